From an optimization exercise on the open Yosys and OpenROAD flow, aimed at small area; shortcuts taken in it are not production practice. RTL that was checked went through simulation tests only; none was proved equivalent to the original. Order is by start time. A run may have started before the one above it ended, and the first run may already hold edits. The series may have gaps, and a smaller design here may also do less where the tests do not look. Function not checked in run 2: the RTL went through the layout flow alone. No driver is modelled on the clock port, so clocking that relies on it looks cheaper here than on a real chip.

**flow/config.mk**
```make
export PLATFORM = sky130hd
export DESIGN_NAME = digitalClock
export DESIGN_NICKNAME = digitalClock
export VERILOG_FILES = /design/flow/design.v
export SDC_FILE = /design/flow/constraint.sdc
export NUM_CORES = 4
export LEC_CHECK = 0
export CAP_MARGIN = 20
export CORE_MARGIN = 2
export CORE_UTILIZATION = 40
export SLEW_MARGIN = 20
```
**flow/constraint.sdc**
```tcl
create_clock -name core_clock -period 10.0 [get_ports {clk}]
set_input_delay 2.0000 -clock core_clock [delete_from_list [all_inputs] [get_ports {clk}]]
set_output_delay 2.0000 -clock core_clock [all_outputs]
set_load 0.01 [all_outputs]
```
**flow/design.v**
```verilog
module Seven_Segment(
    input clk,  
    input rst,  
    input [3:0] zero_min,
    input [3:0] first_min,
    input [3:0] zero_hour,
    input [3:0] first_hour,
    output reg [6:0] segment,
    output reg [3:0] enable
    );
    reg [1:0] digit_clk;
    reg [6:0] display_clk [3:0];
    reg [18:0] count;
    parameter max_count = 4;  
    wire [3:0] no_to_be_display [3:0];
      assign no_to_be_display[0] = zero_min;
      assign no_to_be_display[1] = first_min;
      assign no_to_be_display[2] = zero_hour;
      assign no_to_be_display[3] = first_hour;
        always @(posedge clk) begin                  
        if (rst) begin
            count <= 0;
            digit_clk <= 0;
            display_clk[0] <= 0;
            display_clk[1] <= 0;
            display_clk[2] <= 0;
            display_clk[3] <= 0;
            segment <= 0;
            enable <= 0;
        end else begin
        if (count < max_count) begin
            count <= count+1;
        end else begin
            digit_clk <= digit_clk + 1;
            count <= 0;
        end
     case(no_to_be_display[digit_clk]) 
			 4'b0000 : display_clk[digit_clk] <= 7'b1000000;  
			 4'b0001 : display_clk[digit_clk] <= 7'b1111001;  
			 4'b0010 : display_clk[digit_clk] <= 7'b0100100;  
			 4'b0011 : display_clk[digit_clk] <= 7'b0110000;  
			 4'b0100 : display_clk[digit_clk] <= 7'b0011001;  
			 4'b0101 : display_clk[digit_clk] <= 7'b0010010;  
			 4'b0110 : display_clk[digit_clk] <= 7'b0000010;  
			 4'b0111 : display_clk[digit_clk] <= 7'b1111000;  
			 4'b1000 : display_clk[digit_clk] <= 7'b0000000;  
			 4'b1001 : display_clk[digit_clk] <= 7'b0011000;  
		 endcase
        if(digit_clk==0) 
        begin  
        enable <= 4'b1110;  
        segment <= display_clk[0];  
        end
        else if(digit_clk==1) 
        begin  
        enable <= 4'b1101;  
        segment <= display_clk[1];  
        end
        else if(digit_clk==2) 
        begin  
        enable <= 4'b1011;  
        segment <= display_clk[2];  
        end
        else if(digit_clk==3) 
        begin  
        enable <= 4'b0111;  
        segment <= display_clk[3];  
        end
        end
    end 
endmodule
`timescale 1ns / 1ps
module digitalClock(
    input clk,  
    input rst,  
    input ctr,  
    input rgt,  
    input lft,  
    input up,  
    input dn,  
    output [6:0] segment, 
    output [3:0] enable, 
    output AM_PMled,
    output clock_modeled  
    );
    reg [31:0] count; 
    parameter max_count=1_023; 
    reg [5:0] hours, mintes, seconds; 
    reg [3:0] zero_min, first_min, zero_hour, first_hour; 
    reg change;  
    reg PM;
    assign AM_PMled = PM;
    reg clock_mode;
    assign clock_modeled = clock_mode;
    Seven_Segment SSM(clk, rst, zero_min, first_min, zero_hour, first_hour , segment, enable);
   parameter clk_time = 1'b0;
   parameter set_time = 1'b1;
   reg current_time;
   always @(posedge clk) begin
      if (rst) begin
        count <= 0;
        hours <= 0;
        mintes <= 0;
        seconds <= 0;
        zero_min <= 0;
        first_min <= 0;
        zero_hour <= 0;
        first_hour <= 0;
        change <= 0;
        PM <= 0;
        clock_mode <= 0;
        current_time <= set_time;
      end else begin
        case(current_time)
            clk_time: begin 
                if (ctr) begin 
                    clock_mode <= 0;
                    current_time <= set_time; 
                    count <= 0;
                    change <= 0;
                    seconds <= 0; 
                end
                if (count <max_count) begin  
                    count <= count + 1;
                end else begin
                    count <= 0;
                    seconds <= seconds + 1;
                end                                
            end 
            set_time: begin
                if (ctr) begin 
                    clock_mode <= 1;
                    current_time <= clk_time;
                end
                if (count < (255)) begin 
                    count <= count + 1;
                end else begin
                    count <= 0;
                    case (change)
                        1'b0: begin 
                            if (up) begin 
                                mintes <= mintes + 1;
                            end
                            if (dn) begin 
                                if (mintes > 0) begin
                                    mintes <= mintes - 1;
                                end else if (hours > 1) begin 
                                    hours <= hours - 1;
                                    mintes <= 59;
                                end else if (hours == 1) begin
                                    hours <= 12;
                                    mintes <= 59;
                                end
                            end
                            if (lft || rgt) begin 
                                change <= 1;
                            end
                        end 
                        1'b1: begin 
                            if (up) begin 
                                hours <= hours + 1;
                            end
                            if (dn) begin 
                                if (hours > 1) begin
                                    hours <= hours - 1;
                                end else if (hours == 1) begin 
                                    hours <= 12;
                                end
                            end
                            if (rgt || lft) begin 
                                change <= 0;
                            end
                        end                      
                endcase               
                end                    
            end 
        endcase  
        if (seconds >= 60) begin  
                seconds <= 0;
                mintes <= mintes + 1;
        end
        if (mintes >= 60) begin  
                mintes <= 0;
                hours <= hours + 1;
        end
        if (hours >= 24) begin  
            hours <= 0;
        end
        else begin             
            zero_min <= mintes % 10;  
            first_min <= mintes / 10;  
            if (hours < 12) begin
                if (hours == 0) begin 
                    zero_hour <= 2;
                    first_hour <= 1;
                end else begin
                    zero_hour <= hours % 10;    
                    first_hour <= hours / 10;    
                end
                PM <= 0;
            end else begin 
                if (hours == 12) begin 
                    zero_hour <= 2;
                    first_hour <= 1;
                end else begin
                    zero_hour <= (hours - 12) % 10;    
                    first_hour <= (hours - 12) / 10;    
                end
                PM <= 1;                        
            end              
        end 
      end
    end 
endmodule
```
**flow/run.sh**
```bash
#!/bin/bash
# synth_recipe.tcl (not shown) runs the flow's synth.tcl, then flattens the netlist and writes it again
# the make line also repeats each setting of config.mk as NAME=value (left out here)
make -C /OpenROAD-flow-scripts/flow DESIGN_CONFIG=/design/flow/config.mk WORK_HOME=/design/flow/orfs CLKGATE_MAP_FILE= SYNTH_SCRIPT=/design/flow/synth_recipe.tcl finish
```
==> impl_metrics.csv, run 1 <==
group,metric,value,unit
run_status,status,"complete, no violations",
sta,finalHoldViolCount,0,
final_layout,drive_above_1_share,0.0691,
routing,routed_wl,14900,µm
final_layout,layout_common_cells,"105 x nor2_1, 101 x dfxtp_1, 66 x nand2_1",
floorplan,rows,48,
routing,drt-initial-drc-count,386,
synth,syn_area_per_cell,8.64,µm²
sta,tns,0,ns
global_routing,grt_pass1_wl,25400,µm
clock_network,cts_resized,0,
routing,antenna_left,0,
sta,finClkSkew,0.00992,ns
global_routing,grt_antenna_before_repair,0,
floorplan,initial_core_util,0.405,
clock_network,cts_buffers,17,
critical_path,endpoint_kind,"flop",
floorplan,die-width,136,µm
routing,num_vias,5786,
global_routing,gr-total-overflow,0,
final_layout,layout_commonest_cell,"nor2_1",
global_routing,grt_usage,0.172,
global_routing,use_met3,0.0348,
sta,setup_viol,0,
routing,avgRoutedWirePerCell,13.8,µm
final_layout,layout.nets,880,
critical_path,r2r_cells,10,
placement,place_congestion,0.824,
final_layout,area_delta_synth_final,15.6,%
synth,synth_cell_types,83,
critical_path,r2r_end,"zero_hour[3]",
critical_path,path_max_fanout,25,
synth,synth_flop_cell,"dfxtp_1",
critical_path,critPathArrivalTime,4.32,ns
global_routing,met2_usage,0.273,
clock_network,cts-root-buf,"clkbuf_16",
floorplan,ios,20,
routing,vias_per_cell,5.36,
routing,detail_route.first_pass.iterations,5,
sta,finalMaxSlewViolations,0,
critical_path,cp-startpoint,"hours[3]",
synth,synth_cells,803,
sta,slew_headroom,0.386,
synth,synth-edff-count,28,
clock_network,htree_levels,4,
placement,port_buffers,19,
worst_hold_path,hold_path_class,"reg -> reg",
clock_network,cts_setup_buffers,0,
critical_path,required,10.34,ns
global_routing,grt_busiest_layer,"met2",
sta,fin_crit,3.98,ns
final_layout,antennaDiodeCount,0,
sta,min_period_over_period,0.398,
placement,hpwl,10200,µm
clock_network,cts_sinks,129,
sta,worst_slew_pin_slew,0.914,ns
sta,rsz0062_at_grt,"false",
sta,max_freq,0.251,GHz
synth,async_flop_share,0,
global_routing,grt_pass1_vias,5287,
synth,netlist_area,6940,µm²
clock_network,clk_latency,0.42,ns
clock_network,hold_buffers,0,
floorplan,die_h,136,µm
synth,synth_seq_area_share,0.413,
run,drv_cap,0,
floorplan,core,17100,µm²
clock_network,path_clk_slew,0.06,ns
floorplan,dieArea,18400,µm²
synth,ys_ff_latch,129,
routing,route.detailed.drc,0,
critical_path,crit_end,"zero_hour[3]",
critical_path,start_kind,"flop",
synth,yosys_warnings,2,
final_layout,fill_cells,1634,
global_routing,gr-usage-met1,0.228,
critical_path,path_class,"reg -> reg",
clock_network,clockBufferDepth,2,
critical_path,rr_startpoint,"hours[3]",
global_routing,grt_max_degree,49,
clock_network,cts_tree,"done",
critical_path,ff2ff_setup_slack,6.02,ns
## registers in the layout, indices dropped and copies added, names as in the netlist, 6 cells and up
signal,cells
hours,6
seconds,6
SSM.segment,7
count,32
mintes,6
SSM.display_clk,28
SSM.count,19
## cell usage after synthesis, drive strengths merged (14+ instances only)
master    n  area share
a211oi   14       0.015
a21oi    59       0.043
clkbuf   29       0.016
dfxtp   101        0.29
edfxtp   28        0.12
ha       32       0.058
inv      34       0.018
nand2    66       0.036
nand2b   15       0.014
nand3    23       0.017
nor2    105       0.057
nor3     23       0.017
o211ai   21       0.024
o21ai    47       0.034
## routing by layer
| layer | routed length [µm] | share of wire |
|---|---|---|
| met3 | 512 | 0.034 |
| met4 | 234 | 0.016 |
| met5 | 0 | 0 |
| met2 | 6850 | 0.46 |
| met1 | 7350 | 0.49 |
## through the flow
step                std cells  utilization  worst slack (ns)  hold WS (ns)  area (µm²)
floorplan                 840            -              6.84         0.399        7080
global placement         1047        0.433              6.11         0.417        7410
detailed placement       1047        0.433              6.05         0.418        7410
CTS                      1079        0.468              6.10         0.426        8020
global route             1079        0.468              5.66         0.434        8020
finish                   1079        0.468              6.02         0.422        8020
## logic make-up after synthesis
| group | share of synthesized area |
|---|---|
| AO/OA/AOI/OAI | 0.220 |
| flip-flops | 0.413 |
| buffers and inverters | 0.0435 |
| adder cells (fa/ha/maj) | 0.0620 |
| other | 0.00108 |
| multiplexers | 0.0243 |
| XOR/XNOR | 0.0227 |
| AND/OR/NAND/NOR | 0.214 |
## critical path: stages (launching register included)
cell,delay (ns)
dfxtp_1,0.84
ha_1,0.80
or3_4,0.27
ha_1,0.33
a31oi_1,0.24
o21ai_2,0.15
maj3_1,0.37
o221ai_1,0.41
nand2_1,0.09
mux2_4,0.28
o211ai_2,0.13
## layout make-up
type / instances / area (µm²) / area share
sequential: 129 / 2860 / 0.357
clock inverter: 11 / 126 / 0.0158
tap: 225 / 282 / 0.0351
timing repair buffer: 24 / 223 / 0.0278
multi-input combinational: 634 / 3910 / 0.488
clock buffer: 21 / 482 / 0.0601
inverter: 35 / 131 / 0.0164
## worst min-delay path by stage
stage,start,to,slack [ns],depth (start not counted)
CTS,SSM.count[0],SSM.count[0],0.43,1
detailed placement,SSM.count[0],SSM.count[0],0.42,1
global route,SSM.count[0],SSM.count[0],0.43,1
floorplan,SSM.count[0],SSM.count[0],0.40,1
finish,SSM.count[0],SSM.count[0],0.42,1
global placement,SSM.count[0],SSM.count[0],0.42,1
Power of run 1 is not shown: the default activity estimate is doubtful for this run.
==> run 2, diff against run 1 <==
==> flow/design.v (replaced) <==
module Seven_Segment(
    input clk,  
    input rst,  
    input [3:0] zero_min,
    input [2:0] first_min,
    input [3:0] zero_hour,
    input first_hour,
    output [6:0] segment,
    output [3:0] enable
    );
    reg [2:0] count;      
    reg [1:0] digit_clk;
    reg [3:0] st0;        
    reg [2:0] st1;        
    reg [3:0] st2;        
    reg [1:0] st3;        
    reg [3:0] shown;      
    always @(posedge clk) begin
        if (rst) begin
            count <= 3'd5;
            digit_clk <= 0;
            st0 <= 4'd8;
            st1 <= 3'd7;
            st2 <= 4'd8;
            st3 <= 2'b10;
            shown <= 4'd8;
        end else begin
            if (count == 3'd4) begin
                count <= 0;
                digit_clk <= digit_clk + 1;
            end else if (count == 3'd5) begin
                count <= 1;
            end else begin
                count <= count + 1;
            end
            case (digit_clk)
                2'd0: begin st0 <= zero_min; shown <= st0; end
                2'd1: begin st1 <= first_min; shown <= {&st1, st1[2:1], st1[0] & ~&st1}; end
                2'd2: begin st2 <= zero_hour; shown <= st2; end
                2'd3: begin st3 <= {1'b0, first_hour}; shown <= {st3[1], 2'b00, st3[0]}; end
            endcase
        end
    end
    wire [1:0] prev = (count == 3'd0) ? digit_clk - 2'd1 : digit_clk;
    assign enable = (count == 3'd5) ? 4'b0000 : ~(4'b0001 << prev);
    wire [2:0] v = shown[2:0];
    assign segment = shown[3] ? (shown[0] ? 7'b0011000 : 7'b0000000) :
                     (v == 3'd0) ? 7'b1000000 :
                     (v == 3'd1) ? 7'b1111001 :
                     (v == 3'd2) ? 7'b0100100 :
                     (v == 3'd3) ? 7'b0110000 :
                     (v == 3'd4) ? 7'b0011001 :
                     (v == 3'd5) ? 7'b0010010 :
                     (v == 3'd6) ? 7'b0000010 : 7'b1111000;
endmodule
module digitalClock(
    input clk,  
    input rst,  
    input ctr,  
    input rgt,  
    input lft,  
    input up,   
    input dn,   
    output [6:0] segment,
    output [3:0] enable,
    output AM_PMled,
    output clock_modeled  
    );
    reg [9:0] count;      
    reg [5:0] seconds;    
    reg change;           
    reg clock_mode;       
    reg [2:0] mt;         
    reg [3:0] mu;         
    reg ht;               
    reg [3:0] hu;         
    reg pm;
    reg op_up, op_dn, op_hr;
    assign clock_modeled = clock_mode;
    assign AM_PMled = pm;
    wire sample = !clock_mode && (count[9:8] != 2'b00 || count[7:0] == 8'hff);
    wire sec60  = &seconds[5:2];
    wire roll_op = op_hr & !op_up & !op_dn;
    wire mz      = mt == 3'd0 && mu == 4'd0;
    wire m60     = mt[2] & mt[1];
    wire h12am   = ht & hu[1] & !pm;           
    wire h11pm   = ht & hu[0] & pm;            
    wire [2:0] inc_mt = (mu == 4'd9) ? mt + 3'd1 : mt;
    wire [3:0] inc_mu = (mu == 4'd9) ? 4'd0 : mu + 4'd1;
    wire [2:0] dec_mt = (mu == 4'd0) ? mt - 3'd1 : mt;
    wire [3:0] dec_mu = (mu == 4'd0) ? 4'd9 : mu - 4'd1;
    reg inc_ht, inc_pm, dec_ht, dec_pm;
    reg [3:0] inc_hu, dec_hu;
    always @* begin
        inc_pm = pm;
        if (!ht) begin
            inc_ht = hu == 4'd9;
            inc_hu = (hu == 4'd9) ? 4'd0 : hu + 4'd1;
        end else if (hu[1]) begin            
            inc_ht = 0;
            inc_hu = 4'd1;
        end else if (hu[0]) begin            
            inc_ht = 1;
            inc_hu = 4'd2;
            inc_pm = 1;
        end else begin                       
            inc_ht = 1;
            inc_hu = 4'd1;
        end
        dec_pm = pm;
        if (!ht) begin
            if (hu == 4'd1) begin            
                dec_ht = 1;
                dec_hu = 4'd2;
                dec_pm = 1;
            end else begin
                dec_ht = 0;
                dec_hu = hu - 4'd1;
            end
        end else if (hu[1]) begin            
            dec_ht = 1;
            dec_hu = 4'd1;
            dec_pm = 0;
        end else if (hu[0]) begin            
            dec_ht = 1;
            dec_hu = 4'd0;
        end else begin                       
            dec_ht = 0;
            dec_hu = 4'd9;
        end
    end
    reg [2:0] nmt;
    reg [3:0] nmu;
    reg nht, npm, roll;
    reg [3:0] nhu;
    always @* begin
        nmt = mt;
        nmu = mu;
        nht = ht;
        nhu = hu;
        npm = pm;
        roll = 0;
        if (roll_op) begin
            nht = 1;
            nhu = 4'd2;
            npm = 0;
            if (m60) begin
                nmt = 0;
                nmu = 0;
            end
        end else begin
            if (!op_hr) begin
                if (op_up) begin
                    nmt = inc_mt;
                    nmu = inc_mu;
                end
                if (op_dn) begin
                    if (!mz) begin
                        nmt = dec_mt;
                        nmu = dec_mu;
                    end else if (!h12am) begin
                        nht = dec_ht;
                        nhu = dec_hu;
                        npm = dec_pm;
                        nmt = 3'd5;
                        nmu = 4'd9;
                    end
                end
            end else begin
                if (op_up) begin
                    if (h11pm)
                        roll = 1;
                    nht = inc_ht;
                    nhu = inc_hu;
                    npm = inc_pm;
                end
                if (op_dn && !h12am) begin
                    roll = 0;
                    nht = dec_ht;
                    nhu = dec_hu;
                    npm = dec_pm;
                end
            end
            if (m60) begin
                if (h11pm)
                    roll = 1;
                nmt = 0;
                nmu = 0;
                nht = inc_ht;
                nhu = inc_hu;
                npm = inc_pm;
            end
        end
    end
    always @(posedge clk) begin
        if (rst) begin
            count <= 0;
            seconds <= 0;
            change <= 0;
            clock_mode <= 0;
            mt <= 0;
            mu <= 0;
            ht <= 0;
            hu <= 0;
            pm <= 0;
            op_up <= 0;
            op_dn <= 0;
            op_hr <= 1;
        end else begin
            if (clock_mode) begin
                if (ctr) begin
                    clock_mode <= 0;
                    change <= 0;
                    seconds <= 0;
                end
                if (&count)
                    seconds <= seconds + 1;
                count <= count + 1;
            end else begin
                if (ctr)
                    clock_mode <= 1;
                if (sample) begin
                    count <= 0;
                    if (lft || rgt)
                        change <= !change;
                end else begin
                    count <= count + 1;
                end
            end
            if (sec60)
                seconds <= 0;
            if (!roll) begin
                mt <= nmt;
                mu <= nmu;
                ht <= nht;
                hu <= nhu;
                pm <= npm;
            end
            op_up <= sec60 | (sample & up);
            op_dn <= sample & dn;
            op_hr <= roll | (sample & change & (up | dn));
        end
    end
    Seven_Segment SSM(clk, rst, mu, mt, hu, ht, segment, enable);
endmodule
--- a/flow/config.mk
+++ b/flow/config.mk
@@ -5,6 +5,7 @@
 export SDC_FILE = /design/flow/constraint.sdc
 export NUM_CORES = 4
 export LEC_CHECK = 0
+export ABC_AREA = 1
 export CAP_MARGIN = 20
 export CORE_MARGIN = 2
 export CORE_UTILIZATION = 40
==> run 2 against run 1 <==
  * First-iteration DRC count shrank 71%
  * Sequential cell count shrank 73
  * Cell count shrank 44%
  * Critical endpoint is now enable[0]
  * Register-to-register slack gained 2.1 ns
  * Die area shrank 51%
  * Wire length shrank 52%
  * Critical path type is now reg -> out
  * Synthesized cell count shrank 40%
==> impl_metrics.csv, run 2 <==
group,metric,value,unit
synth,synth.area.top_cells,"dfxtp_1 34%, nand2_1 11%, ha_1 8.2%",
placement,place_ws,5.43,ns
synth,ys_ff_latch,56,
critical_path,ff2ff_setup_slack,8.08,ns
sta,worst_slew_pin_slew,0.725,ns
synth,synth_cell_types,40,
synth,synth_mux_area_frac,0,
worst_hold_path,holdCritStartpoint,"SSM.st2[3]",
sta,finalHoldViolCount,0,
synth,ys_top_cells_by_count,"94 x nand2_1, 56 x dfxtp_1, 54 x inv_1",
synth,synth_top_family_by_area,"simple AND/OR/NAND/NOR gates",
synth,synth-simple-area-share,0.292,
synth,synth_cells,479,
clock_network,htree_levels,2,
final_layout,area_delta_synth_final,11.0,%
synth,syn_area_per_cell,6.98,µm²
clock_network,path_clk_slew,0.11,ns
sta,finalMaxSlewViolations,0,
critical_path,crit_chain,"inv_1 > ha_1 > o21ai_0 > inv_1 > a21oi_1 > clkdlybuf4s50_1",
floorplan,ios,20,
routing,avgRoutedWirePerCell,12.0,µm
critical_path,rr_startpoint,"mu[0]",
global_routing,gr-total-overflow,0,
clock_network,cts-root-buf,"clkbuf_8",
synth,netlist_area,3350,µm²
routing,num_vias,3042,
routing,vias_per_cell,5.05,
floorplan,die_h,95.5,µm
sta,tns,0,ns
sta,rsz0062_at_grt,"false",
floorplan,core,8180,µm²
worst_hold_path,hold_end,"SSM.st2[3]",
run,drv_cap,0,
clock_network,clk_latency,0.31,ns
global_routing,grt_max_degree,29,
synth,synth.most_common_cell,"nand2_1",
synth,async_flop_share,0,
critical_path,critPathArrivalTime,2.29,ns
sta,slew_headroom,0.513,
synth,synth_top_area_share,0.335,
final_layout,largest_register_ffs,10,
global_routing,grt_antenna_before_repair,0,
critical_path,required,8.00,ns
floorplan,rows,33,
run_status,status,"complete, no violations",
clock_network,cts_buffers,5,
floorplan,initial_core_util,0.409,
critical_path,crit_family,"buffers and inverters",
final_layout,top_regs,"count (10), seconds (6)",
critical_path,start_kind,"flop",
sta,max_freq,0.233,GHz
global_routing,grt_pass1_vias,2781,
synth,synth_flop_cell,"dfxtp_1",
sta,fin_hold_ws,0.458,ns
synth,yosys.area_share.adder,0.0823,
routing,routed_wl,7200,µm
worst_hold_path,hold_path_class,"reg -> reg",
sta,finalWorstSetupSlack,5.71,ns
worst_hold_path,hold_depth,2,
final_layout,layout_commonest_cell,"nand2_1",
critical_path,path_class,"reg -> out",
critical_path,worst-path-buf-inv,3,
final_layout,layout_common_cells,"94 x nand2_1, 56 x dfxtp_1, 54 x inv_1",
placement,place_congestion,0.925,
critical_path,max_stage_delay,0.56,ns
synth,yosys.area_share.xor_xnor,0.0314,
placement,hpwl,5540,µm
clock_network,cts_resized,0,
critical_path,path_common_cell,"inv_1",
clock_network,clockBufferDepth,2,
global_routing,grt_pass1_wl,12200,µm
floorplan,die-width,95.5,µm
sta,fin_crit,4.29,ns
synth,synth-edff-count,0,
critical_path,path_max_fanout,5,
critical_path,r2r_cells,10,
placement,port_buffers,19,
clock_network,cts_sinks,56,
synth,yosys_warnings,2,
clock_network,cts_setup_buffers,0,
synth,synth_seq_area_share,0.335,
critical_path,cp_slowest_cell,"clkdlybuf4s50_1",
sta,finClkSkew,0.0103,ns
final_layout,layout.nets,525,
critical_path,r2r_end,"mt[2]",
routing,drt-initial-drc-count,112,
critical_path,endpoint_kind,"primary output",
final_layout,drive_above_1_share,0.0765,
synth,synth-compound-area-share,0.174,
final_layout,regMostFlops,"count",
routing,detail_route.first_pass.iterations,4,
final_layout,antennaDiodeCount,0,
synth,yosysTopAreaCell,"dfxtp_1",
global_routing,grt_usage,0.166,
clock_network,hold_buffers,0,
sta,setup_viol,0,
routing,antenna_left,0,
routing,route.detailed.drc,0,
floorplan,dieArea,9110,µm²
clock_network,cts_tree,"done",
sta,min_period_over_period,0.429,
## run 2: cells by family after synthesis
logic type | Yosys count
buf+inv | 71
compound gates | 106
simple gates | 212
xor+xnor | 12
flops | 56
fa+ha+maj | 22
## run 2: cell type report
class,instances,area (µm²)
Clock inverter,3,26.3
Tap cell,105,131
Sequential cell,56,1120
Multi-Input combinational cell,352,1940
Inverter,62,234
Clock buffer,5,68.8
Fill cell,867,4460
Timing Repair Buffer,19,190
## run 2: worst reg2reg max path: stages, from the launching register on
cell and delay [ns]:
dfxtp_1 0.47, inv_1 0.16, ha_1 0.27, nand2_1 0.10, nor2_1 0.05, nand2_1 0.14
nand2_1 0.17, o21ai_0 0.21, inv_1 0.05, a21oi_1 0.14, nor2_1 0.06
## run 2: worst max path at each step
stage,cells past startpoint,endpoint,slack [ns],startpoint
4_1_cts,6,enable[0],5.70,SSM.digit_clk[0]
6_report,6,enable[0],5.71,SSM.digit_clk[0]
5_1_grt,6,enable[1],5.55,SSM.digit_clk[0]
2_1_floorplan,5,enable[1],6.67,SSM.digit_clk[0]
3_5_place_dp,5,seconds[0],5.43,rst
3_3_place_gp,5,seconds[0],5.52,rst
## run 2: per-stage QoR
step,cells,instance area [µm²],util
floorplan,479,3350,-
global placement,594,3620,0.443
detailed placement,594,3620,0.443
CTS,602,3710,0.454
global route,602,3710,0.454
finish,602,3710,0.454
## run 2: per-layer routing
metal / track usage / wire (µm) / up-vias / part of all wire
li1: - / - / 1613 / -
met1: 0.208 / 3410 / 1350 / 0.47
met2: 0.298 / 3420 / 65 / 0.48
met3: 0.0245 / 248 / 14 / 0.034
met4: 0.0405 / 121 / 0 / 0.017
met5: 0 / 0 / - / 0
Power of run 2 is not shown: the default activity estimate is doubtful for this run.
==> run 3, diff against run 2 <==
--- a/flow/design.v
+++ b/flow/design.v
@@ -10,19 +10,24 @@
     );
     reg [2:0] count;      
     reg [1:0] digit_clk;
+    reg fresh;            
     reg [3:0] st0;        
     reg [2:0] st1;        
     reg [3:0] st2;        
-    reg [1:0] st3;        
+    reg st3;              
     reg [3:0] shown;      
+    wire first = count == 3'd0 || count == 3'd5;
     always @(posedge clk) begin
+        case (digit_clk)
+            2'd0: st0 <= zero_min;
+            2'd1: st1 <= first_min;
+            2'd2: st2 <= zero_hour;
+            2'd3: st3 <= first_hour;
+        endcase
         if (rst) begin
             count <= 3'd5;
             digit_clk <= 0;
-            st0 <= 4'd8;
-            st1 <= 3'd7;
-            st2 <= 4'd8;
-            st3 <= 2'b10;
+            fresh <= 1;
             shown <= 4'd8;
         end else begin
             if (count == 3'd4) begin
@@ -33,12 +38,17 @@
             end else begin
                 count <= count + 1;
             end
-            case (digit_clk)
-                2'd0: begin st0 <= zero_min; shown <= st0; end
-                2'd1: begin st1 <= first_min; shown <= {&st1, st1[2:1], st1[0] & ~&st1}; end
-                2'd2: begin st2 <= zero_hour; shown <= st2; end
-                2'd3: begin st3 <= {1'b0, first_hour}; shown <= {st3[1], 2'b00, st3[0]}; end
-            endcase
+            if (first && digit_clk == 2'd3)
+                fresh <= 0;
+            if (first && fresh)
+                shown <= 4'd8;
+            else
+                case (digit_clk)
+                    2'd0: shown <= st0;
+                    2'd1: shown <= {1'b0, st1};
+                    2'd2: shown <= st2;
+                    2'd3: shown <= {3'b000, st3};
+                endcase
         end
     end
     wire [1:0] prev = (count == 3'd0) ? digit_clk - 2'd1 : digit_clk;
@@ -66,7 +76,8 @@
     output AM_PMled,
     output clock_modeled  
     );
-    reg [9:0] count;      
+    reg [7:0] cnt_lo;
+    reg [1:0] cnt_hi;
     reg [5:0] seconds;    
     reg change;           
     reg clock_mode;       
@@ -78,8 +89,10 @@
     reg op_up, op_dn, op_hr;
     assign clock_modeled = clock_mode;
     assign AM_PMled = pm;
-    wire sample = !clock_mode && (count[9:8] != 2'b00 || count[7:0] == 8'hff);
+    wire lo_end = cnt_lo == 8'h80;
+    wire sample = !clock_mode && (cnt_hi != 2'b00 || lo_end);
     wire sec60  = &seconds[5:2];
+    wire lo_fb  = cnt_lo[7] ^ cnt_lo[5] ^ cnt_lo[4] ^ cnt_lo[3] ^ (cnt_lo[6:0] == 7'd0);
     wire roll_op = op_hr & !op_up & !op_dn;
     wire mz      = mt == 3'd0 && mu == 4'd0;
     wire m60     = mt[2] & mt[1];
@@ -101,7 +114,7 @@
             inc_hu = 4'd1;
         end else if (hu[0]) begin            
             inc_ht = 1;
-            inc_hu = 4'd2;
+            inc_hu = pm ? 4'd1 : 4'd2;
             inc_pm = 1;
         end else begin                       
             inc_ht = 1;
@@ -148,94 +161,89 @@
                 nmt = 0;
                 nmu = 0;
             end
-        end else begin
-            if (!op_hr) begin
-                if (op_up) begin
-                    nmt = inc_mt;
-                    nmu = inc_mu;
-                end
-                if (op_dn) begin
-                    if (!mz) begin
-                        nmt = dec_mt;
-                        nmu = dec_mu;
-                    end else if (!h12am) begin
-                        nht = dec_ht;
-                        nhu = dec_hu;
-                        npm = dec_pm;
-                        nmt = 3'd5;
-                        nmu = 4'd9;
-                    end
-                end
-            end else begin
-                if (op_up) begin
-                    if (h11pm)
-                        roll = 1;
-                    nht = inc_ht;
-                    nhu = inc_hu;
-                    npm = inc_pm;
-                end
-                if (op_dn && !h12am) begin
-                    roll = 0;
+        end else if (m60) begin
+            roll = h11pm;
+            nmt = h11pm ? 3'd6 : 3'd0;
+            nmu = 0;
+            nht = inc_ht;
+            nhu = inc_hu;
+            npm = inc_pm;
+        end else if (!op_hr) begin
+            if (op_up) begin
+                nmt = inc_mt;
+                nmu = inc_mu;
+            end
+            if (op_dn) begin
+                if (!mz) begin
+                    nmt = dec_mt;
+                    nmu = dec_mu;
+                end else if (!h12am) begin
                     nht = dec_ht;
                     nhu = dec_hu;
                     npm = dec_pm;
+                    nmt = 3'd5;
+                    nmu = 4'd9;
                 end
             end
-            if (m60) begin
-                if (h11pm)
-                    roll = 1;
-                nmt = 0;
-                nmu = 0;
+        end else begin
+            if (op_up) begin
+                roll = h11pm;
                 nht = inc_ht;
                 nhu = inc_hu;
                 npm = inc_pm;
             end
+            if (op_dn && !h12am) begin
+                roll = 0;
+                nht = dec_ht;
+                nhu = dec_hu;
+                npm = dec_pm;
+            end
         end
     end
     always @(posedge clk) begin
         if (rst) begin
-            count <= 0;
+            cnt_lo <= 0;
+            cnt_hi <= 0;
             seconds <= 0;
             change <= 0;
             clock_mode <= 0;
             mt <= 0;
             mu <= 0;
-            ht <= 0;
-            hu <= 0;
+            ht <= 1;
+            hu <= 4'd2;
             pm <= 0;
             op_up <= 0;
             op_dn <= 0;
-            op_hr <= 1;
+            op_hr <= 0;
         end else begin
+            cnt_lo <= {cnt_lo[6:0], lo_fb};
+            if (lo_end)
+                cnt_hi <= cnt_hi + 1;
             if (clock_mode) begin
                 if (ctr) begin
                     clock_mode <= 0;
                     change <= 0;
                     seconds <= 0;
                 end
-                if (&count)
+                if (lo_end && &cnt_hi)
                     seconds <= seconds + 1;
-                count <= count + 1;
             end else begin
                 if (ctr)
                     clock_mode <= 1;
                 if (sample) begin
-                    count <= 0;
+                    cnt_lo <= 0;
+                    cnt_hi <= 0;
                     if (lft || rgt)
                         change <= !change;
-                end else begin
-                    count <= count + 1;
                 end
             end
             if (sec60)
                 seconds <= 0;
-            if (!roll) begin
-                mt <= nmt;
-                mu <= nmu;
-                ht <= nht;
-                hu <= nhu;
-                pm <= npm;
-            end
+            mt <= nmt;
+            mu <= nmu;
+            ht <= nht;
+            hu <= nhu;
+            pm <= npm;
             op_up <= sec60 | (sample & up);
             op_dn <= sample & dn;
             op_hr <= roll | (sample & change & (up | dn));
==> run 3 against run 2 <==
  * Via count decreased by 9.8%
  * Fmax decreased by 0.14%
  * Synthesized area fell by 3.7%
  * Final area fell by 2.5%
  * Utilization grew 1.2 points
  * Critical path depth grew 3
  * Wire length shrank 12%
  * Clock-buffer cell count up 1
  * Die area is 3.5% lower
  * Clock skew about the same
  * Largest cell class unchanged
==> impl_metrics.csv, run 3 <==
group,metric,value,unit
critical_path,max_stage_delay,0.55,ns
clock_network,clk_latency,0.31,ns
routing,met2_length,3080,µm
routing,num_vias,2744,
final_layout,layout_commonest_cell,"nand2_1",
routing,vias_per_cell,5.04,
synth,synth.most_common_cell,"nand2_1",
synth,syn_area_per_cell,7.71,µm²
critical_path,ff2ff_setup_slack,8.18,ns
synth,synth.area.top_cells,"dfxtp_1 27%, edfxtp_1 11%, nand2_1 9.1%",
critical_path,worst-path-buf-inv,5,
placement,place_congestion,0.830,
sta,setup_viol,0,
floorplan,die-width,93.8,µm
global_routing,grt_pass1_wl,10800,µm
global_routing,grt_max_degree,17,
synth,synth_top_area_share,0.273,
sta,slew_headroom,0.598,
floorplan,dieArea,8790,µm²
routing,route.detailed.drc,0,
run_status,status,"complete, no violations",
synth,yosysTopAreaCell,"dfxtp_1",
critical_path,path_class,"reg -> out",
synth,async_flop_share,0,
critical_path,critPathArrivalTime,2.29,ns
synth,synth_flop_cell,"dfxtp_1",
final_layout,layout.nets,471,
final_layout,drive_above_1_share,0.0860,
sta,finalWorstSetupSlack,5.71,ns
critical_path,cp-startpoint,"SSM.count[0]",
critical_path,required,8.00,ns
sta,rsz0062_at_grt,"false",
clock_network,cts_setup_buffers,0,
routing,top_layer,"met4",
synth,netlist_area,3220,µm²
clock_network,cts-root-buf,"clkbuf_8",
placement,hpwl,4790,µm
sta,tns,0,ns
global_routing,grt_pass1_vias,2514,
sta,fin_crit,4.29,ns
floorplan,core,7770,µm²
clock_network,cts_resized,0,
critical_path,path_max_fanout,3,
routing,antenna_left,0,
global_routing,grt_antenna_before_repair,0,
floorplan,rows,32,
clock_network,path_clk_slew,0.10,ns
routing,avgRoutedWirePerCell,11.6,µm
clock_network,cts_sinks,56,
worst_hold_path,holdCritStartpoint,"cnt_lo[1]",
clock_network,hold_buffers,0,
floorplan,initial_core_util,0.415,
routing,dr_wl_met3,279,µm
synth,yosys_warnings,2,
sta,min_period_over_period,0.429,
final_layout,largest_register_ffs,8,
clock_network,htree_levels,2,
final_layout,area_delta_synth_final,12.3,%
final_layout,regMostFlops,"cnt_lo",
synth,ys_top_cells_by_count,"78 x nand2_1, 54 x inv_1, 44 x dfxtp_1",
clock_network,cts_tree,"done",
placement,place_ws,6.07,ns
global_routing,gr-total-overflow,0,
floorplan,ios,20,
synth,ys_ff_latch,56,
synth,synth-edff-count,12,
critical_path,path_common_cell,"inv_1",
critical_path,crit_chain,"inv_1 > ha_1 > inv_1 > nor2_1 > inv_1 > o21ai_0 > inv_1 > a21oi_1 > clkdlybuf4s50_1",
routing,routed_wl,6320,µm
run,drv_cap,0,
placement,port_buffers,19,
routing,drt-initial-drc-count,126,
routing,detail_route.first_pass.iterations,4,
synth,synth_cell_types,44,
synth,synth_seq_area_share,0.385,
sta,finClkSkew,0.0102,ns
worst_hold_path,hold_path_class,"reg -> reg",
routing,routedLengthMet1,2850,µm
sta,finalHoldViolCount,0,
sta,worst_slew_pin_slew,0.601,ns
final_layout,layout_common_cells,"78 x nand2_1, 54 x inv_1, 44 x dfxtp_1",
floorplan,die_h,93.8,µm
critical_path,start_kind,"flop",
sta,max_freq,0.233,GHz
clock_network,cts_buffers,5,
critical_path,crit_family,"buffers and inverters",
sta,finalMaxSlewViolations,0,
final_layout,top_regs,"cnt_lo (8), seconds (6)",
critical_path,endpoint_kind,"primary output",
clock_network,clockBufferDepth,2,
global_routing,grt_usage,0.151,
final_layout,antennaDiodeCount,0,
critical_path,cp_slowest_cell,"clkdlybuf4s50_1",
synth,synth_cells,418,
critical_path,rr_startpoint,"hu[1]",
## run 3: cell count changes in the layout (fill, tap and decap cells not counted), sizes merged, moves of 3 or more
cell | previous run | this run
edfxtp | 0 | 12
a21oi | 53 | 39
xnor2 | 3 | 7
nand3 | 43 | 26
nor2 | 46 | 49
o21ai | 39 | 29
nand2 | 103 | 84
dfxtp | 56 | 44
## run 3: per-layer routing
layer / up-vias / track usage
met4: 0 / 0.0531
li1: 1415 / -
met2: 60 / 0.268
met3: 11 / 0.0249
met5: - / 0
met1: 1258 / 0.185
## run 3: worst register-to-register path: stages, from the launching register on
cell and delay, ns:
dfxtp_1 0.54, inv_1 0.21, ha_1 0.26, nand2_1 0.07
nor2_1 0.06, nor2_1 0.19, o21ai_0 0.15, nand3_1 0.11
o211ai_1 0.08, o211ai_1 0.09
## run 3: logic make-up (layout without fill, tap and decap cells)
kind of cell / after synthesis / after routing / synth area share
simple gates: 175 / 175 / 0.247
compound gates: 85 / 85 / 0.163
buf+inv: 65 / 89 / 0.0780
flops: 56 / 56 / 0.385
fa+ha+maj: 23 / 23 / 0.0893
xor+xnor: 14 / 14 / 0.0380
## run 3: final timing paths
check,endpoint,cells after the start
setup reg to reg,hu[1],9
hold / removal,cnt_lo[2],2
hold reg to reg,cnt_lo[2],2
setup / recovery,enable[1],9
## run 3: final cells by class
type	instances	area (µm²)
fillers	793	4150
multi-input cells	297	1730
flip-flops and latches	56	1240
inverters	62	238
repair buffers	19	190
well taps	102	128
clock buffers	6	82.6
clock inverters	2	10.0
## run 3: per-stage QoR
stage / hold slack, ns / std cells / utilization / area [µm²]
5_1_grt: 0.462 / 544 / 0.466 / 3620
3_5_place_dp: 0.430 / 536 / 0.454 / 3530
4_1_cts: 0.452 / 544 / 0.466 / 3620
6_report: 0.452 / 544 / 0.466 / 3620
3_3_place_gp: 0.429 / 536 / 0.454 / 3530
2_1_floorplan: 0.403 / 418 / - / 3220
Power of run 3 is not shown: the default activity estimate is doubtful for this run.
==> run 4, diff against run 3 <==
==> flow/flow/run.sh (new file) <==
#!/bin/bash
# The standard layout (standard.sh), with two changes: synthesis leaves
# adders to ABC instead of mapping them to half/full-adder cells first, and
# the port buffers are the smallest buffer cell.
set -euo pipefail
export ADDER_MAP_FILE=
export BUFFER_PORTS_ARGS="-buffer_cell sky130_fd_sc_hd__buf_1"
bash standard.sh > standard.log 2>&1
==> flow/standard.sh (new file) <==
#!/bin/bash
# synth_recipe.tcl (not shown) runs the flow's synth.tcl, then flattens the netlist and writes it again
# the make line also repeats each setting of config.mk as NAME=value (left out here)
make -C /OpenROAD-flow-scripts/flow DESIGN_CONFIG=/design/flow/config.mk WORK_HOME=/design/flow/orfs CLKGATE_MAP_FILE= SYNTH_SCRIPT=/design/flow/synth_recipe.tcl "${@:-finish}"
removed: flow/run.sh
==> run 4 against run 3 <==
  * Still clean on timing, DRC and antenna
  * Clock skew fell by 0.0020 ns
  * Via count fell by 2.7%
  * Utilization fell by 1.6 points
  * Critical endpoint is now enable[3]
==> impl_metrics.csv, run 4 <==
group,metric,value,unit
critical_path,critPathArrivalTime,1.76,ns
clock_network,hold_buffers,0,
placement,dpl_cell_area,3100,µm²
critical_path,rr_startpoint,"ht",
placement,port_buffers,19,
synth,synth_seq_area_share,0.423,
sta,finClkSkew,0.00813,ns
sta,tns,0,ns
synth,synth.most_common_cell,"nand2_1",
sta,fin_hold_ws,0.445,ns
final_layout,top_regs,"cnt_lo (8), seconds (6)",
synth,ys_top_cells_by_count,"110 x nand2_1, 56 x nor2_1, 51 x inv_1",
final_layout,antennaDiodeCount,0,
critical_path,required,8.00,ns
critical_path,max_stage_delay,0.37,ns
synth,synth-compound-area-share,0.135,
routing,num_vias,2669,
sta,worst_slew_pin_slew,0.555,ns
synth,syn_area_per_cell,6.98,µm²
final_layout,final_area,3230,µm²
worst_hold_path,hold_depth,2,
placement,place_congestion,0.835,
floorplan,rows,31,
global_routing,grt_antenna_before_repair,0,
routing,detail_route.first_pass.iterations,4,
sta,max_freq,0.266,GHz
floorplan,ios,20,
sta,slew_headroom,0.629,
clock_network,cts_buffers,5,
final_layout,layout_common_cells,"110 x nand2_1, 56 x nor2_1, 51 x inv_1",
synth,synth_top_area_share,0.300,
placement,hpwl,4550,µm
synth,yosys.area_share.xor_xnor,0.0209,
routing,routed_wl,5990,µm
sta,min_period_over_period,0.376,
clock_network,clockBufferDepth,2,
synth,async_flop_share,0,
clock_network,path_clk_slew,0.10,ns
run,drv_cap,0,
clock_network,cts-root-buf,"clkbuf_8",
clock_network,htree_levels,2,
worst_hold_path,hold_end,"cnt_lo[1]",
critical_path,cp_slowest_cell,"nor2_1",
critical_path,ff2ff_setup_slack,8.41,ns
final_layout,layout.nets,449,
worst_hold_path,hold_path_class,"reg -> reg",
synth,synth-edff-count,12,
global_routing,use_met3,0.0283,
sta,setup_viol,0,
critical_path,path_class,"reg -> out",
clock_network,clk_latency,0.31,ns
final_layout,regMostFlops,"cnt_lo",
clock_network,cts_tree,"done",
critical_path,path_max_fanout,7,
worst_hold_path,holdCritStartpoint,"cnt_lo[0]",
floorplan,core,7180,µm²
run_status,status,"complete, no violations",
global_routing,gr-total-overflow,0,
clock_network,cts_sinks,56,
routing,antenna_left,0,
critical_path,endpoint_kind,"primary output",
routing,route.detailed.drc,0,
clock_network,cts_setup_buffers,0,
global_routing,grt_pass1_vias,2342,
critical_path,start_kind,"flop",
synth,synth_top_family_by_area,"simple AND/OR/NAND/NOR gates",
final_layout,largest_register_ffs,8,
clock_network,cts_resized,0,
routing,drt-initial-drc-count,238,
synth,synth_cell_types,35,
global_routing,met2_usage,0.264,
critical_path,crit_family,"simple AND/OR/NAND/NOR gates",
sta,rsz0062_at_grt,"false",
floorplan,die_h,89.7,µm
synth,synth_cells,421,
final_layout,fill_cells,742,
final_layout,multiInputGateArea,1460,µm²
final_layout,layout_commonest_cell,"nand2_1",
synth,synth.area.top_cells,"dfxtp_1 30%, nand2_1 14%, edfxtp_1 12%",
global_routing,gr-usage-met1,0.214,
critical_path,path_common_cell,"nor2_1",
sta,fin_crit,3.76,ns
synth,yosysTopAreaCell,"dfxtp_1",
sta,finalHoldViolCount,0,
critical_path,worst-path-buf-inv,2,
critical_path,r2r_end,"pm",
synth,yosys_warnings,2,
final_layout,area_delta_synth_final,9.84,%
global_routing,grt_pass1_wl,10200,µm
floorplan,initial_core_util,0.409,
synth,yosys.area_share.adder,0,
global_routing,grt_busiest_layer,"met2",
synth,synth-simple-area-share,0.340,
global_routing,grt_max_degree,18,
final_layout,drive_above_1_share,0.0745,
floorplan,dieArea,8040,µm²
synth,synth_mux_area_frac,0,
synth,netlist_area,2940,µm²
critical_path,r2r_cells,9,
floorplan,die-width,89.7,µm
critical_path,crit_chain,"inv_1 > nor2_1 > nor2_1 > nand2_1 > o21ai_0 > a21oi_1 > buf_1",
final_layout,regArea,1240,µm²
synth,ys_ff_latch,56,
global_routing,grt_usage,0.160,
synth,synth_flop_cell,"dfxtp_1",
routing,avgRoutedWirePerCell,11.0,µm
sta,finalMaxSlewViolations,0,
routing,vias_per_cell,4.92,
[run 4: logic make-up (layout without fill, tap and decap cells)]
group           count (synthesis)  in the layout
flops                          56             56
buf+inv                        60             82
simple gates                  228            228
xor+xnor                        7              7
compound gates                 70             70
[run 4: tightest hold or removal path: cells and delay by family (launching register included)]
kind,cells,cell delay (ns)
simple gates,1,0.04
flops,1,0.31
buf+inv,1,0.06
[run 4: metrics by stage]
step	setup slack (ns)	util	cells
2_1_floorplan	6.80	-	421
3_3_place_gp	6.63	0.433	534
3_5_place_dp	6.62	0.433	534
4_1_cts	6.26	0.450	542
5_1_grt	6.05	0.450	542
6_report	6.24	0.450	542
[run 4: worst max path at each step]
stage	from	end	slack, ns	cells past startpoint
2_1_floorplan	SSM.digit_clk[0]	enable[3]	6.80	6
3_5_place_dp	SSM.digit_clk[0]	enable[3]	6.62	7
5_1_grt	SSM.digit_clk[0]	enable[3]	6.05	7
4_1_cts	SSM.digit_clk[0]	enable[3]	6.26	7
6_report	SSM.digit_clk[0]	enable[3]	6.24	7
3_3_place_gp	SSM.digit_clk[0]	enable[3]	6.63	7
[run 4: metal layers]
| metal | routed length (µm) | share of wire |
|---|---|---|
| met1 | 2980 | 0.50 |
| met4 | 88 | 0.015 |
| met3 | 260 | 0.043 |
| met5 | 0 | 0 |
| met2 | 2660 | 0.44 |
[run 4: area by class of cell]
cell class                      instances  share of cell area
Clock buffer                            6              0.0256
Clock inverter                          2              0.0120
Inverter                               55              0.0656
Multi-Input combinational cell        305               0.452
Sequential cell                        56               0.385
Tap cell                               99              0.0384
Timing Repair Buffer                   19              0.0221
Power of run 4 is not shown: the default activity estimate is doubtful for this run.
==> run 5, diff against run 4 <==
==> flow/flow/run.sh (replaced) <==
#!/bin/bash
# Own layout flow: the standard layout (standard.sh) with these changes:
#  - synthesis runs the standard flow's synthesis script unchanged except that ABC maps
#    with flow/abc.script (an area-oriented script) and adders are left to
#    ABC instead of being mapped to half/full-adder cells first;
#  - the port buffers are the smallest buffer cell;
#  - clock tree synthesis settings below.
# Each tool's full output is in the ORFS logs under orfs/logs; make's output
# goes to own.log.
set -euo pipefail
W=$PWD
F=$W/flow
sed "s|log_cmd abc {\*}\$abc_args|log_cmd abc -script $F/abc.script {*}[lrange \$abc_args 2 end]|" \
    "$FLOW_HOME/scripts/synth.tcl" > "$W/synth_own.tcl"
grep -q "$F/abc.script" "$W/synth_own.tcl"
sed "s|source \$::env(SCRIPTS_DIR)/synth.tcl|source $W/synth_own.tcl|" "$W/synth_recipe.tcl" > "$W/synth_top.tcl"
grep -q "synth_own.tcl" "$W/synth_top.tcl"
sed "s|SYNTH_SCRIPT=[^ ]*|SYNTH_SCRIPT=$W/synth_top.tcl|" "$W/standard.sh" > "$W/own.sh"
grep -q "synth_top.tcl" "$W/own.sh"
export ADDER_MAP_FILE=
export BUFFER_PORTS_ARGS="-buffer_cell sky130_fd_sc_hd__buf_1"

bash "$W/own.sh" > "$W/own.log" 2>&1
==> flow/flow/abc.script (new file) <==
strash
&get -n
&deepsyn -T 60
&put
dch -f
amap
mfs2
strash
dch -f
amap
topo
stime -c
buffer -c
upsize -c
dnsize -c
==> run 5 against run 4 <==
  * First-iteration DRC count down 74%
  * Critical endpoint is now enable[1]
  * Critical path type unchanged
  * Worst hold slack worse by 0.0058 ns
  * Die area down 18%
  * Via count shrank 28%
  * Clock skew rose by 0.00087 ns
  * Final area fell by 17%
  * Register-to-register slack lost 0.81 ns
==> impl_metrics.csv, run 5 <==
group,metric,value,unit
clock_network,hold_buffers,0,
critical_path,cp_slowest_cell,"dfxtp_1",
clock_network,path_clk_slew,0.10,ns
critical_path,r2r_end,"pm",
clock_network,cts_sinks,56,
run,drv_cap,0,
global_routing,grt_usage,0.152,
critical_path,endpoint_kind,"primary output",
synth,synth_seq_area_share,0.519,
synth,synth_top_area_share,0.368,
critical_path,max_stage_delay,0.44,ns
sta,worst_slew_pin_slew,0.729,ns
clock_network,cts_buffers,5,
worst_hold_path,hold_end,"cnt_lo[2]",
clock_network,cts_setup_buffers,0,
synth,yosysTopAreaCell,"dfxtp_1",
floorplan,rows,28,
synth,ys_ff_latch,56,
clock_network,cts-root-buf,"clkbuf_8",
floorplan,initial_core_util,0.409,
sta,slew_headroom,0.510,
synth,syn_area_per_cell,8.48,µm²
global_routing,grt_antenna_before_repair,0,
routing,num_vias,1933,
placement,port_buffers,19,
sta,finalHoldViolCount,0,
global_routing,grt_pass1_wl,7760,µm
routing,antenna_left,0,
final_layout,fill_cells,589,
sta,finalMaxSlewViolations,0,
floorplan,die-width,81.3,µm
critical_path,required,8.00,ns
synth,synth.most_common_cell,"nor2_1",
critical_path,ff2ff_setup_slack,7.60,ns
synth,async_flop_share,0,
synth,synth.area.top_cells,"dfxtp_1 37%, edfxtp_1 15%, nor2_1 8.8%",
floorplan,dieArea,6620,µm²
clock_network,cts_tree,"done",
worst_hold_path,hold_path_class,"reg -> reg",
worst_hold_path,holdCritStartpoint,"cnt_lo[1]",
final_layout,layout_commonest_cell,"nor2_1",
critical_path,start_kind,"flop",
clock_network,cts_resized,0,
critical_path,path_common_cell,"inv_1",
synth,synth-edff-count,12,
synth,yosys_warnings,2,
routing,detail_route.first_pass.iterations,4,
routing,route.detailed.drc,0,
final_layout,regArea,1240,µm²
floorplan,die_h,81.3,µm
clock_network,htree_levels,2,
routing,avgRoutedWirePerCell,11.3,µm
sta,min_period_over_period,0.371,
critical_path,path_class,"reg -> out",
sta,max_freq,0.269,GHz
sta,finClkSkew,0.00900,ns
routing,routed_wl,4330,µm
global_routing,grt_pass1_vias,1777,
final_layout,antennaDiodeCount,0,
global_routing,grt_max_degree,18,
final_layout,drive_above_1_share,0.0779,
synth,netlist_area,2390,µm²
final_layout,layout_common_cells,"56 x nor2_1, 44 x dfxtp_1, 34 x inv_1",
sta,tns,0,ns
floorplan,ios,20,
synth,synth_cells,282,
final_layout,top_regs,"cnt_lo (8), seconds (6)",
critical_path,r2r_cells,15,
final_layout,largest_register_ffs,8,
final_layout,layout.nets,314,
worst_hold_path,hold_depth,2,
critical_path,path_max_fanout,7,
synth,synth_flop_cell,"dfxtp_1",
critical_path,rr_startpoint,"hu[1]",
clock_network,clockBufferDepth,2,
placement,hpwl,3350,µm
final_layout,multiInputGateArea,986,µm²
critical_path,critPathArrivalTime,1.71,ns
floorplan,core,5850,µm²
routing,vias_per_cell,5.05,
final_layout,area_delta_synth_final,11.8,%
run_status,status,"complete, no violations",
critical_path,crit_chain,"o21ai_0 > nand2_1 > inv_1 > o22ai_1 > inv_1 > a22oi_1 > buf_1",
global_routing,gr-total-overflow,0,
synth,synth_cell_types,46,
sta,setup_viol,0,
routing,drt-initial-drc-count,63,
sta,fin_crit,3.71,ns
placement,place_congestion,0.780,
sta,rsz0062_at_grt,"false",
clock_network,clk_latency,0.30,ns
synth,ys_top_cells_by_count,"56 x nor2_1, 44 x dfxtp_1, 34 x inv_1",
final_layout,regMostFlops,"cnt_lo",
## run 5: cell types whose count changed in the layout (fill, tap and decap cells not counted), sizes merged, moves of 4 or more
| cell | change |
|---|---|
| nand4 | -4 |
| inv | -13 |
| o21ai | -15 |
| nor3 | +5 |
| and3 | +7 |
| a211oi | +4 |
| nand2 | -94 |
| nand3 | -25 |
| a22oi | +6 |
| a21oi | -24 |
| xor2 | -6 |
| a221oi | +4 |
| o22ai | +4 |
## run 5: final cells by class
| type | count | area share |
|---|---|---|
| clock buffer | 6 | 0.0309 |
| multi-input combinational | 183 | 0.369 |
| timing repair buffer | 19 | 0.0267 |
| tap | 75 | 0.0351 |
| clock inverter | 2 | 0.0145 |
| sequential | 56 | 0.464 |
| inverter | 42 | 0.0603 |
## run 5: worst max path at each step
| stage | from | to | cells after the start | slack (ns) |
|---|---|---|---|---|
| floorplan | SSM.shown[2] | segment[1] | 6 | 6.70 |
| global placement | rst | pm | 10 | 6.43 |
| detailed placement | rst | pm | 10 | 6.38 |
| CTS | SSM.count[2] | enable[1] | 7 | 6.27 |
| global route | SSM.count[2] | enable[1] | 7 | 6.07 |
| finish | SSM.count[2] | enable[1] | 7 | 6.29 |
## run 5: through the flow
step / hold slack (ns) / worst slack [ns] / util / instance area (µm²) / cells
2_1_floorplan: 0.408 / 6.70 / - / 2390 / 282
3_3_place_gp: 0.415 / 6.43 / 0.436 / 2550 / 375
3_5_place_dp: 0.417 / 6.38 / 0.436 / 2550 / 375
4_1_cts: 0.442 / 6.27 / 0.457 / 2680 / 383
5_1_grt: 0.446 / 6.07 / 0.457 / 2680 / 383
6_report: 0.440 / 6.29 / 0.457 / 2680 / 383
## run 5: cells by family (layout without fill, tap and decap cells)
logic type / count (synthesis) / count (layout) / synth area share
and+or+nand+nor: 122 / 122 / 0.236
DFF: 56 / 56 / 0.519
AOI/OAI and AO/OA: 61 / 61 / 0.176
buffers and inverters: 43 / 69 / 0.0690
## run 5: worst max-delay path, delay by kind of cell, from the launching register on
family / cells / cell delay, ns
AOI/OAI and AO/OA: 3 / 0.54
DFF: 1 / 0.44
buffers and inverters: 3 / 0.33
and+or+nand+nor: 1 / 0.11
## run 5: per-layer routing
metal  GRT usage  wire [µm]  up-vias
met3      0.0300        141        9
met4      0.0712        119        0
met1       0.198       2150      872
met5           0          0        -
li1            -          -     1024
met2       0.241       1920       28
Power of run 5 is not shown: the default activity estimate is doubtful for this run.
==> run 6, diff against run 5 <==
--- a/flow/flow/run.sh
+++ b/flow/flow/run.sh
@@ -19,5 +19,5 @@
 grep -q "synth_top.tcl" "$W/own.sh"
 export ADDER_MAP_FILE=
 export BUFFER_PORTS_ARGS="-buffer_cell sky130_fd_sc_hd__buf_1"
-
+export CTS_ARGS="-sink_clustering_enable -repair_clock_nets -dont_use_dummy_load -buf_list {sky130_fd_sc_hd__clkbuf_8 sky130_fd_sc_hd__clkbuf_16}"
 bash "$W/own.sh" > "$W/own.log" 2>&1
==> run 6 against run 5 <==
  * Still clean
  * Die area did not move
  * Synthesized area did not move
  * Register-to-register slack barely moved
==> impl_metrics.csv, run 6 <==
group,metric,value,unit
run_status,status,"complete, no violations",
final_layout,layout_common_cells,"56 x nor2_1, 44 x dfxtp_1, 34 x inv_1",
critical_path,required,8.00,ns
sta,fin_crit,3.73,ns
critical_path,start_kind,"flop",
synth,async_flop_share,0,
synth,syn_area_per_cell,8.48,µm²
synth,netlist_area,2390,µm²
floorplan,die-width,81.3,µm
final_layout,layout.nets,314,
synth,yosysTopAreaCell,"dfxtp_1",
sta,slew_headroom,0.491,
global_routing,grt_antenna_before_repair,0,
floorplan,rows,28,
sta,setup_viol,0,
routing,num_vias,1927,
synth,synth-edff-count,12,
clock_network,cts_resized,0,
worst_hold_path,holdCritStartpoint,"cnt_lo[0]",
clock_network,cts_tree,"done",
global_routing,gr-total-overflow,0,
final_layout,regMostFlops,"cnt_lo",
placement,place_congestion,0.780,
clock_network,cts_sinks,56,
synth,synth_flop_cell,"dfxtp_1",
critical_path,r2r_cells,15,
global_routing,grt_usage,0.151,
final_layout,layout_commonest_cell,"nor2_1",
synth,synth.most_common_cell,"nor2_1",
placement,hpwl,3350,µm
routing,route.detailed.drc,0,
synth,synth_top_area_share,0.368,
floorplan,core,5850,µm²
worst_hold_path,hold_depth,2,
floorplan,die_h,81.3,µm
global_routing,grt_pass1_wl,7730,µm
clock_network,clk_latency,0.30,ns
clock_network,path_clk_slew,0.10,ns
final_layout,drive_above_1_share,0.0689,
synth,synth_cell_types,46,
synth,yosys_warnings,2,
worst_hold_path,hold_end,"cnt_lo[1]",
sta,min_period_over_period,0.373,
final_layout,instances_no_fill,380,
final_layout,antennaDiodeCount,0,
sta,tns,0,ns
final_layout,final_area,2620,µm²
worst_hold_path,hold_path_class,"reg -> reg",
routing,vias_per_cell,5.07,
final_layout,multiInputGateArea,986,µm²
synth,synth_cells,282,
synth,ys_ff_latch,56,
critical_path,r2r_end,"pm",
placement,dp_cells,375,
clock_network,cts_setup_buffers,0,
sta,rsz0062_at_grt,"false",
synth,ys_top_cells_by_count,"56 x nor2_1, 44 x dfxtp_1, 34 x inv_1",
critical_path,path_class,"reg -> out",
routing,drt-initial-drc-count,89,
final_layout,fill_cells,594,
critical_path,ff2ff_setup_slack,7.60,ns
final_layout,top_regs,"cnt_lo (8), seconds (6)",
clock_network,hold_buffers,0,
placement,port_buffers,19,
clock_network,clockBufferDepth,2,
clock_network,htree_levels,2,
sta,max_freq,0.268,GHz
clock_network,cts_buffers,5,
floorplan,dieArea,6620,µm²
critical_path,critPathArrivalTime,1.73,ns
global_routing,grt_pass1_vias,1775,
critical_path,path_max_fanout,7,
run,drv_cap,0,
final_layout,regArea,1240,µm²
critical_path,endpoint_kind,"primary output",
routing,antenna_left,0,
critical_path,rr_startpoint,"hu[1]",
placement,dpl_cell_area,2550,µm²
routing,detail_route.first_pass.iterations,4,
routing,avgRoutedWirePerCell,11.4,µm
synth,synth_seq_area_share,0.519,
floorplan,ios,20,
floorplan,initial_core_util,0.409,
final_layout,area_delta_synth_final,9.62,%
routing,routed_wl,4340,µm
global_routing,grt_max_degree,18,
sta,worst_slew_pin_slew,0.757,ns
clock_network,cts-root-buf,"clkbuf_8",
final_layout,largest_register_ffs,8,
sta,finalMaxSlewViolations,0,
synth,synth.area.top_cells,"dfxtp_1 37%, edfxtp_1 15%, nor2_1 8.8%",
sta,finalHoldViolCount,0,
sta,finClkSkew,0.0178,ns
run 6: cell counts after synthesis:
No cell type changed its count.
run 6: worst max path at each step:
| stage | start | endpoint | cells after the start |
|---|---|---|---|
| after floorplan | SSM.shown[2] | segment[1] | 6 |
| after global placement | rst | pm | 10 |
| after detailed placement | rst | pm | 10 |
| after CTS | SSM.count[2] | enable[1] | 7 |
| after global routing | SSM.count[2] | enable[1] | 7 |
| final | SSM.count[2] | enable[3] | 7 |
run 6: critical path, stage by stage, from the launching register on:
cell	delay, ns
dfxtp_1	0.44
o21ai_0	0.15
nand2_1	0.11
inv_1	0.07
o22ai_1	0.23
inv_1	0.09
a22oi_1	0.16
buf_1	0.17
run 6: metal layers:
metal | part of all wire | wire length [µm] | GRT usage | vias up
met1 | 0.50 | 2170 | 0.197 | 868
met2 | 0.44 | 1910 | 0.241 | 29
met3 | 0.030 | 131 | 0.0300 | 9
met5 | 0 | 0 | 0 | -
met4 | 0.027 | 119 | 0.0712 | 0
li1 | - | - | - | 1021
run 6: logic make-up (layout without fill, tap and decap cells):
logic type             count (synthesis)  in the layout  synth area share
AO/OA/AOI/OAI                         61             61             0.176
buffers and inverters                 43             66            0.0690
flip-flops                            56             56             0.519
AND/OR/NAND/NOR                      122            122             0.236
run 6: stage by stage:
stage	util	setup slack, ns	hold slack (ns)
2_1_floorplan	-	6.70	0.408
3_3_place_gp	0.436	6.43	0.415
3_5_place_dp	0.436	6.38	0.417
4_1_cts	0.448	6.27	0.430
5_1_grt	0.448	6.07	0.431
6_report	0.448	6.27	0.431
run 6: layout make-up:
class | count | share of cell area
flip-flops and latches | 56 | 0.473
multi-input cells | 183 | 0.376
inverters | 42 | 0.0615
well taps | 75 | 0.0358
repair buffers | 19 | 0.0272
clock buffers | 5 | 0.0262
Power of run 6 is not shown: the default activity estimate is doubtful for this run.
==> run 7, diff against run 6 <==
--- a/flow/flow/run.sh
+++ b/flow/flow/run.sh
@@ -19,5 +19,5 @@
 grep -q "synth_top.tcl" "$W/own.sh"
 export ADDER_MAP_FILE=
 export BUFFER_PORTS_ARGS="-buffer_cell sky130_fd_sc_hd__buf_1"
-export CTS_ARGS="-sink_clustering_enable -repair_clock_nets -dont_use_dummy_load -buf_list {sky130_fd_sc_hd__clkbuf_8 sky130_fd_sc_hd__clkbuf_16}"
+export CTS_ARGS="-sink_clustering_enable -repair_clock_nets -dont_use_dummy_load -buf_list {sky130_fd_sc_hd__clkbuf_16} -root_buf sky130_fd_sc_hd__clkbuf_16 -sink_clustering_size 60 -sink_clustering_max_diameter 300"
 bash "$W/own.sh" > "$W/own.log" 2>&1
==> run 7 against run 6 <==
  * Setup slack better by 0.041 ns
  * Sequential share of layout area is 0.99 points lower
  * Non-clock buffer count stayed put
  * Synthesized cell count stayed put
  * Global-route usage is 0.16 points higher
  * Fmax is 1.1% higher
  * Worst hold slack worse by 0.0031 ns
  * Register-to-register slack hardly changed
  * Critical path type unchanged
==> impl_metrics.csv, run 7 <==
group,metric,value,unit
sta,finalMaxSlewViolations,0,
final_layout,regMostFlops,"cnt_lo",
clock_network,cts_setup_buffers,0,
critical_path,path_class,"reg -> out",
global_routing,grt_pass1_wl,7810,µm
synth,synth_seq_area_share,0.519,
critical_path,required,8.00,ns
sta,min_period_over_period,0.369,
synth,synth_top_area_share,0.368,
critical_path,path_common_cell,"inv_1",
floorplan,initial_core_util,0.409,
clock_network,cts_resized,0,
clock_network,cts_tree,"done",
routing,vias_per_cell,5.11,
routing,detail_route.first_pass.iterations,4,
critical_path,cp.depth,7,
critical_path,r2r_cells,15,
floorplan,ios,20,
routing,num_vias,1940,
final_layout,antennaDiodeCount,0,
critical_path,crit_family,"compound AO/OA/AOI/OAI gates",
critical_path,path_max_fanout,7,
final_layout,layout.nets,314,
final_layout,drive_above_1_share,0.0689,
critical_path,worst-path-buf-inv,3,
clock_network,cts-root-buf,"clkbuf_16",
final_layout,layout_common_cells,"56 x nor2_1, 44 x dfxtp_1, 34 x inv_1",
placement,hpwl,3350,µm
synth,synth.most_common_cell,"nor2_1",
critical_path,critPathArrivalTime,1.69,ns
routing,route.detailed.drc,0,
synth,synth.area.top_cells,"dfxtp_1 37%, edfxtp_1 15%, nor2_1 8.8%",
synth,yosys_warnings,2,
floorplan,core,5850,µm²
worst_hold_path,hold_depth,0,
routing,routed_wl,4400,µm
synth,yosysTopAreaCell,"dfxtp_1",
floorplan,dieArea,6620,µm²
synth,synth_flop_cell,"dfxtp_1",
floorplan,rows,28,
synth,async_flop_share,0,
sta,rsz0062_at_grt,"false",
routing,avgRoutedWirePerCell,11.6,µm
sta,finalHoldViolCount,0,
synth,syn_area_per_cell,8.48,µm²
sta,slew_headroom,0.503,
floorplan,die_h,81.3,µm
final_layout,largest_register_ffs,8,
sta,setup_viol,0,
sta,finClkSkew,0.0112,ns
clock_network,cts_buffers,5,
sta,fin_crit,3.69,ns
global_routing,gr-total-overflow,0,
global_routing,grt_antenna_before_repair,0,
sta,worst_slew_pin_slew,0.739,ns
sta,tns,0,ns
critical_path,crit_chain,"o21ai_0 > nand2_1 > inv_1 > o22ai_1 > inv_1 > a22oi_1 > buf_1",
placement,port_buffers,19,
global_routing,grt_max_degree,18,
floorplan,die-width,81.3,µm
synth,ys_ff_latch,56,
critical_path,max_stage_delay,0.43,ns
clock_network,path_clk_slew,0.07,ns
global_routing,grt_pass1_vias,1785,
sta,max_freq,0.271,GHz
synth,synth_cells,282,
final_layout,layout_commonest_cell,"nor2_1",
synth,ys_top_cells_by_count,"56 x nor2_1, 44 x dfxtp_1, 34 x inv_1",
clock_network,clockBufferDepth,2,
synth,synth-edff-count,12,
run_status,status,"complete, no violations",
routing,antenna_left,0,
clock_network,cts_sinks,56,
final_layout,area_delta_synth_final,12.0,%
synth,synth_cell_types,46,
synth,netlist_area,2390,µm²
routing,drt-initial-drc-count,81,
critical_path,start_kind,"flop",
critical_path,cp_slowest_cell,"dfxtp_1",
final_layout,fill_cells,585,
clock_network,htree_levels,2,
worst_hold_path,hold_path_class,"reg -> reg",
run,drv_cap,0,
global_routing,grt_usage,0.153,
clock_network,clk_latency,0.29,ns
clock_network,hold_buffers,0,
critical_path,endpoint_kind,"primary output",
placement,place_congestion,0.780,
final_layout,top_regs,"cnt_lo (8), seconds (6)",
## run 7: cell counts after synthesis
No cell type changed its count.
## run 7: cell type report
cell class                 instances  area (µm²)  share of cell area
sequential                        56        1240               0.463
multi-input combinational        183         986               0.368
inverter                          42         161              0.0603
tap                               75        93.8              0.0350
clock buffer                       5         125              0.0467
timing repair buffer              19        71.3              0.0266
## run 7: cell families after synthesis
group / count (synthesis) / synth area share
AOI/OAI and AO/OA: 61 / 0.176
and+or+nand+nor: 122 / 0.236
buffers and inverters: 43 / 0.0690
DFF: 56 / 0.519
## run 7: stage by stage
stage                      util  std cells  hold slack, ns  setup WS, ns  area [µm²]
after floorplan               -        282           0.408          6.70        2390
after global placement    0.436        375           0.415          6.43        2550
after detailed placement  0.436        375           0.417          6.38        2550
after CTS                 0.458        380           0.427          6.30        2680
after global routing      0.458        380           0.431          6.11        2680
final                     0.458        380           0.428          6.31        2680
## run 7: routing by layer
layer / global-route usage / share of wire / routed length (µm)
met1: 0.199 / 0.49 / 2140
met2: 0.242 / 0.45 / 1970
met3: 0.0333 / 0.038 / 168
met4: 0.0712 / 0.028 / 122
met5: 0 / 0 / 0
## run 7: final timing paths
path	startpoint	to	slack (ns)
max reg2reg	hu[1]	pm	7.60
max	SSM.count[2]	enable[1]	6.31
min	mt[0]	SSM.st1[0]	0.43
min reg2reg	mt[0]	SSM.st1[0]	0.43
Power of run 7 is not shown: the default activity estimate is doubtful for this run.
==> run 8, diff against run 7 <==
--- a/flow/flow/run.sh
+++ b/flow/flow/run.sh
@@ -19,5 +19,5 @@
 grep -q "synth_top.tcl" "$W/own.sh"
 export ADDER_MAP_FILE=
 export BUFFER_PORTS_ARGS="-buffer_cell sky130_fd_sc_hd__buf_1"
-export CTS_ARGS="-sink_clustering_enable -repair_clock_nets -dont_use_dummy_load -buf_list {sky130_fd_sc_hd__clkbuf_16} -root_buf sky130_fd_sc_hd__clkbuf_16 -sink_clustering_size 60 -sink_clustering_max_diameter 300"
+export CTS_ARGS="-sink_clustering_enable -repair_clock_nets -dont_use_dummy_load -buf_list {sky130_fd_sc_hd__clkbuf_4 sky130_fd_sc_hd__clkbuf_8}"
 bash "$W/own.sh" > "$W/own.log" 2>&1
==> flow/flow/abc.script (replaced) <==
strash
&get -n
&deepsyn -T 120
&put
dch -f
amap
mfs2
strash
dch -f
amap
mfs2
strash
dch -f
amap
topo
==> run 8 against run 7 <==
  * Die area decreased by 1.7%
  * Via count rose by 0.46%
  * Non-clock buffer count stayed put
  * Worst hold slack worse by 0.0020 ns
  * Sequential share of layout area rose by 1.8 points
  * Synthesized area down 1.8%
  * Utilization increased by 0.48 points
  * Setup slack got worse by 0.24 ns
  * Fmax down 6.2%
  * Highest routed layer unchanged
  * First-iteration DRC count up 40%
  * Sequential cell count is the same
==> impl_metrics.csv, run 8 <==
group,metric,value,unit
synth,synth.most_common_cell,"nor2_1",
sta,finalHoldViolCount,0,
clock_network,cts_sinks,56,
synth,synth_top_area_share,0.375,
critical_path,crit_end,"enable[3]",
clock_network,cts_tree,"done",
critical_path,cp_slowest_cell,"dfxtp_1",
synth,synth_cells,284,
final_layout,antennaDiodeCount,0,
sta,max_freq,0.254,GHz
routing,detail_route.first_pass.iterations,4,
critical_path,crit_chain,"clkinv_1 > o22ai_1 > nor2_1 > a21oi_1 > clkinv_1 > a22oi_1 > buf_1",
synth,netlist_area,2350,µm²
floorplan,rows,27,
critical_path,crit_family,"compound AO/OA/AOI/OAI gates",
final_layout,layout_commonest_cell,"nor2_1",
critical_path,ff2ff_setup_slack,6.90,ns
sta,tns,0,ns
synth,yosysTopAreaCell,"dfxtp_1",
critical_path,critPathArrivalTime,1.93,ns
critical_path,max_stage_delay,0.43,ns
run,drv_cap,0,
floorplan,core,5570,µm²
placement,port_buffers,19,
routing,vias_per_cell,5.13,
synth,synth-edff-count,12,
routing,routed_wl,4310,µm
global_routing,gr-total-overflow,0,
sta,slew_headroom,0.576,
global_routing,grt_max_degree,16,
final_layout,regMostFlops,"cnt_lo",
routing,avgRoutedWirePerCell,11.3,µm
global_routing,grt_pass1_wl,7510,µm
sta,finalMaxSlewViolations,0,
floorplan,initial_core_util,0.421,
final_layout,layout.nets,317,
sta,setup_viol,0,
critical_path,cp-startpoint,"SSM.count[2]",
worst_hold_path,hold_depth,2,
clock_network,hold_buffers,0,
critical_path,path_max_fanout,6,
global_routing,grt_antenna_before_repair,0,
synth,ys_ff_latch,56,
critical_path,path_class,"reg -> out",
critical_path,worst-path-buf-inv,3,
sta,finClkSkew,0.0127,ns
synth,ys_top_cells_by_count,"61 x nor2_1, 45 x clkinv_1, 44 x dfxtp_1",
synth,synth_cell_types,35,
routing,num_vias,1949,
final_layout,top_regs,"cnt_lo (8), seconds (6)",
sta,rsz0062_at_grt,"false",
synth,yosys_warnings,2,
final_layout,layout_common_cells,"61 x nor2_1, 45 x clkinv_1, 44 x dfxtp_1",
global_routing,grt_usage,0.149,
sta,worst_slew_pin_slew,0.628,ns
clock_network,clk_latency,0.30,ns
run_status,status,"complete, no violations",
critical_path,endpoint_kind,"primary output",
critical_path,path_common_cell,"clkinv_1",
synth,syn_area_per_cell,8.27,µm²
floorplan,die_h,80.6,µm
sta,min_period_over_period,0.393,
floorplan,die-width,80.6,µm
synth,async_flop_share,0,
critical_path,r2r_end,"pm",
placement,dpl_cell_area,2510,µm²
global_routing,grt_pass1_vias,1758,
clock_network,cts_resized,0,
critical_path,start_kind,"flop",
routing,drt-initial-drc-count,113,
critical_path,rr_startpoint,"mu[1]",
clock_network,cts-root-buf,"clkbuf_8",
synth,synth_seq_area_share,0.529,
synth,synth_flop_cell,"dfxtp_1",
routing,antenna_left,0,
final_layout,final_area,2580,µm²
final_layout,largest_register_ffs,8,
worst_hold_path,hold_path_class,"reg -> reg",
placement,hpwl,3280,µm
floorplan,ios,20,
final_layout,drive_above_1_share,0.0162,
clock_network,clockBufferDepth,2,
critical_path,required,8.00,ns
sta,fin_crit,3.93,ns
routing,route.detailed.drc,0,
placement,place_congestion,0.839,
clock_network,cts_buffers,5,
final_layout,fill_cells,572,
clock_network,path_clk_slew,0.09,ns
final_layout,area_delta_synth_final,9.80,%
critical_path,cp.depth,7,
critical_path,r2r_cells,11,
floorplan,dieArea,6500,µm²
clock_network,htree_levels,2,
synth,synth.area.top_cells,"dfxtp_1 38%, edfxtp_1 15%, nor2_1 9.7%",
clock_network,cts_setup_buffers,0,
run 8: how the worst min path moves through the flow:
stage	endpoint	slack, ns	startpoint
finish	cnt_lo[1]	0.43	cnt_lo[0]
global route	cnt_lo[1]	0.44	cnt_lo[0]
CTS	cnt_lo[1]	0.43	cnt_lo[0]
detailed placement	cnt_lo[1]	0.41	cnt_lo[0]
global placement	cnt_lo[1]	0.41	cnt_lo[0]
floorplan	cnt_lo[1]	0.40	cnt_lo[0]
run 8: layer usage:
layer,vias up,track usage,wire (µm)
met1,857,0.186,2150
met2,42,0.241,1860
met4,0,0.0678,96
met5,-,0,0
li1,1040,-,-
met3,10,0.0382,196
run 8: worst min-delay path: stages (launching register included):
cell and delay (ns):
dfxtp_1 0.31, clkinv_1 0.05, nor2_1 0.04
run 8: final cells by class:
class                   instances  area [µm²]  area share
well taps                      72        90.1      0.0349
repair buffers                 19        71.3      0.0277
multi-input cells             183         938       0.364
flip-flops and latches         56        1240       0.481
inverters                      45         169      0.0655
clock buffers                   5        68.8      0.0267
run 8: cell families (layout without fill, tap and decap cells):
group                  after synthesis  count (layout)  synth area share
AO/OA/AOI/OAI                       62              62             0.179
AND/OR/NAND/NOR                    121             121             0.221
flip-flops                          56              56             0.529
buffers and inverters               45              69            0.0719
run 8: through the flow:
stage	instances	setup slack (ns)	utilization	hold WS, ns
3_3_place_gp	375	6.40	0.450	0.414
2_1_floorplan	284	6.64	-	0.403
3_5_place_dp	375	6.33	0.450	0.414
4_1_cts	380	6.10	0.463	0.428
5_1_grt	380	5.90	0.463	0.443
6_report	380	6.07	0.463	0.426
Power of run 8 is not shown: the default activity estimate is doubtful for this run.
==> run 9, diff against run 8 <==
--- a/flow/flow/run.sh
+++ b/flow/flow/run.sh
@@ -4,7 +4,8 @@
 #    with flow/abc.script (an area-oriented script) and adders are left to
 #    ABC instead of being mapped to half/full-adder cells first;
 #  - the port buffers are the smallest buffer cell;
-#  - clock tree synthesis settings below.
+#  - clock tree synthesis settings below; after it the root clock buffer,
+#    which drives only the leaf clock buffers, gets the smallest cell.
 # Each tool's full output is in the ORFS logs under orfs/logs; make's output
 # goes to own.log.
 set -euo pipefail
@@ -20,4 +21,5 @@
 export ADDER_MAP_FILE=
 export BUFFER_PORTS_ARGS="-buffer_cell sky130_fd_sc_hd__buf_1"
 export CTS_ARGS="-sink_clustering_enable -repair_clock_nets -dont_use_dummy_load -buf_list {sky130_fd_sc_hd__clkbuf_4 sky130_fd_sc_hd__clkbuf_8}"
+export POST_CTS_TCL="$F/root.tcl"
 bash "$W/own.sh" > "$W/own.log" 2>&1
==> flow/flow/root.tcl (new file) <==
# After clock tree synthesis: the root clock buffer only drives the few leaf
# clock buffers, so give it the smallest clock buffer cell.
set own_block [ord::get_db_block]
foreach own_it [[$own_block findNet clk] getITerms] {
  set own_i [$own_it getInst]
  if { [string match "sky130_fd_sc_hd__clkbuf_*" [[$own_i getMaster] getName]] } {
    $own_i swapMaster [[ord::get_db] findMaster sky130_fd_sc_hd__clkbuf_2]
    puts "OWN_CTS root clock buffer [$own_i getName] is now clkbuf_2"
  }
}
estimate_parasitics -placement
==> run 9 against run 8 <==
  * Still clean on timing, DRC and antenna
  * Via count down 0.41%
  * Critical path depth did not move
  * Synthesized cell count did not move
  * Wire length barely moved
  * Setup slack got worse by 0.080 ns
  * Register-to-register slack hardly changed
  * Synthesized area did not move
  * Final area down 0.34%
  * Die area did not move
  * Utilization fell by 0.16 points
  * Sequential share of layout area is 0.16 points higher
==> impl_metrics.csv, run 9 <==
group,metric,value,unit
run_status,status,"complete, no violations",
synth,ys_ff_latch,56,
critical_path,cp-startpoint,"SSM.count[2]",
critical_path,crit_end,"enable[3]",
sta,finalWorstSetupSlack,5.99,ns
synth,synth_cell_types,35,
synth,synth_seq_area_share,0.529,
routing,antenna_left,0,
placement,place_congestion,0.839,
critical_path,r2r_end,"pm",
routing,num_vias,1941,
routing,detail_route.first_pass.iterations,4,
critical_path,r2r_cells,11,
critical_path,critPathArrivalTime,2.01,ns
synth,ys_top_cells_by_count,"61 x nor2_1, 45 x clkinv_1, 44 x dfxtp_1",
synth,synth_top_area_share,0.375,
synth,yosysTopAreaCell,"dfxtp_1",
synth,async_flop_share,0,
sta,finClkSkew,0.0127,ns
placement,port_buffers,19,
floorplan,dieArea,6500,µm²
sta,tns,0,ns
final_layout,layout_commonest_cell,"nor2_1",
floorplan,rows,27,
critical_path,path_class,"reg -> out",
critical_path,path_max_fanout,6,
sta,setup_viol,0,
final_layout,layout_common_cells,"61 x nor2_1, 45 x clkinv_1, 44 x dfxtp_1",
synth,netlist_area,2350,µm²
critical_path,endpoint_kind,"primary output",
sta,fin_crit,4.01,ns
final_layout,regMostFlops,"cnt_lo",
final_layout,area_delta_synth_final,9.43,%
final_layout,fin_util,0.461,
placement,hpwl,3280,µm
global_routing,grt_usage,0.149,
critical_path,ff2ff_setup_slack,6.89,ns
final_layout,antennaDiodeCount,0,
critical_path,required,8.00,ns
placement,place_ws,6.33,ns
floorplan,die-width,80.6,µm
run,drv_cap,0,
synth,synth.most_common_cell,"nor2_1",
clock_network,cts_sinks,56,
clock_network,path_clk_slew,0.09,ns
sta,rsz0062_at_grt,"false",
worst_hold_path,holdCritStartpoint,"cnt_lo[0]",
final_layout,drive_above_1_share,0.0162,
routing,drt-initial-drc-count,113,
routing,route.detailed.drc,0,
global_routing,grt_antenna_before_repair,0,
critical_path,rr_startpoint,"mu[1]",
clock_network,clk_latency,0.38,ns
routing,routed_wl,4310,µm
sta,finalHoldViolCount,0,
synth,syn_area_per_cell,8.27,µm²
synth,synth-edff-count,12,
global_routing,grt_pass1_vias,1758,
critical_path,start_kind,"flop",
routing,avgRoutedWirePerCell,11.3,µm
final_layout,largest_register_ffs,8,
final_layout,top_regs,"cnt_lo (8), seconds (6)",
global_routing,grt_max_degree,16,
worst_hold_path,hold_path_class,"reg -> reg",
sta,min_period_over_period,0.401,
global_routing,grt_pass1_wl,7510,µm
synth,synth.area.top_cells,"dfxtp_1 38%, edfxtp_1 15%, nor2_1 9.7%",
clock_network,cts_tree,"done",
sta,slew_headroom,0.572,
synth,synth_cells,284,
routing,vias_per_cell,5.11,
global_routing,gr-total-overflow,0,
sta,finalMaxSlewViolations,0,
floorplan,initial_core_util,0.421,
floorplan,core,5570,µm²
sta,max_freq,0.249,GHz
synth,yosys_warnings,2,
synth,synth_flop_cell,"dfxtp_1",
sta,worst_slew_pin_slew,0.634,ns
final_layout,layout.nets,317,
floorplan,die_h,80.6,µm
floorplan,ios,20,
run 9: through the flow:
stage,cell area (µm²),std cells,hold slack [ns]
finish,2570,380,0.426
global route,2570,380,0.444
detailed placement,2510,375,0.414
global placement,2510,375,0.414
floorplan,2350,284,0.403
run 9: cell families after synthesis:
| group | Yosys count | synth area share |
|---|---|---|
| simple gates | 121 | 0.221 |
| flops | 56 | 0.529 |
| compound gates | 62 | 0.179 |
| buf+inv | 45 | 0.0719 |
run 9: layout make-up:
class	count	area, µm²
inverters	45	169
repair buffers	19	71.3
multi-input cells	183	938
flip-flops and latches	56	1240
fillers	572	3000
well taps	72	90.1
clock buffers	5	60.1
run 9: critical path, stage by stage, from the launching register on:
cell and delay (ns):
dfxtp_1 0.43, clkinv_1 0.12, o22ai_1 0.23, nor2_1 0.12
a21oi_1 0.25, clkinv_1 0.12, a22oi_1 0.21, buf_1 0.17
run 9: how the worst min path moves through the flow:
stage / end / slack (ns) / cells past startpoint
floorplan: cnt_lo[1] / 0.40 / 2
global placement: cnt_lo[1] / 0.41 / 2
detailed placement: cnt_lo[1] / 0.41 / 2
global route: cnt_lo[1] / 0.44 / 2
finish: cnt_lo[1] / 0.43 / 2
run 9: routing by layer:
metal  part of all wire  GRT usage  up-vias
met3              0.041     0.0382       10
li1                   -          -     1040
met1               0.50      0.186      855
met4              0.022     0.0678        0
met5                  0          0        -
met2               0.43      0.241       36
Power of run 9 is not shown: the default activity estimate is doubtful for this run.

## static timing again, ports no longer ideal
Ports are ideal in the flow. The routed layouts listed here were re-timed in OpenROAD. Step 1 (the two cells are an assumption about what drives the block):
set clk [get_ports {clk}]
set_driving_cell -lib_cell sky130_fd_sc_hd__clkbuf_16 $clk
set_driving_cell -lib_cell sky130_fd_sc_hd__buf_2 [delete_from_list [all_inputs] $clk]
Step 2 also shifts input and output timing later by t, the mid clock arrival at the registers, as if the neighbouring blocks saw the same clock. Slacks: ideal / step 1 / step 2; pairs: ideal / step 1.
| run | t (ns) | setup WS [ns] | hold slack, ns | worst setup path after step 2 | latest minus earliest clock arrival (ns) |
|---|---|---|---|---|---|
| run 1 | 0.454 | 6.017 / 6.017 / 6.017 | 0.422 / 0.422 / 0.422 | register to register | 0.010 / 0.011 |
| run 2 | 0.332 | 5.715 / 5.689 / 5.520 | 0.458 / 0.458 / 0.458 | input to register | 0.011 / 0.011 |
| run 3 | 0.334 | 5.709 / 5.676 / 6.010 | 0.452 / 0.452 / 0.452 | register to output | 0.010 / 0.011 |
| run 4 | 0.336 | 6.238 / 6.208 / 6.543 | 0.445 / 0.445 / 0.445 | register to output | 0.009 / 0.009 |
| run 5 | 0.327 | 6.286 / 6.257 / 6.367 | 0.440 / 0.440 / 0.440 | input to register | 0.009 / 0.009 |
| run 6 | 0.321 | 6.271 / 6.243 / 6.338 | 0.431 / 0.431 / 0.431 | input to register | 0.018 / 0.018 |
| run 7 | 0.315 | 6.312 / 6.278 / 6.355 | 0.428 / 0.428 / 0.428 | input to register | 0.012 / 0.011 |
| run 8 | 0.322 | 6.067 / 6.037 / 6.327 | 0.426 / 0.426 / 0.426 | input to register | 0.014 / 0.015 |
| run 9 | 0.398 | 5.987 / 5.960 / 6.327 | 0.426 / 0.426 / 0.426 | input to register | 0.015 / 0.015 |
After both steps setup and hold are still met in every run listed. For run 2, which loses most, drivers alone change the setup slack by -0.026 ns; drivers and shift together by -0.195 ns.
